Context: an optimization exercise on an open-source flow, tuned for small area, a short achievable clock period and few clock cycles. The choices shown serve that exercise and are no tape-out recipe.
At most, simulation tests tie the RTL to the original design; equivalence was not proved.
Order is by start time. A run may have started before the one above it ended, and the first run may already hold edits.
Not every run is shown, and edits may drop behaviour that the tests do not exercise.
No functional check of the RTL was part of run 4.
Power and IR drop assume default switching activity.

==> design/flow/design.v <==
`default_nettype none
module riscv32i (
    input  wire         clk,
    input  wire [31:0]  GPIO0_R0_CH1,    
    input  wire [31:0]  GPIO0_R0_CH2,    
    input  wire [31:0]  GPIO0_R1_CH1,    
    input  wire [31:0]  GPIO0_R1_CH2,    
    output wire         STOP_sim,
    output wire         data_mem_enb,
    output wire [3:0]   data_mem_web,
    output wire [31:0]  data_mem_addrb,
    output wire [31:0]  data_mem_dinb,
    input  wire [31:0]  data_mem_doutb,
    output wire         ins_mem_enb,
    output wire [31:0]  ins_mem_addrb,
    input  wire [31:0]  ins_mem_doutb
);
    reg  [1:0] ctl_prev;
    reg        rst_p, start_p, run;
    always @(posedge clk) begin
        ctl_prev <= GPIO0_R0_CH1[1:0];
        rst_p    <= GPIO0_R0_CH1[1] & ~ctl_prev[1];
        start_p  <= GPIO0_R0_CH1[0] & ~ctl_prev[0];
    end
    wire reset = rst_p;
    always @(posedge clk)
        if (reset)        run <= 1'b0;
        else if (start_p) run <= 1'b1;
    wire go = run | start_p;
    reg  [31:0] pc_f;            
    reg  [31:0] pc_d;            
    reg         d_valid;
    reg         x_valid;
    reg  [31:0] x_a, x_b, x_t, x_c2;
    reg  [31:0] noff;            
    reg  [4:0]  x_sh;            
    reg         xa_m1, xa_m2, xb_m1, xb_m2;    
    reg  [4:0]  x_rd;
    reg         x_we;            
    reg  [2:0]  x_f3;
    reg         x_sub, x_arith, x_uset, x_link, x_br, x_pred, x_jalr, x_ld, x_st;
    reg  [31:0] m1_res;
    reg  [4:0]  m1_rd;
    reg         m1_we, m1_ld;
    reg  [2:0]  m1_f3;
    reg  [31:0] m2_res;
    reg  [4:0]  m2_rd;
    reg         m2_we, m2_ld;
    reg  [2:0]  m2_f3;
    reg  [1:0]  m2_al;
    reg         dm_en;
    reg  [3:0]  dm_we;
    reg  [31:0] dm_addr, dm_din;
    reg  [31:0] rf [1:31];
    reg  [31:0] rfv;
    wire [31:0] m2_wdata;
    wire [31:0] ins = ins_mem_doutb;
    wire [6:0]  op  = ins[6:0];
    wire [4:0]  rd  = ins[11:7];
    wire [2:0]  f3  = ins[14:12];
    wire [4:0]  rs1 = ins[19:15];
    wire [4:0]  rs2 = ins[24:20];
    wire op_lui   = (op == 7'b0110111);
    wire op_auipc = (op == 7'b0010111);
    wire op_jal   = (op == 7'b1101111);
    wire op_jalr  = (op == 7'b1100111);
    wire op_br    = (op == 7'b1100011);
    wire op_ld    = (op == 7'b0000011);
    wire op_st    = (op == 7'b0100011);
    wire op_alur  = (op == 7'b0110011);
    wire [31:0] imm_i = {{20{ins[31]}}, ins[31:20]};
    wire [31:0] imm_s = {{20{ins[31]}}, ins[31:25], ins[11:7]};
    wire [31:0] imm_b = {{19{ins[31]}}, ins[31], ins[7], ins[30:25], ins[11:8], 1'b0};
    wire [31:0] imm_u = {ins[31:12], 12'b0};
    wire [31:0] imm_j = {{11{ins[31]}}, ins[31], ins[19:12], ins[20], ins[30:21], 1'b0};
    wire use_rs1 = ~(op_lui | op_auipc | op_jal);
    wire use_rs2 = op_alur | op_br | op_st;
    wire wr_rd   = ~(op_br | op_st) & (rd != 5'd0);
    wire [31:0] x_res;
    wire f21 = m2_we & (m2_rd == rs1);
    wire f22 = m2_we & (m2_rd == rs2);
    wire [31:0] rf1 = (rs1 == 5'd0 || !rfv[rs1]) ? 32'd0 : rf[rs1];
    wire [31:0] rf2 = (rs2 == 5'd0 || !rfv[rs2]) ? 32'd0 : rf[rs2];
    wire [31:0] rv1 = f21 ? m2_wdata : rf1;
    wire [31:0] rv2 = f22 ? m2_wdata : rf2;
    wire ld_x  = x_we & x_ld;
    wire ld_m1 = m1_we & m1_ld;
    wire replay = (use_rs1 & ((ld_x & (x_rd == rs1)) | (ld_m1 & (m1_rd == rs1)))) |
                  (use_rs2 & ((ld_x & (x_rd == rs2)) | (ld_m1 & (m1_rd == rs2))));
    wire [31:0] sum_j = pc_d + imm_j;
    wire [31:0] sum_b = pc_d + imm_b;
    wire [31:0] sum_u = pc_d + imm_u;
    wire [31:0] pc4   = pc_d + 32'd4;
    wire pred = op_br & ins[31];             
    wire        x_redir;
    wire [31:0] x_target;
    wire d_ok    = go & d_valid & ~x_redir;
    wire d_pass  = d_ok & ~replay;
    wire d_redir = d_pass & (op_jal | pred);
    assign ins_mem_enb   = go | ~d_valid;
    assign ins_mem_addrb = pc_f;
    always @(posedge clk) begin
        if (reset) begin
            pc_f    <= GPIO0_R1_CH1;
            d_valid <= 1'b0;
        end else if (!go) begin
            if (!d_valid) begin
                d_valid <= 1'b1;
                pc_d    <= pc_f;
                pc_f    <= pc_f + 32'd4;
            end
        end else begin
            pc_d <= pc_f;
            if (x_redir) begin
                pc_f    <= x_target;
                d_valid <= 1'b0;
            end else if (d_ok & replay) begin
                pc_f    <= pc_d;
                d_valid <= 1'b0;
            end else if (d_redir) begin
                pc_f    <= op_jal ? sum_j : sum_b;
                d_valid <= 1'b0;
            end else begin
                pc_f    <= pc_f + 32'd4;
                d_valid <= 1'b1;
            end
        end
    end
    always @(posedge clk) begin
        if (reset) begin
            x_valid <= 1'b0;
            x_we    <= 1'b0;
        end else begin
            x_valid <= d_pass;
            x_we    <= d_pass & wr_rd;
        end
        x_rd   <= rd;
        x_f3   <= f3;
        x_a    <= rv1;
        xa_m1  <= x_we & (x_rd == rs1);
        xa_m2  <= m1_we & (m1_rd == rs1);
        xb_m1  <= use_rs2 & x_we & (x_rd == rs2);
        xb_m2  <= use_rs2 & m1_we & (m1_rd == rs2);
        x_b    <= (op_alur | op_br | op_st) ? rv2 :
                  op_lui ? imm_u : op_auipc ? sum_u : imm_i;
        x_sh   <= op_alur ? rv2[4:0] : ins[24:20];
        x_t    <= (pred | op_jal | op_jalr) ? pc4 : sum_b;
        x_c2   <= op_st ? imm_s : imm_i;
        x_sub  <= op_alur & ins[30];
        x_arith <= ins[30];
        x_uset <= op_lui | op_auipc;
        x_link <= op_jal | op_jalr;
        x_br   <= op_br;
        x_pred <= pred;
        x_jalr <= op_jalr;
        x_ld   <= op_ld;
        x_st   <= op_st;
    end
    wire [31:0] a  = xa_m1 ? m1_res : xa_m2 ? m2_res : x_a;
    wire [31:0] b  = xb_m1 ? m1_res : xb_m2 ? m2_res : x_b;
    wire [4:0]  sh = xb_m1 ? m1_res[4:0] : xb_m2 ? m2_res[4:0] : x_sh;
    wire [31:0] sum   = x_sub ? a - b : a + b;
    wire        eq    = (a == b);
    wire        ltu   = (a < b);
    wire        lt    = (a[31] != b[31]) ? a[31] : ltu;
    wire [31:0] sll   = a << sh;
    wire signed [32:0] sa = {x_arith & a[31], a};
    wire signed [32:0] sr = sa >>> sh;
    wire [31:0] srx   = sr[31:0];
    reg  [31:0] alu;
    always @(*) begin
        case (x_f3)
            3'd0: alu = sum;
            3'd1: alu = sll;
            3'd2: alu = {31'd0, lt};
            3'd3: alu = {31'd0, ltu};
            3'd4: alu = a ^ b;
            3'd5: alu = srx;
            3'd6: alu = a | b;
            default: alu = a & b;
        endcase
    end
    assign x_res = x_link ? x_t : x_uset ? x_b : alu;
    reg cond;
    always @(*) begin
        case (x_f3)
            3'd0: cond = eq;
            3'd1: cond = ~eq;
            3'd4: cond = lt;
            3'd5: cond = ~lt;
            3'd6: cond = ltu;
            default: cond = ~ltu;
        endcase
    end
    always @(posedge clk) noff <= 32'd0 - GPIO0_R0_CH2;
    wire [31:0] addr = a + x_c2 + noff;
    assign x_redir  = x_valid & (x_jalr | (x_br & (cond ^ x_pred)));
    assign x_target = x_jalr ? {sum[31:1], 1'b0} : x_t;
    reg [3:0]  web;
    reg [31:0] wdat;
    always @(*) begin
        case (x_f3[1:0])
            2'd0: begin web = 4'b0001 << addr[1:0];         wdat = {4{b[7:0]}};  end
            2'd1: begin web = addr[1] ? 4'b1100 : 4'b0011;  wdat = {2{b[15:0]}}; end
            default: begin web = 4'b1111;                   wdat = b;            end
        endcase
    end
    always @(posedge clk) begin
        if (reset) begin
            dm_en <= 1'b0;
            dm_we <= 4'b0000;
        end else begin
            dm_en <= x_valid & (x_ld | x_st);
            dm_we <= (x_valid & x_st) ? web : 4'b0000;
        end
        dm_addr <= addr;
        dm_din  <= wdat;
    end
    assign data_mem_enb   = dm_en;
    assign data_mem_web   = dm_we;
    assign data_mem_addrb = dm_addr;
    assign data_mem_dinb  = dm_din;
    always @(posedge clk) begin
        if (reset) begin
            m1_we <= 1'b0;
            m2_we <= 1'b0;
        end else begin
            m1_we <= x_we;
            m2_we <= m1_we;
        end
        m1_rd  <= x_rd;
        m1_res <= x_res;
        m1_ld  <= x_ld;
        m1_f3  <= x_f3;
        m2_rd  <= m1_rd;
        m2_res <= m1_res;
        m2_ld  <= m1_ld;
        m2_f3  <= m1_f3;
        m2_al  <= dm_addr[1:0];
    end
    wire [31:0] lw  = data_mem_doutb;
    wire [15:0] lh  = m2_al[1] ? lw[31:16] : lw[15:0];
    wire [7:0]  lb  = m2_al[0] ? lh[15:8] : lh[7:0];
    reg  [31:0] ldv;
    always @(*) begin
        case (m2_f3)
            3'd0: ldv = {{24{lb[7]}}, lb};
            3'd1: ldv = {{16{lh[15]}}, lh};
            3'd4: ldv = {24'd0, lb};
            3'd5: ldv = {16'd0, lh};
            default: ldv = lw;
        endcase
    end
    assign m2_wdata = m2_ld ? ldv : m2_res;
    integer k;
    always @(posedge clk) begin
        for (k = 1; k < 32; k = k + 1)
            if (m2_we && m2_rd == k) rf[k] <= m2_wdata;
    end
    always @(posedge clk) begin
        if (reset) rfv <= 32'd0;
        else if (m2_we) rfv[m2_rd] <= 1'b1;
    end
    reg       hit, stop;
    reg [4:0] cnt;
    always @(posedge clk) begin
        if (reset) begin
            hit  <= 1'b0;
            cnt  <= 5'd0;
            stop <= 1'b0;
        end else begin
            if (dm_we == 4'b1111 && dm_addr[31:2] == 30'd0 && dm_din == GPIO0_R1_CH2)
                hit <= 1'b1;
            if (hit && cnt != 5'd31) cnt <= cnt + 5'd1;
            if (cnt >= 5'd30) stop <= 1'b1;
        end
    end
    assign STOP_sim = stop;
endmodule
==> design/flow/run.sh <==
#!/bin/bash
# synth_recipe.tcl (not shown) runs the flow's synth.tcl, then flattens the netlist and writes it again
# the make line also repeats each setting of config.mk as NAME=value (left out here)
make -C /OpenROAD-flow-scripts/flow DESIGN_CONFIG=/design/flow/config.mk WORK_HOME=/design/flow/orfs CLKGATE_MAP_FILE= SYNTH_SCRIPT=/design/flow/synth_recipe.tcl finish
==> design/flow/config.mk <==
export PLATFORM = sky130hd
export DESIGN_NAME = riscv32i
export DESIGN_NICKNAME = riscv32i
export VERILOG_FILES = /design/flow/design.v
export SDC_FILE = /design/flow/constraint.sdc
export NUM_CORES = 4
export LEC_CHECK = 0
export CAP_MARGIN = 20
export CORE_MARGIN = 2
export CORE_UTILIZATION = 30
export PLACE_DENSITY = 0.5
export SLEW_MARGIN = 20
==> design/flow/constraint.sdc <==
create_clock -name core_clock -period 10.0 [get_ports {clk}]
set_input_delay 2.0000 -clock core_clock [delete_from_list [all_inputs] [get_ports {clk}]]
set_output_delay 2.0000 -clock core_clock [all_outputs]
set_load 0.01 [all_outputs]
==> summary.txt, run 1 <==
The run gives 67,100 as the total via count in the routed design. The internal power of the cells totals 11,300 µW. The area fraction in compound gates after synthesis was 0.219. Root buffer cell: clkbuf_16. The final period utilization is 0.707, and the share of the yosys chip area belonging to registers is 0.525. The combinational share of power is 0.198, and the simple logic cell fraction of the synthesized area is 0.101. Largest fanout on the critical path: 22. Total routing usage reported by global routing: 0.306.

The switching fraction of total power is 0.312. The run gives 0.0303 µW as the leakage power. The sequential cells in the finished layout cover a total of 39,100 µm².

Setup violations remaining at the end of the flow were counted as 0. Critical register-to-register path endpoint: pc_f[31]. Sort of element at the start of the critical path: a flop. Prior to clock tree synthesis, the placed netlist has a worst setup slack of 2.95 ns. The number of nets with antenna violations after detailed routing is 0. Buffers inserted to repair hold after CTS numbered 0.

The tools report the remaining global-route overflow as 0. The time the worst path needs with I/O delays and setup is 7.07 ns. The run gives 62,800 as the number of global-route vias before repair. The post-detailed-route via-to-cell ratio came out at 6.48.

Data on the critical path is required at its endpoint by 10.58 ns. The longest clock path from root to sink contains 3 buffers. For the worst flop-to-flop path, the logic depth is 17. The tools report the count of endpoints failing hold in the final timing report as 0.

The startpoint identified for the worst hold timing path is m1_f3[1]. For this design the total switching power over the nets is 5110 µW. The xor-xnor portion of the synthesized cell area works out to 0.0329. Counting every net in the synthesized netlist gives 7,145. Ranked by instance count, the synthesized netlist is headed by edfxtp_1, nor2_1, nand2_1, a221oi_1, clkbuf_1. The cell depth of the worst hold path works out to 0. The class of the most critical hold timing path is flop to flop. Count of buffers from port buffering: 265. Measured along the y axis, the die boundary spans 502 µm. Buffers added to address setup during post-CTS repair amount to 0. The multiplexer share of the synthesized area was 0.0455; the area growth from synthesis to layout was 17.4%. The portion of synthesized cell area occupied by the leading cell type is 0.427, and the sequential group share of total power is 0.439. The fraction of the mapped netlist area in adder cells is 0.0421, and the max-cap violation count is 0. The run gives 7,331 as the total number of nets in the final design. Gates resized during post-CTS repair numbered 0. Clock-pin slew was measured on the worst setup and hold paths at 0.06 ns. In this run the critical register-to-register path is launched from xb_m2.

The run gives 0.158 as the normalized max-slew margin. Sorting the synthesized cells by area gives the leading types as edfxtp_1, dfxtp_1, a221oi_1. For the pin with the worst max-slew slack, the measured transition is 1.26 ns. The largest single stage delay on the critical path is 0.86 ns. Among all stages on the critical path, the largest delay is contributed by a21oi_1. The share of synthesized flip-flops with an asynchronous set or reset is 0.

The critical path capture point type was a flop. Sum of internal, switching and leakage power: 16,400 µW. For this block, the initial DRC count from the detailed router was 12,200.

296 I/O pins were placed. The tools report the total negative slack for setup checks as 0 ns. For hold timing, the worst endpoint is m2_f3[1]. At the end of routability-driven placement, the weighted congestion stood at 1.00. In this run, synthesis inferred 1,056 flip-flops with an integrated enable. The fraction of layout instances using a drive strength above 1 is 0.103. After synthesis, the largest family of logic cells by area is compound AO/OA/AOI/OAI gates. IR analysis of the VDD net gives a maximum drop of 211 µV.

The class of the most critical setup path is flop to flop. For the final database, setup skew stands at 0.0612 ns. The top achievable clock speed is 141 MHz.

The primary flip-flop cell chosen by synthesis mapping was edfxtp_1. The clock power share came out at 0.362. TritonCTS built the clock tree. For the first-pass GRT wire length, the log shows 535,000 µm.

Setup repair after global routing left no endpoint under its margin. The multi-input combinational cells in the finished layout cover a total of 33,600 µm². The H-tree was split into 4 levels. The Yosys step of the flow raised 34 warnings. The max-slew violation count was 0; the arrival time reported for the critical path endpoint was 7.65 ns. The total wire length after detailed routing was 401,000 µm; the count of different cell masters after synthesis was 92. For the worst-skew pair, the clock arrives at the later sink with an insertion delay of 0.86 ns. The number of flip-flops and latches in the synthesized netlist is 1,422. After detailed routing, the number of remaining DRC violations is 0.

Power per standard cell area: 188 nW/µm². Entering global routing, the biggest net connects 62 pins. The synthesized design spends more area on one cell type than any other, namely edfxtp_1.

The cell count after synthesis came out at 6,724. For the area of the die, the log shows 252,000 µm². Number of clock sinks: 1,422. Detailed placement ended at an HPWL of 256,000 µm.

The core region is 246,000 µm². The run finished with no timing, DRC or antenna violations. The initial antenna violation count is 22, and the worst setup slack after layout is 2.93 ns. From left edge to right edge, the die measures 502 µm. The first detailed-routing pass took 10 iterations.

The dominant cell by count in the synthesized netlist was edfxtp_1. The logs give 182 for the number of standard-cell rows in the floorplan and 156 for the number of buffers created by CTS. The average wire per cell in the routed design was 38.7 µm. Walking the worst path, the cells encountered are buf_4, mux2i_1, nor2_1, a21oi_1, ha_1, nor4_1, nand3_1, nor4_1, nor3_1, a21oi_1, o211a_1, a2111oi_4, o21ai_4, buf_4, nand2b_1, a211oi_1, or4b_1.

The count of filler cells inserted in the layout was 24,200. Across all register-to-register paths, the minimum setup slack is 2.93 ns. For the starting density of the core, the log shows 0.302. The synthesized area divided by synthesized cell count works out to 11.1 µm².

In this run the cell area of the synthesized design comes to 74,300 µm².
-- through the flow --
step,std cells,cell area (µm²),util,hold slack (ns)
global placement,10100,82000,0.333,0.321
CTS,10300,87200,0.354,0.335
detailed placement,10100,82000,0.333,0.316
finish,10400,87200,0.354,0.335
global route,10300,87200,0.354,0.348
floorplan,6724,74300,-,0.310
-- power by group through the flow --
| stage | logic [µW] | registers [µW] | clock network, µW |
|---|---|---|---|
| after floorplan | 1720 | 7130 | 0 |
| after global placement | 3130 | 7300 | 0 |
| after detailed placement | 3140 | 7300 | 0 |
| after CTS | 3150 | 7170 | 5950 |
| after global routing | 3410 | 7200 | 6190 |
| final | 3250 | 7190 | 5930 |
-- per-layer routing --
| metal | wire length [µm] | GRT usage | vias up |
|---|---|---|---|
| met3 | 50900 | 0.0970 | 1446 |
| met4 | 32500 | 0.203 | 18 |
| met1 | 149000 | 0.383 | 33100 |
| met5 | 127 | 0 | - |
| li1 | - | - | 26800 |
| met2 | 169000 | 0.451 | 5684 |
-- worst max-delay path: cells and delay by family, from the launching register on --
family / cells / cell delay [ns]
AOI/OAI and AO/OA: 6 / 2.10
DFF: 1 / 0.80
buffers and inverters: 2 / 0.80
adders and majority gates: 1 / 0.49
muxes: 1 / 0.23
and+or+nand+nor: 7 / 2.38
-- cells by family after synthesis --
group / count (synthesis)
AO/OA/AOI/OAI: 2188
AND/OR/NAND/NOR: 1621
flip-flops: 1422
buffers and inverters: 681
multiplexers: 305
XOR/XNOR: 279
adder cells (fa/ha/maj): 228
-- final cells by class --
| cell class | count | share of cell area |
|---|---|---|
| diodes | 9 | 0.000258 |
| inverters | 203 | 0.00873 |
| clock inverters | 84 | 0.0110 |
| well taps | 3312 | 0.0475 |
| flip-flops and latches | 1422 | 0.448 |
| clock buffers | 200 | 0.0481 |
| repair buffers | 506 | 0.0515 |
| multi-input cells | 4621 | 0.385 |
-- layout by cell type (no fill, tap or decap), drive strengths merged, types with 33 or more instances in the layout --
cell and count:
fa 37, nand4 155, o21ai 234, buf 243, nand2 504, ha 191
a21o 48, a31oi 48, a221oi 426, edfxtp 1056, nand2b 44, nor2 509
clkinv 65, nor2b 45, o21a 50, clkbuf 200, clkdlybuf4s50 263, o211ai 41
xor2 108, a22o 334, nor3 86, inv 203, dfxtp 366, xnor2 171
o22ai 86, a211oi 75, a22oi 138, mux2 33, mux2i 249, nand3 99
a21oi 386, nor4 35, a222oi 66
-- flip-flops by register name (all words and copies together), names as in the netlist, 12 cells and up --
signal and count:
m2_res 32, x_c2 12, dm_addr 32, rfv 31, pc_d 32, x_a 32
pc_f 32, dm_din 32, m1_res 32, x_t 32, rf 992, x_b 32
noff 32
-- worst max-delay path by stage --
stage / depth (start not counted) / startpoint / slack, ns / to
finish: 17 / xb_m2 / 2.93 / pc_f[31]
global route: 17 / xb_m2 / 2.76 / pc_f[31]
CTS: 17 / xb_m2 / 3.09 / pc_f[31]
detailed placement: 15 / ins_mem_doutb[8] / 2.95 / pc_f[31]
global placement: 15 / ins_mem_doutb[8] / 2.89 / pc_f[31]
floorplan: 19 / xb_m2 / 4.76 / pc_f[14]
Testbench counts, summed over its fixed seeds: cycles 32,556.
==> run 2: changes to the inputs <==
--- a/design/flow/config.mk
+++ b/design/flow/config.mk
@@ -8,5 +8,6 @@
 export CAP_MARGIN = 20
 export CORE_MARGIN = 2
-export CORE_UTILIZATION = 30
-export PLACE_DENSITY = 0.5
+export CORE_UTILIZATION = 50
+export PLACE_DENSITY = 0.65
+export SETUP_SLACK_MARGIN = 5
 export SLEW_MARGIN = 20
==> run 2 against run 1 <==
Compared with the run above: critical path depth decreased by 9; critical endpoint is now x_a[28]; combinational power increased by 6.5%; largest power group unchanged; fmax grew 35%; clock skew about the same; highest routed layer unchanged; register-to-register slack better by 1.8 ns; largest cell class unchanged.
==> summary.txt, run 2 <==
From synthesis to final layout, the design area changed by 18.8%. The final period utilization is 0.522 (-0.185), and the post-detailed-route via-to-cell ratio is 7.64 (+18%). Leaving out fill and tap cells, the most frequent cells in the layout are edfxtp_1, nand2_1, a221oi_1, nor2_1, dfxtp_1. The clock-pin transition on the worst setup and hold timing paths is 0.06 ns (about the same). The switching fraction of total power is 0.310 (-0.00241). The remaining design rule violation count was 0 (unchanged).

Horizontal extent of the die: 390 µm (-22%). The most used flip-flop cell after synthesis is edfxtp_1. The run gives 1.07 (+6.6%) as the routability congestion estimate from global placement. The total number of nets in the final design is 7,434 (+1.4%), and the normalized max-slew margin is 0.203 (+0.0455). For the number of buffers created by CTS, the log shows 151 (-3.2%). The estimated wirelength of the detail-placed design was 237,000 µm (-7.5%).

Setup repair after global routing could not meet its margin everywhere. The run gives 0.359 (-0.003) as the clock power share. The class of the most critical hold timing path was flop to flop. The run gives 0.477 (+0.171) as the total routing usage reported by global routing. Yosys attributes the largest share of cell area to edfxtp_1, dfxtp_1, a221oi_1. The tools report the maximum clock insertion buffer count as 3 (unchanged).

Arrival time reported for the critical path endpoint: 5.88 ns (-1.77 ns). TritonCTS built the clock tree. The total number of yosys warnings is 34 (unchanged). The flip-flop count of the largest register, all copies and words added is 992 (unchanged), and the top achievable clock speed is 191 MHz (+35%). The run gives 179 µV (-15%) as the worst ir drop on vdd. Clock latency at the later pin of the worst-skew pair: 0.81 ns (-0.05 ns). The clock skew is 0.0616 ns (+0.000456 ns), and the total wire length after detailed routing is 376,000 µm (-6.3%).

The tools report the cell-internal power as 11,400 µW (+1.6%). The total negative slack for setup checks is 0 ns (unchanged), and the area of the placeable core is 148,000 µm² (-40%). The logs give 35,000 µm² (+4.2%) for the area of combinational cells with multiple inputs and 5130 µW (+0.48%) for the net switching power. The starting density of the core is 0.503 (+0.201). Root buffer cell: clkbuf_16. For the remaining global-route overflow, the log shows 0 (unchanged). The number of cells produced by synthesis was 6,724 (unchanged); the share of synthesized flip-flops with an asynchronous set or reset was 0 (unchanged). The dominant cell by count in the synthesized netlist is edfxtp_1. The largest net degree at the start of global routing was 61 (-1.6%); the maximum level of the CTS H-tree was 4 (unchanged). The final-report setup violation count is 0 (unchanged).

The class of the most critical setup path was input pin to flop. The run gives 0.433 (-0.006) as the sequential group share of total power. The number of clock sinks came out at 1,422 (unchanged).

The power per standard cell area was 188 nW/µm² (about the same). The flow ran to the end and the layout has no timing, DRC or antenna violations. The violation count after the first detailed-routing iteration came out at 13,900 (+14%). The number of search-and-repair iterations in the first detailed-routing pass is 11 (+1).

The height of the die works out to 390 µm (-22%). rf holds more flip-flops than any other register. The sort of element at the start of the critical path is an input pin. The max-cap violation count is 0 (unchanged), and the fraction of layout instances using a drive strength above 1 is 0.148 (+0.0449).

The library cell used most frequently in the layout, excluding fill and tap cells, is edfxtp_1. The average wire per cell in the routed design works out to 41.3 µm (+6.8%). The number of global-route vias before repair is 64,200 (+2.2%). The logs give 92 (unchanged) for the count of different cell masters after synthesis and 12,100 (-50%) for the count of filler cells inserted in the layout. The portion of synthesized cell area occupied by the leading cell type was 0.427 (unchanged); the initial antenna violation count was 20 (-9.1%).

The number of nets with antenna violations after detailed routing is 0 (unchanged), and the net count after synthesis is 7,145 (unchanged). Counting instances in the post-synthesis netlist gives the leading cell types as edfxtp_1, nor2_1, nand2_1, a221oi_1, clkbuf_1. The slew at the pin closest to its max-slew limit was 1.19 ns (-0.0710 ns); the number of standard-cell rows in the floorplan was 141 (-23%).

The synthesized area divided by synthesized cell count is 11.1 µm² (unchanged). The logs give 0 (unchanged) for the number of hold buffers added after cts and 16,600 µW (+1.3%) for the sum of internal, switching and leakage power. The count of buffers from port buffering came out at 265 (unchanged). The number of flops mapped to enable cells by yosys was 1,056 (unchanged); the max-slew violation count was 0 (unchanged).

The area of the die was 152,000 µm² (-40%). The first-pass GRT wire length was 507,000 µm (-5.2%); the data required time at the worst endpoint was 10.65 ns (+0.07 ns). The number of flip-flops and latches in the synthesized netlist was 1,422 (unchanged).

The time the worst path needs with I/O delays and setup came out at 5.22 ns (-1.85 ns). The logs give 74,300 µm² (unchanged) for the cell area after synthesis and 69,400 (+3.4%) for the total via count in the routed design. The leakage power came out at 0.0312 µW (+3.1%).

The run gives 0.208 (+0.010) as the combinational share of power. Top-level I/O count: 296 (unchanged). The run gives 0.322 ns (-0.0132 ns) as the tightest hold margin. The tools report the share of the yosys chip area belonging to registers as 0.525 (unchanged). The count of endpoints failing hold in the final timing report was 0 (unchanged). The largest fanout on the critical path is 18 (-18%).

The combined flip-flop and latch cell area came out at 39,100 µm² (about the same). The critical path capture point type was a flop. Summed over all instances, the cell type with the most area after synthesis is edfxtp_1.
-- run 2: final cells by class --
cell class	instances	area share
Antenna cell	17	0.000482
Clock buffer	182	0.0455
Clock inverter	97	0.0139
Inverter	203	0.00907
Multi-Input combinational cell	4625	0.397
Sequential cell	1422	0.442
Tap cell	1930	0.0274
Timing Repair Buffer	607	0.0643
Timing Repair inverter	3	0.000227
-- run 2: final timing paths --
kind / start / depth (start not counted) / end / slack [ns]
setup / recovery: ins_mem_doutb[19] / 8 / x_a[28] / 4.78
hold / removal: m1_f3[1] / 0 / m2_f3[1] / 0.32
setup reg to reg: xb_m1 / 17 / pc_f[14] / 4.78
hold reg to reg: m1_f3[1] / 0 / m2_f3[1] / 0.32
-- run 2: power groups by stage --
stage | combinational [µW] | clock, µW | sequential (µW)
finish | 3460 | 5950 | 7170
global route | 3570 | 6170 | 7170
CTS | 3190 | 5930 | 7140
detailed placement | 3070 | 0 | 7250
global placement | 3060 | 0 | 7260
floorplan | 1720 | 0 | 7130
-- run 2: what timing repair did --
item,in CTS,in global routing
setup endpoints to repair,260,126
gates cloned,9,5
pin swaps,35,40
gates resized for setup,226,139
setup buffers,69,47
-- run 2: critical path, stage by stage --
cell and delay, ns:
dlygate4sd2_1 0.79, nand3b_1 0.48, nor2_4 0.92, buf_4 0.58, a222oi_1 0.20, nand4_1 0.15, o22ai_1 0.21, o22ai_1 0.48
-- run 2: kinds of logic after synthesis --
| group | count (synthesis) | share of synthesized area |
|---|---|---|
| simple gates | 1621 | 0.101 |
| mux | 305 | 0.0455 |
| flops | 1422 | 0.525 |
| compound gates | 2188 | 0.219 |
| xor+xnor | 279 | 0.0329 |
| fa+ha+maj | 228 | 0.0421 |
| buf+inv | 681 | 0.0349 |
-- run 2: per-layer routing --
| layer | routed length (µm) | up-vias | GRT usage |
|---|---|---|---|
| li1 | - | 27000 | - |
| met1 | 127000 | 33200 | 0.587 |
| met2 | 151000 | 7007 | 0.669 |
| met3 | 58700 | 2129 | 0.180 |
| met4 | 38800 | 16 | 0.380 |
| met5 | 139 | - | 0.00893 |
-- run 2: metrics by stage --
stage	utilization	setup slack, ns	area [µm²]	instances
floorplan	-	5.00	74400	6724
global placement	0.543	3.04	80100	8657
detailed placement	0.543	2.94	80200	8658
CTS	0.590	4.93	87100	9015
global route	0.598	4.75	88300	9073
finish	0.598	4.78	88300	9086
==> run 3: changes to the inputs <==
==> design/flow/flow/run.sh (new file) <==
#!/bin/bash
# Standard ORFS layout (standard.sh), with these changes:
#  - port buffers are sky130_fd_sc_hd__buf_4 instead of the default delay-cell buffers
#  - the resizer may swap cells across footprints (MATCH_CELL_FOOTPRINT=0)
#  - setup repair aims for a margin of SETUP_SLACK_MARGIN below the design's period
set -euo pipefail
bash standard.sh \
  "BUFFER_PORTS_ARGS=-buffer_cell sky130_fd_sc_hd__buf_4" \
  MATCH_CELL_FOOTPRINT=0 \
  SETUP_SLACK_MARGIN=5.5 \
  finish > make_finish.log 2>&1
==> design/flow/standard.sh (new file) <==
#!/bin/bash
# synth_recipe.tcl (not shown) runs the flow's synth.tcl, then flattens the netlist and writes it again
# the make line also repeats each setting of config.mk as NAME=value (left out here)
make -C /OpenROAD-flow-scripts/flow DESIGN_CONFIG=/design/flow/config.mk WORK_HOME=/design/flow/orfs CLKGATE_MAP_FILE= SYNTH_SCRIPT=/design/flow/synth_recipe.tcl "${@:-finish}"
--- a/design/flow/config.mk
+++ b/design/flow/config.mk
@@ -10,4 +10,3 @@
 export CORE_UTILIZATION = 50
 export PLACE_DENSITY = 0.65
-export SETUP_SLACK_MARGIN = 5
 export SLEW_MARGIN = 20
removed: design/flow/run.sh
==> run 3 against run 2 <==
Compared with the run above: largest power group unchanged; clock-buffer cell count is 9 higher; non-clock buffer count fell by 11; global-route usage is 0.51 points higher; critical endpoint is now pc_f[31]; first-iteration DRC count increased by 3.5%; register-to-register slack better by 0.13 ns; critical path depth grew 9; combinational power is 2% higher; hold slack better by 0.0049 ns; critical path type is now flop to flop; setup slack improved by 0.13 ns.
==> summary.txt, run 3 <==
The flow ran to the end and the layout has no timing, DRC or antenna violations. The total via count in the routed design came out at 68,900 (-0.65%). The tools report the final-report setup violation count as 0 (unchanged). The logs give 19 (-5.0%) for the initial antenna violation count and 381,000 µm (+1.4%) for the total wire length after detailed routing. The fraction of layout instances using a drive strength above 1 is 0.194 (+0.0458), and the clock skew is 0.0765 ns (+0.0148 ns). The run gives 0.688 (+0.0190) as the global-route met2 utilization. TritonCTS built the clock tree. The data required time at the worst endpoint is 10.56 ns (-0.09 ns).

The run gives 0 (unchanged) as the max-cap violation count. The flip-flop count of the largest register, all copies and words added is 992 (unchanged). The remaining global-route overflow is 0 (unchanged). The power per standard cell area is 188 nW/µm² (+0.15%).

The tools report the design area as 88,300 µm² (about the same). The tools report the number of clock sinks as 1,422 (unchanged). Counting stages on the worst path, the most repeated cell is buf_4. After synthesis, the cell types taking the most area are edfxtp_1, dfxtp_1, a221oi_1.

The slowest stage of the critical path belongs to the cell o21a_1. The total number of nets in the final design was 7,420 (-0.19%); the worst ir drop on vdd was 197 µV (+10%). Switching fraction of total power: 0.315 (+0.00578). The count of endpoints failing hold in the final timing report was 0 (unchanged). The most used flip-flop cell after synthesis is edfxtp_1. The logs give 0 ns (unchanged) for the total negative slack for setup checks and 0 (unchanged) for the number of nets with antenna violations after detailed routing. The maximum clock insertion buffer count is 3 (unchanged). Leaving out fill and tap cells, the most frequent cells in the layout are edfxtp_1, buf_4, nand2_1, nor2_1, a221oi_1. The logs give 5230 µW (+2.0%) for the net switching power and 0.433 (about the same) for the sequential group share of total power.

The startpoint identified for the worst register-to-register timing path is xa_m2. For the number of global-route vias before repair, the log shows 63,300 (-1.4%). The height of the die is 390 µm (unchanged), and the count of different cell masters after synthesis is 92 (unchanged). The run gives 0.146 (-0.0571) as the normalized max-slew margin.

Setup repair after global routing could not meet its margin everywhere. Walking the worst path, the cells encountered are buf_4, clkbuf_16, mux2i_1, o21a_1, ha_1, nor3_1, nand4b_1, buf_4, o22ai_2, a21o_4, a311oi_4, a2111oi_4, o21ai_4, buf_12, nor2b_4, o211ai_1, or4b_1. The total routing usage reported by global routing was 0.482 (+0.00507); the area of combinational cells with multiple inputs was 35,700 µm² (+2.1%).

The number of hold buffers added after cts came out at 0 (unchanged). Summed over all instances, the cell type with the most area after synthesis is edfxtp_1. The tools report the number of search-and-repair iterations in the first detailed-routing pass as 13 (+2).

Root buffer cell: clkbuf_16. The run gives 11,400 µW (-0.71%) as the cell-internal power. The class of the most critical hold timing path is flop to flop.

The run gives 0.525 (unchanged) as the share of the yosys chip area belonging to registers. The number of standard-cell rows in the floorplan is 141 (unchanged), and the routability congestion estimate from global placement is 1.02 (-4.4%). The area of the die was 152,000 µm² (unchanged). For the remaining design rule violation count, the log shows 0 (unchanged).

The horizontal extent of the die is 390 µm (unchanged), and the number of cells produced by synthesis is 6,724 (unchanged). The count of buffers from port buffering was 265 (unchanged); the global-route met3 utilization was 0.172 (-0.00853). The first element of the critical path is xa_m2.

The tools report the max-slew violation count as 0 (unchanged). The run gives 232,000 µm (-1.7%) as the estimated wirelength of the detail-placed design. The peak per-stage delay on the critical path came out at 0.64 ns (-0.28 ns).

The logs give 74,300 µm² (unchanged) for the cell area after synthesis and 0.0315 µW (+0.80%) for the leakage power. The dominant cell by count in the synthesized netlist is edfxtp_1. By count the netlist is led by edfxtp_1, nor2_1, nand2_1, a221oi_1, clkbuf_1. The run gives 148,000 µm² (unchanged) as the area of the placeable core. Tightest hold margin: 0.327 ns (+0.00494 ns). Combined flip-flop and latch cell area: 39,100 µm² (about the same). The portion of synthesized cell area occupied by the leading cell type came out at 0.427 (unchanged). Largest net degree at the start of global routing: 61 (unchanged). The count of filler cells inserted in the layout came out at 12,100 (-0.091%).

Total number of yosys warnings: 34 (unchanged). The tools report the starting density of the core as 0.503 (unchanged). The tools report the sort of element at the start of the critical path as a flop. The violation count after the first detailed-routing iteration was 14,400 (+3.5%); the clock-pin transition on the worst setup and hold timing paths was 0.07 ns (about the same).

The first-pass GRT wire length was 508,000 µm (+0.21%); the share of synthesized flip-flops with an asynchronous set or reset was 0 (unchanged). For the top achievable clock speed, the log shows 196 MHz (+2.5%). The number of flops mapped to enable cells by yosys was 1,056 (unchanged).

The register containing the most flip-flops in the final layout is rf. Number of buffers created by CTS: 151 (unchanged). The cell area reported after detailed placement is 79,500 µm² (-0.80%), and the largest fanout on the critical path is 10 (-8). The slew at the pin closest to its max-slew limit is 1.27 ns (+0.0794 ns). The sum of internal, switching and leakage power is 16,600 µW (+0.12%), and the clock latency at the later pin of the worst-skew pair is 0.84 ns (+0.03 ns). The tools report the combinational share of power as 0.212 (+0.004). Most common cell after layout, fill and taps aside: edfxtp_1. The number of flip-flops and latches in the synthesized netlist came out at 1,422 (unchanged).

The tools report the met1 track demand over resource as 0.598 (+0.0104). Area growth from synthesis to layout: 18.8% (about the same). Critical path capture point type: a flop. The final period utilization is 0.510 (-0.0126). The average wire per cell in the routed design works out to 42.0 µm (+1.6%). The worst setup path is of the flop to flop kind. The post-detailed-route via-to-cell ratio came out at 7.60 (-0.47%). The arrival time reported for the critical path endpoint is 5.66 ns (-0.22 ns).

The startpoint identified for the worst hold timing path is m1_f3[0]. After global routing, the most crowded layer is met2. The synthesized area divided by synthesized cell count is 11.1 µm² (unchanged).

For the maximum level of the CTS H-tree, the log shows 4 (unchanged). The run gives 0.355 (-0.004) as the clock power share. The top-level I/O count is 296 (unchanged), and the net count after synthesis is 7,145 (unchanged).

The time the worst path needs with I/O delays and setup was 5.10 ns (-0.126 ns).
[run 3: cell counts after synthesis]
No cell type changed its count.
[run 3: final cells by class]
| type | count | share of cell area |
|---|---|---|
| Timing Repair inverter | 2 | 0.000113 |
| Timing Repair Buffer | 596 | 0.0566 |
| Inverter | 203 | 0.00914 |
| Antenna cell | 18 | 0.000510 |
| Tap cell | 1930 | 0.0274 |
| Clock inverter | 85 | 0.0119 |
| Multi-Input combinational cell | 4623 | 0.405 |
| Clock buffer | 191 | 0.0467 |
| Sequential cell | 1422 | 0.443 |
[run 3: cells by family after synthesis]
kind of cell             after synthesis  synth area share
AO/OA/AOI/OAI                       2188             0.219
XOR/XNOR                             279            0.0329
adder cells (fa/ha/maj)              228            0.0421
buffers and inverters                681            0.0349
flip-flops                          1422             0.525
multiplexers                         305            0.0455
AND/OR/NAND/NOR                     1621             0.101
[run 3: worst paths after layout]
| check | endpoint | slack [ns] | cells past startpoint |
|---|---|---|---|
| worst max register to register | pc_f[31] | 4.90 | 17 |
| worst max-delay path | pc_f[31] | 4.90 | 17 |
| worst min-delay path | m2_f3[0] | 0.33 | 0 |
| worst min register to register | m2_f3[0] | 0.33 | 0 |
[run 3: power groups by stage]
| stage | clock, µW | combinational (µW) | sequential (µW) |
|---|---|---|---|
| after floorplan | 0 | 1750 | 7130 |
| after global placement | 0 | 3090 | 7270 |
| after detailed placement | 0 | 3100 | 7260 |
| after CTS | 5890 | 3250 | 7150 |
| after global routing | 6110 | 3640 | 7180 |
| final | 5890 | 3520 | 7180 |
[run 3: timing repair]
action | CTS | global route
gates resized for setup | 266 | 170
pin swaps | 67 | 70
cloned | 11 | 2
setup endpoints to repair | 215 | 141
setup buffers | 84 | 54
[run 3: layer usage]
layer / wire, µm / up-vias / part of all wire
met4: 37900 / 20 / 0.099
met1: 130000 / 32900 / 0.34
met3: 58100 / 2044 / 0.15
met5: 344 / - / 0.00090
li1: - / 27000 / -
met2: 155000 / 6962 / 0.41
[run 3: through the flow]
stage | utilization | std cells | setup WS (ns)
detailed placement | 0.539 | 8625 | 3.17
finish | 0.598 | 9070 | 4.90
global placement | 0.539 | 8624 | 3.19
CTS | 0.589 | 8996 | 4.92
floorplan | - | 6724 | 5.20
global route | 0.598 | 9061 | 4.84
[run 3: critical path, delay by kind of cell (launching register included)]
family          cells  cell delay, ns
flops               1            0.42
buf+inv             4            0.74
simple gates        4            0.97
fa+ha+maj           1            0.49
compound gates      7            1.98
mux                 1            0.20
==> run 4: changes to the inputs <==
--- a/design/flow/design.v
+++ b/design/flow/design.v
@@ -35,9 +35,10 @@
     reg  [31:0] noff;            
     reg  [4:0]  x_sh;            
-    reg         xa_m1, xa_m2, xb_m1, xb_m2;    
+    reg         xa_m1, xb_m1;    
+    reg         r_eq, r_ne, r_lt, r_ge, r_ltu, r_geu, r_jr;   
     reg  [4:0]  x_rd;
     reg         x_we;            
     reg  [2:0]  x_f3;
-    reg         x_sub, x_arith, x_uset, x_link, x_br, x_pred, x_jalr, x_ld, x_st;
+    reg         x_sub, x_arith, x_uset, x_link, x_jalr, x_ld, x_st;
     reg  [31:0] m1_res;
     reg  [4:0]  m1_rd;
@@ -78,17 +79,21 @@
     wire wr_rd   = ~(op_br | op_st) & (rd != 5'd0);
     wire [31:0] x_res;
+    wire f11 = m1_we & (m1_rd == rs1);
+    wire f12 = m1_we & (m1_rd == rs2);
     wire f21 = m2_we & (m2_rd == rs1);
     wire f22 = m2_we & (m2_rd == rs2);
     wire [31:0] rf1 = (rs1 == 5'd0 || !rfv[rs1]) ? 32'd0 : rf[rs1];
     wire [31:0] rf2 = (rs2 == 5'd0 || !rfv[rs2]) ? 32'd0 : rf[rs2];
-    wire [31:0] rv1 = f21 ? m2_wdata : rf1;
-    wire [31:0] rv2 = f22 ? m2_wdata : rf2;
+    wire [31:0] rv1 = f11 ? m1_res : f21 ? m2_wdata : rf1;
+    wire [31:0] rv2 = f12 ? m1_res : f22 ? m2_wdata : rf2;
     wire ld_x  = x_we & x_ld;
     wire ld_m1 = m1_we & m1_ld;
     wire replay = (use_rs1 & ((ld_x & (x_rd == rs1)) | (ld_m1 & (m1_rd == rs1)))) |
                   (use_rs2 & ((ld_x & (x_rd == rs2)) | (ld_m1 & (m1_rd == rs2))));
-    wire [31:0] sum_j = pc_d + imm_j;
-    wire [31:0] sum_b = pc_d + imm_b;
-    wire [31:0] sum_u = pc_d + imm_u;
+    wire [31:0] sum_j, sum_b, sum_u;
+    wire        co_j, co_b, co_u;
+    ks_add add_j (.a(pc_d), .b(imm_j), .ci(1'b0), .s(sum_j), .co(co_j));
+    ks_add add_b (.a(pc_d), .b(imm_b), .ci(1'b0), .s(sum_b), .co(co_b));
+    ks_add add_u (.a(pc_d), .b(imm_u), .ci(1'b0), .s(sum_u), .co(co_u));
     wire [31:0] pc4   = pc_d + 32'd4;
     wire pred = op_br & ins[31];             
@@ -127,11 +132,22 @@
         end
     end
+    wire bq = d_pass & op_br;
+    wire [2:0] bf = {f3[2:1], f3[0] ^ pred};
     always @(posedge clk) begin
         if (reset) begin
             x_valid <= 1'b0;
             x_we    <= 1'b0;
+            r_eq <= 1'b0; r_ne <= 1'b0; r_lt <= 1'b0; r_ge <= 1'b0;
+            r_ltu <= 1'b0; r_geu <= 1'b0; r_jr <= 1'b0;
         end else begin
             x_valid <= d_pass;
             x_we    <= d_pass & wr_rd;
+            r_eq  <= bq & (bf == 3'd0);
+            r_ne  <= bq & (bf == 3'd1);
+            r_lt  <= bq & (bf == 3'd4);
+            r_ge  <= bq & (bf == 3'd5);
+            r_ltu <= bq & (bf == 3'd6);
+            r_geu <= bq & (bf == 3'd7);
+            r_jr  <= d_pass & op_jalr;
         end
         x_rd   <= rd;
@@ -139,7 +155,5 @@
         x_a    <= rv1;
         xa_m1  <= x_we & (x_rd == rs1);
-        xa_m2  <= m1_we & (m1_rd == rs1);
         xb_m1  <= use_rs2 & x_we & (x_rd == rs2);
-        xb_m2  <= use_rs2 & m1_we & (m1_rd == rs2);
         x_b    <= (op_alur | op_br | op_st) ? rv2 :
                   op_lui ? imm_u : op_auipc ? sum_u : imm_i;
@@ -151,16 +165,17 @@
         x_uset <= op_lui | op_auipc;
         x_link <= op_jal | op_jalr;
-        x_br   <= op_br;
-        x_pred <= pred;
         x_jalr <= op_jalr;
         x_ld   <= op_ld;
         x_st   <= op_st;
     end
-    wire [31:0] a  = xa_m1 ? m1_res : xa_m2 ? m2_res : x_a;
-    wire [31:0] b  = xb_m1 ? m1_res : xb_m2 ? m2_res : x_b;
-    wire [4:0]  sh = xb_m1 ? m1_res[4:0] : xb_m2 ? m2_res[4:0] : x_sh;
-    wire [31:0] sum   = x_sub ? a - b : a + b;
+    wire [31:0] a  = xa_m1 ? m1_res : x_a;
+    wire [31:0] b  = xb_m1 ? m1_res : x_b;
+    wire [4:0]  sh = xb_m1 ? m1_res[4:0] : x_sh;
+    wire [31:0] sum, dif;
+    wire        co_s, co_d;
+    ks_add add_s (.a(a), .b(x_sub ? ~b : b), .ci(x_sub), .s(sum), .co(co_s));
+    ks_add add_d (.a(a), .b(~b), .ci(1'b1), .s(dif), .co(co_d));    
     wire        eq    = (a == b);
-    wire        ltu   = (a < b);
+    wire        ltu   = ~co_d;
     wire        lt    = (a[31] != b[31]) ? a[31] : ltu;
     wire [31:0] sll   = a << sh;
@@ -182,18 +197,12 @@
     end
     assign x_res = x_link ? x_t : x_uset ? x_b : alu;
-    reg cond;
-    always @(*) begin
-        case (x_f3)
-            3'd0: cond = eq;
-            3'd1: cond = ~eq;
-            3'd4: cond = lt;
-            3'd5: cond = ~lt;
-            3'd6: cond = ltu;
-            default: cond = ~ltu;
-        endcase
-    end
     always @(posedge clk) noff <= 32'd0 - GPIO0_R0_CH2;
-    wire [31:0] addr = a + x_c2 + noff;
-    assign x_redir  = x_valid & (x_jalr | (x_br & (cond ^ x_pred)));
+    wire [31:0] cs_s = a ^ x_c2 ^ noff;
+    wire [31:0] cs_c = (a & x_c2) | (a & noff) | (x_c2 & noff);
+    wire [31:0] addr;
+    wire        co_a;
+    ks_add add_a (.a(cs_s), .b({cs_c[30:0], 1'b0}), .ci(1'b0), .s(addr), .co(co_a));
+    assign x_redir  = (r_eq & eq) | (r_ne & ~eq) | (r_lt & lt) | (r_ge & ~lt) |
+                      (r_ltu & ltu) | (r_geu & ~ltu) | r_jr;
     assign x_target = x_jalr ? {sum[31:1], 1'b0} : x_t;
     reg [3:0]  web;
@@ -278,2 +287,32 @@
     assign STOP_sim = stop;
 endmodule
+module ks_add (
+    input  wire [31:0] a,
+    input  wire [31:0] b,
+    input  wire        ci,
+    output wire [31:0] s,
+    output wire        co
+);
+    wire [31:0] p0 = a ^ b;
+    wire [31:0] g0 = a & b;
+    wire [32:0] g [0:6];
+    wire [32:0] p [0:6];
+    assign g[0] = {g0, ci};
+    assign p[0] = {p0, 1'b0};
+    genvar k, i;
+    generate
+        for (k = 0; k < 6; k = k + 1) begin : lv
+            for (i = 0; i < 33; i = i + 1) begin : bt
+                if (i >= (1 << k)) begin : c
+                    assign g[k+1][i] = g[k][i] | (p[k][i] & g[k][i - (1 << k)]);
+                    assign p[k+1][i] = p[k][i] & p[k][i - (1 << k)];
+                end else begin : n
+                    assign g[k+1][i] = g[k][i];
+                    assign p[k+1][i] = p[k][i];
+                end
+            end
+        end
+    endgenerate
+    assign s  = p0 ^ g[6][31:0];
+    assign co = g[6][32];
+endmodule
==> run 4 against run 3 <==
Compared with the run above: routed wire length is 3.3% lower; final cell count is 0.86% higher; sequential cell count is 3 higher; die area is 0.82% lower; clock power is 4.4% lower; still clean on timing, DRC and antenna; non-clock buffer count is 101 higher; clock-buffer cell count is 1 lower; clock skew is 0.018 ns lower; largest cell class unchanged; final area hardly changed; first-iteration DRC count is 3.0% higher; hold slack better by 0.0029 ns; fmax is 5.8% higher.
==> summary.txt, run 4 <==
The tools report the max-cap violation count as 0 (unchanged). The net count after synthesis was 7,134 (-0.15%). The total negative slack for setup checks is 0 ns (unchanged), and the share of the yosys chip area belonging to registers is 0.530 (+0.00522). The number of flip-flops and latches in the synthesized netlist is 1,425 (+0.21%), and the count of buffers from port buffering is 265 (unchanged).

The peak per-stage delay on the critical path came out at 0.89 ns (+0.25 ns). Leaving out fill and tap cells, the most frequent cell in the layout is edfxtp_1. The clock latency at the later pin of the worst-skew pair was 0.83 ns (about the same); the total number of nets in the final design was 7,540 (+1.6%). The largest individual stage delay along the critical path comes from the cell clkinvlp_2. The largest fanout on the critical path was 16 (+6); the top-level I/O count was 296 (unchanged).

Category of cells accounting for the largest share of critical-path delay: buffers and inverters. The run gives 222,000 µm (-4.5%) as the estimated wirelength of the detail-placed design. The run gives 0.604 (+0.00585) as the end-of-flow core utilization. The run finished with no timing, DRC or antenna violations. Top achievable clock speed: 208 MHz (+5.8%).

The time the worst path needs with I/O delays and setup was 4.82 ns (-0.279 ns). Summed over all instances, the cell type with the most area after synthesis is edfxtp_1. The tools report the cell area after synthesis as 73,700 µm² (-0.83%).

The number of flops mapped to enable cells by yosys works out to 1,056 (unchanged). Post-detailed-route via-to-cell ratio: 7.65 (+0.70%). Number of global-route vias before repair: 64,800 (+2.4%). The slew at the pin closest to its max-slew limit came out at 1.17 ns (-0.102 ns). The tools report the critical path capture point type as a flop.

The starting density of the core is 0.505 (+0.00119), and the count of different cell masters after synthesis is 94 (+2.2%). The number of cells produced by synthesis is 6,684 (-0.59%). By area the synthesized netlist is led by edfxtp_1, dfxtp_1, a22oi_1. Sum of internal, switching and leakage power: 15,500 µW (-6.7%). The critical path goes through buf_4, mux4_2, nor3b_1, a21oi_1, a21oi_1, nor2_1, a21oi_1, mux2i_2, clkinvlp_2. Count of non-filler cells in the finished layout: 9,148 (+0.86%).

The setup path with the least slack is of type input pin to flop. Leaving out fill and tap cells, the most frequent cells in the layout are edfxtp_1, buf_4, nand2_1, nor2_1, a21oi_1. The final period utilization is 0.482 (-0.0279). Cell count after placement: 8,624 (-0.012%).

The run gives 17 (+4) as the number of search-and-repair iterations in the first detailed-routing pass. The number of buffers and inverters on the critical path came out at 2 (-2). TritonCTS built the clock tree.

The area of the die came out at 151,000 µm² (-0.82%). Combined flip-flop and latch cell area: 39,100 µm² (+0.13%). The largest net degree at the start of global routing is 63 (+3.3%). The number of standard-cell rows in the floorplan was 140 (-0.71%). The register containing the most flip-flops in the final layout is rf. Number of nets with antenna violations after detailed routing: 0 (unchanged). The tools report the data required time at the worst endpoint as 10.31 ns (-0.25 ns).

Total via count in the routed design: 70,000 (+1.6%). For the total number of yosys warnings, the log shows 35 (+2.9%). The root buffer cell was clkbuf_16. The synthesized area divided by synthesized cell count is 11.0 µm² (-0.24%). For the total routing usage reported by global routing, the log shows 0.469 (-0.0130).

The first-pass GRT wire length came out at 497,000 µm (-2.1%). The remaining design rule violation count is 0 (unchanged). The remaining global-route overflow came out at 0 (unchanged). Clock skew: 0.0585 ns (-0.0180 ns). The height of the die was 388 µm (-0.41%). The leakage power is 0.0315 µW (about the same).

The final-report setup violation count came out at 0 (unchanged). The sort of element at the start of the critical path was an input pin. Net switching power: 4660 µW (-11%). The tools report the arrival time reported for the critical path endpoint as 5.13 ns (-0.53 ns). The number of clock sinks came out at 1,425 (+0.21%). The power per standard cell area is 175 nW/µm² (-6.7%), and the total wire length after detailed routing is 368,000 µm (-3.3%). The switching fraction of total power is 0.301 (-0.0143), and the clock-pin transition on the worst setup and hold timing paths is 0.06 ns (about the same).

The tools report the normalized max-slew margin as 0.216 (+0.0696). The tools report the initial antenna violation count as 17 (-2). The clock power share is 0.364 (+0.009). Horizontal extent of the die: 388 µm (-0.41%).

The number of hold buffers added after cts came out at 0 (unchanged). The portion of synthesized cell area occupied by the leading cell type was 0.430 (+0.00358). Yosys instantiated no cell more often than edfxtp_1. The tools report the number of buffers created by CTS as 150 (-0.66%). Compared with the post-synthesis result, the final layout area differs by 19.6%.

The most used flip-flop cell after synthesis is edfxtp_1. In the synthesized netlist, the cells that appear most often are edfxtp_1, nor2_1, nand2_1, a21oi_1, a22oi_1. The tightest hold margin was 0.329 ns (+0.00294 ns); the routability congestion estimate from global placement was 1.10 (+7.5%). The area of the placeable core came out at 146,000 µm² (-1.1%).

Setup repair after global routing could not meet its margin everywhere. The max-slew violation count came out at 0 (unchanged). In this run the worst hold path is classified as flop to flop. The logs give 3 (unchanged) for the maximum clock insertion buffer count and 0.179 (-0.033) for the combinational share of power. Most repeated library cell on the critical path: a21oi_1. The share of synthesized flip-flops with an asynchronous set or reset was 0 (unchanged); the average wire per cell in the routed design was 40.3 µm (-4.1%).

The sequential group share of total power is 0.457 (+0.024), and the worst ir drop on vdd is 161 µV (-18%). The tools report the maximum level of the CTS H-tree as 4 (unchanged). The tools report the cell-internal power as 10,800 µW (-4.8%). The run gives 35,100 µm² (-1.7%) as the area of combinational cells with multiple inputs.

The flip-flop count of the largest register, all copies and words added was 992 (unchanged). The violation count after the first detailed-routing iteration is 14,800 (+3.0%), and the count of endpoints failing hold in the final timing report is 0 (unchanged). The fraction of layout instances using a drive strength above 1 is 0.200 (+0.00612). The count of filler cells inserted in the layout is 11,800 (-2.3%).
[run 4: cell types whose count changed in the layout (fill, tap and decap cells not counted), sizes merged, moves of 41 or more]
cell | previous run | this run
a21oi | 386 | 444
nand2 | 504 | 463
inv | 192 | 149
o21ai | 234 | 294
a221oi | 426 | 269
a22o | 334 | 243
nand3 | 99 | 143
buf | 588 | 689
a22oi | 138 | 385
o22ai | 86 | 20
mux2i | 249 | 194
[run 4: path summary, 6_finish.rpt]
check	slack [ns]	to	from	depth (start not counted)
max	5.18	rf[1][14]	data_mem_doutb[31]	9
min	0.33	m2_f3[0]	m1_f3[0]	0
max reg2reg	5.34	pc_f[7]	xa_m1	17
min reg2reg	0.33	m2_f3[0]	m1_f3[0]	0
[run 4: logic make-up (layout without fill, tap and decap cells)]
| family | count (synthesis) | count (layout) | share of synthesized area |
|---|---|---|---|
| compound gates | 2152 | 2153 | 0.208 |
| simple gates | 1652 | 1658 | 0.105 |
| flops | 1425 | 1425 | 0.530 |
| buf+inv | 623 | 1141 | 0.0324 |
| xor+xnor | 317 | 317 | 0.0377 |
| mux | 258 | 258 | 0.0392 |
| fa+ha+maj | 257 | 257 | 0.0472 |
| other cells | 0 | 22 | 0 |
[run 4: timing repair]
item,in CTS,in global routing
gates cloned,15,6
setup buffers,113,97
pin swaps,66,72
resized for setup,250,175
endpoints found under the setup margin,156,117
[run 4: per-stage QoR]
| stage | instance area, µm² | setup slack (ns) |
|---|---|---|
| 2_1_floorplan | 74000 | 5.32 |
| 5_1_grt | 88100 | 5.28 |
| 6_report | 88200 | 5.18 |
| 3_3_place_gp | 79000 | 3.40 |
| 3_5_place_dp | 79100 | 3.35 |
| 4_1_cts | 86400 | 5.40 |
[run 4: metal layers]
| layer | routed length, µm | global-route usage | vias up |
|---|---|---|---|
| li1 | - | - | 27000 |
| met1 | 118000 | 0.545 | 32900 |
| met2 | 146000 | 0.658 | 7537 |
| met3 | 62600 | 0.218 | 2556 |
| met4 | 41800 | 0.387 | 22 |
| met5 | 249 | 0.00734 | - |
[run 4: final cells by class]
| type | count | share of cell area |
|---|---|---|
| inverter | 167 | 0.00799 |
| timing repair buffer | 697 | 0.0668 |
| tap | 1917 | 0.0272 |
| antenna | 22 | 0.000624 |
| multi-input combinational | 4643 | 0.398 |
| clock buffer | 190 | 0.0456 |
| clock inverter | 81 | 0.00959 |
| timing repair inverter | 6 | 0.000369 |
| sequential | 1425 | 0.444 |
[run 4: power by group through the flow]
stage          Sequential (µW)  Combinational, µW  Clock [µW]
2_1_floorplan             7060               1430           0
3_3_place_gp              7170               2430           0
3_5_place_dp              7170               2450           0
4_1_cts                   7060               2550        5600
5_1_grt                   7090               2870        5820
6_report                  7080               2770        5630
==> run 5: changes to the inputs <==
--- a/design/flow/design.v
+++ b/design/flow/design.v
@@ -28,8 +28,10 @@
         else if (start_p) run <= 1'b1;
     wire go = run | start_p;
-    reg  [31:0] pc_f;            
+    reg  [31:0] pc_seq, pc_tgt;  
+    reg         use_tgt;
     reg  [31:0] pc_d;            
     reg         d_valid;
-    reg         x_valid;
+    reg         x_valid;         
+    reg         x_sq;            
     reg  [31:0] x_a, x_b, x_t, x_c2;
     reg  [31:0] noff;            
@@ -38,5 +40,7 @@
     reg         r_eq, r_ne, r_lt, r_ge, r_ltu, r_geu, r_jr;   
     reg  [4:0]  x_rd;
-    reg         x_we;            
+    reg         x_we_r;          
+    wire        x_we = x_we_r & ~x_sq;
+    wire        xv   = x_valid & ~x_sq;
     reg  [2:0]  x_f3;
     reg         x_sub, x_arith, x_uset, x_link, x_jalr, x_ld, x_st;
@@ -100,47 +104,46 @@
     wire        x_redir;
     wire [31:0] x_target;
-    wire d_ok    = go & d_valid & ~x_redir;
-    wire d_pass  = d_ok & ~replay;
-    wire d_redir = d_pass & (op_jal | pred);
+    wire [31:0] pc_f = use_tgt ? pc_tgt : pc_seq;
+    wire d_seq = go & d_valid & ~replay;           
     assign ins_mem_enb   = go | ~d_valid;
     assign ins_mem_addrb = pc_f;
+    always @(posedge clk) pc_tgt <= x_target;
     always @(posedge clk) begin
         if (reset) begin
-            pc_f    <= GPIO0_R1_CH1;
+            pc_seq  <= GPIO0_R1_CH1;
+            use_tgt <= 1'b0;
             d_valid <= 1'b0;
         end else if (!go) begin
+            use_tgt <= 1'b0;
             if (!d_valid) begin
                 d_valid <= 1'b1;
                 pc_d    <= pc_f;
-                pc_f    <= pc_f + 32'd4;
+                pc_seq  <= pc_f + 32'd4;
             end
         end else begin
-            pc_d <= pc_f;
-            if (x_redir) begin
-                pc_f    <= x_target;
-                d_valid <= 1'b0;
-            end else if (d_ok & replay) begin
-                pc_f    <= pc_d;
-                d_valid <= 1'b0;
-            end else if (d_redir) begin
-                pc_f    <= op_jal ? sum_j : sum_b;
-                d_valid <= 1'b0;
-            end else begin
-                pc_f    <= pc_f + 32'd4;
-                d_valid <= 1'b1;
-            end
+            pc_d    <= pc_f;
+            use_tgt <= x_redir;
+            d_valid <= ~x_redir & ~(d_valid & (replay | op_jal | pred));
+            if (d_valid & replay)
+                pc_seq <= pc_d;
+            else if (d_seq & (op_jal | pred))
+                pc_seq <= op_jal ? sum_j : sum_b;
+            else
+                pc_seq <= pc_f + 32'd4;
         end
     end
-    wire bq = d_pass & op_br;
+    wire bq = d_seq & op_br;
     wire [2:0] bf = {f3[2:1], f3[0] ^ pred};
     always @(posedge clk) begin
         if (reset) begin
             x_valid <= 1'b0;
-            x_we    <= 1'b0;
+            x_we_r  <= 1'b0;
+            x_sq    <= 1'b0;
             r_eq <= 1'b0; r_ne <= 1'b0; r_lt <= 1'b0; r_ge <= 1'b0;
             r_ltu <= 1'b0; r_geu <= 1'b0; r_jr <= 1'b0;
         end else begin
-            x_valid <= d_pass;
-            x_we    <= d_pass & wr_rd;
+            x_valid <= d_seq;
+            x_we_r  <= d_seq & wr_rd;
+            x_sq    <= x_redir;
             r_eq  <= bq & (bf == 3'd0);
             r_ne  <= bq & (bf == 3'd1);
@@ -149,5 +152,5 @@
             r_ltu <= bq & (bf == 3'd6);
             r_geu <= bq & (bf == 3'd7);
-            r_jr  <= d_pass & op_jalr;
+            r_jr  <= d_seq & op_jalr;
         end
         x_rd   <= rd;
@@ -203,6 +206,6 @@
     wire        co_a;
     ks_add add_a (.a(cs_s), .b({cs_c[30:0], 1'b0}), .ci(1'b0), .s(addr), .co(co_a));
-    assign x_redir  = (r_eq & eq) | (r_ne & ~eq) | (r_lt & lt) | (r_ge & ~lt) |
-                      (r_ltu & ltu) | (r_geu & ~ltu) | r_jr;
+    assign x_redir  = ~x_sq & ((r_eq & eq) | (r_ne & ~eq) | (r_lt & lt) | (r_ge & ~lt) |
+                               (r_ltu & ltu) | (r_geu & ~ltu) | r_jr);
     assign x_target = x_jalr ? {sum[31:1], 1'b0} : x_t;
     reg [3:0]  web;
@@ -220,6 +223,6 @@
             dm_we <= 4'b0000;
         end else begin
-            dm_en <= x_valid & (x_ld | x_st);
-            dm_we <= (x_valid & x_st) ? web : 4'b0000;
+            dm_en <= xv & (x_ld | x_st);
+            dm_we <= (xv & x_st) ? web : 4'b0000;
         end
         dm_addr <= addr;
--- a/design/flow/config.mk
+++ b/design/flow/config.mk
@@ -8,5 +8,7 @@
 export CAP_MARGIN = 20
 export CORE_MARGIN = 2
-export CORE_UTILIZATION = 50
-export PLACE_DENSITY = 0.65
+export CORE_UTILIZATION = 40
+export CTS_CLUSTER_DIAMETER = 80
+export CTS_CLUSTER_SIZE = 24
+export PLACE_DENSITY = 0.6
 export SLEW_MARGIN = 20
==> run 5 against run 4 <==
Compared with the run above: clock-buffer cell count shrank 83; final cell count grew 6.2%; clock skew grew 0.028 ns; critical path depth increased by 3; final area is 1.9% lower; largest power group unchanged; synthesized cell count increased by 2.8%; utilization fell by 14 points; non-clock buffer count down 69; still clean; hold slack improved by 0.0067 ns; die area grew 27%; highest routed layer unchanged; sequential share of layout area is 1.7 points higher; clock power shrank 23%.
==> summary.txt, run 5 <==
The end-of-flow core utilization was 0.461 (-0.142). The largest net degree at the start of global routing came out at 65 (+3.2%). Total routing usage reported by global routing: 0.380 (-0.0893).

The tools report the data required time at the worst endpoint as 10.74 ns (+0.43 ns). For the cell area after synthesis, the log shows 75,300 µm² (+2.1%). Synthesized area divided by synthesized cell count: 11.0 µm² (-0.65%). The post-detailed-route via-to-cell ratio was 7.04 (-8.0%); the remaining global-route overflow was 0 (unchanged).

The largest fanout on the critical path is 19 (+3), and the net count after synthesis is 7,319 (+2.6%). The count of different cell masters after synthesis is 93 (-1.1%), and the tightest hold margin is 0.336 ns (+0.00670 ns). The register-to-register path setup slack was 5.42 ns (+0.08 ns); the cell depth of the worst hold path was 0 (unchanged). The final-report setup violation count came out at 0 (unchanged). The maximum clock insertion buffer count was 3 (unchanged); the number of nets with antenna violations after detailed routing was 0 (unchanged). The run gives 159 (+14%) as the number of standard-cell rows in the floorplan. The number of buffers created by CTS came out at 92 (-39%). The number of flops mapped to enable cells by yosys is 1,056 (unchanged), and the remaining design rule violation count is 0 (unchanged). Dominant cell by count in the synthesized netlist: edfxtp_1. The clock skew was 0.0869 ns (+0.0284 ns); the slew at the pin closest to its max-slew limit was 1.19 ns (+0.0157 ns). The slowest stage cell on the critical path was nor3_1. The top achievable clock speed was 217 MHz (+4.6%); the peak per-stage delay on the critical path was 0.61 ns (-0.28 ns). The share of the yosys chip area belonging to registers was 0.529 (-0.00188); the starting density of the core was 0.402 (-0.103). The total number of yosys warnings was 35 (unchanged). The number of hold buffers added after cts was 0 (unchanged).

The run gives 0 (unchanged) as the max-slew violation count. The class of the most critical hold timing path is flop to flop. After synthesis, the most frequently instantiated cells are edfxtp_1, a22oi_1, nor2_1, a21oi_1, nand2_1. The number of flip-flops and latches in the synthesized netlist is 1,459 (+2.4%), and the number of search-and-repair iterations in the first detailed-routing pass is 13 (-4). The count of buffers from port buffering was 265 (unchanged).

TritonCTS built the clock tree. The worst setup path is captured at a flop. The count of filler cells inserted in the layout was 17,200 (+46%); the final period utilization was 0.460 (-0.0214).

The total via count in the routed design is 68,400 (-2.3%). The logs give 183 µV (+14%) for the worst ir drop on vdd and 6,869 (+2.8%) for the number of cells produced by synthesis. The tools report the total wire length after detailed routing as 379,000 µm (+2.9%).

For the routability congestion estimate from global placement, the log shows 1.02 (-6.6%). The count of endpoints failing hold in the final timing report is 0 (unchanged). By area the synthesized netlist is led by edfxtp_1, dfxtp_1, a22oi_1.

The time the worst path needs with I/O delays and setup is 4.60 ns (-0.214 ns). The cell sitting at the root of the clock tree is a clkbuf_16. For hold timing, the worst endpoint is m2_f3[1].

The area of the placeable core is 187,000 µm² (+28%). Setup repair after global routing could not meet its margin everywhere. The average wire per cell in the routed design works out to 39.0 µm (-3.0%). The most common cell after layout, fill and taps aside was edfxtp_1. The cell type with the largest total area after synthesis is edfxtp_1. The first-pass GRT wire length was 510,000 µm (+2.5%); the flip-flop count of the largest register, all copies and words added was 992 (unchanged). Clock-pin transition on the worst setup and hold timing paths: 0.10 ns (+0.04 ns). The area of the die was 192,000 µm² (+27%); the maximum level of the CTS H-tree was 3 (-1). The startpoint of the lowest-slack register-to-register path was xa_m1.

The height of the die works out to 438 µm (+13%). The arrival time reported for the critical path endpoint is 5.34 ns (+0.21 ns), and the violation count after the first detailed-routing iteration is 12,900 (-13%). The run gives 0.84 ns (about the same) as the clock latency at the later pin of the worst-skew pair. The startpoint identified for the worst hold timing path is m1_f3[1].

The leakage power is 0.0308 µW (-2.2%). Critical register-to-register path endpoint: d_valid. The number of clock sinks was 1,459 (+2.4%); the normalized max-slew margin was 0.207 (-0.00865).

Among the stages of the critical path, the cell type that occurs most often is buf_4. The tools report the number of global-route vias before repair as 63,500 (-1.9%). Walking the worst path, the cells encountered are buf_4, nand3b_1, nor2_4, buf_4, buf_4, a22o_1, a221oi_1, nand3_1, nor3_1, nor3_1, a21oi_1, a21oi_1. The run gives 0 (unchanged) as the max-cap violation count.

The estimated wirelength of the detail-placed design is 237,000 µm (+6.8%). The run gives 296 (unchanged) as the top-level I/O count. The total number of nets in the final design was 7,575 (+0.46%); the portion of synthesized cell area occupied by the leading cell type was 0.421 (-0.00886). Sort of element at the start of the critical path: an input pin. Count of non-filler cells in the finished layout: 9,713 (+6.2%). Cell count after placement: 9,428 (+9.3%).

More flip-flops sit in one register than any other, and that register is rf. The total negative slack for setup checks is 0 ns (unchanged). The run finished with no timing, DRC or antenna violations. For the initial antenna violation count, the log shows 22 (+5).

The class of the most critical setup path was input pin to flop. The area growth from synthesis to layout was 14.9%. The power per standard cell area was 174 nW/µm² (-0.72%).

In the synthesized netlist the dominant register cell turns out to be edfxtp_1. The share of synthesized flip-flops with an asynchronous set or reset came out at 0 (unchanged). The library cells used most frequently in the layout, excluding fill and tap cells, are edfxtp_1, a22oi_1, buf_4, nor2_1, a21oi_1. The horizontal extent of the die is 438 µm (+13%). The fraction of layout instances using a drive strength above 1 was 0.164 (-0.0356). The cell depth of the worst flop-to-flop path works out to 14 (-3).
-- run 5: cell types whose count changed after synthesis, sizes merged, moves of 41 or more --
cell	change
a22oi	+322
a221oi	-168
a22o	-147
buf	+90
clkbuf	-80
xnor2	+50
xor2	-47
nor2	+46
nor3	+42
mux2	+41
-- run 5: report_power, final --
| part | switching (µW) | internal (µW) | total, µW |
|---|---|---|---|
| clock network | 2430 | 1910 | 4340 |
| registers | 460 | 6980 | 7440 |
| logic | 2130 | 1160 | 3290 |
-- run 5: worst max-delay path, delay by kind of cell --
family / cells / cell delay (ns)
AND/OR/NAND/NOR: 5 / 1.34
AO/OA/AOI/OAI: 4 / 0.56
buffers and inverters: 3 / 1.35
-- run 5: logic make-up (layout without fill, tap and decap cells) --
kind of cell	Yosys count	count (layout)	share of synthesized area
adders and majority gates	257	257	0.0462
xor gates and xnor gates	320	320	0.0372
muxes	304	304	0.0458
and+or+nand+nor	1721	1721	0.108
DFF	1459	1459	0.529
buffers and inverters	646	972	0.0347
AOI/OAI and AO/OA	2162	2162	0.199
other	0	23	0
-- run 5: stage by stage --
stage,power [µW],worst slack (ns),cell area [µm²]
floorplan,9030,5.44,75300
detailed placement,10600,3.63,81300
CTS,14800,5.45,85400
finish,15100,5.40,86500
global placement,10600,3.61,81300
global route,15400,5.45,86400
-- run 5: what timing repair did --
item,CTS,global route
gates cloned,0,1
resized for setup,106,102
pin swaps,18,22
setup buffers,37,60
setup endpoints to repair,171,95
-- run 5: final cells by class --
type | count | area [µm²] | area share
clock buffer | 107 | 2410 | 0.0279
multi-input combinational | 4764 | 34600 | 0.400
clock inverter | 57 | 803 | 0.00929
tap | 2495 | 3120 | 0.0361
antenna | 23 | 57.6 | 0.000666
timing repair buffer | 628 | 4980 | 0.0576
sequential | 1459 | 39800 | 0.460
inverter | 180 | 708 | 0.00819
-- run 5: worst max path at each step --
stage	startpoint	end	depth (start not counted)
global route	xa_m1	dm_addr[23]	16
floorplan	ins_mem_doutb[22]	pc_seq[21]	14
finish	ins_mem_doutb[18]	x_a[8]	12
detailed placement	ins_mem_doutb[21]	x_b[11]	13
global placement	ins_mem_doutb[21]	x_sh[0]	13
CTS	xa_m1	dm_addr[23]	17
-- run 5: metal layers --
metal	wire, µm	share of wire	global-route usage
met5	403	0.0011	0.00199
met4	36500	0.096	0.277
met3	54700	0.14	0.139
met2	159000	0.42	0.563
met1	128000	0.34	0.454
Testbench counts for the RTL of run 5, summed over its fixed seeds: cycles 32,556.
==> run 6: changes to the inputs <==
--- a/design/flow/config.mk
+++ b/design/flow/config.mk
@@ -9,6 +9,4 @@
 export CORE_MARGIN = 2
 export CORE_UTILIZATION = 40
-export CTS_CLUSTER_DIAMETER = 80
-export CTS_CLUSTER_SIZE = 24
 export PLACE_DENSITY = 0.6
 export SLEW_MARGIN = 20
==> run 6 against run 5 <==
Compared with the run above: still clean; die area unchanged; power up 12%; combinational power about the same; register-to-register slack better by 0.07 ns; final area up 2.4%.
==> summary.txt, run 6 <==
Traced cell by cell, the critical path runs through buf_4, or2_2, nor2_4, buf_4, a22oi_1, nand3_1, nor4_1, nor3_2, a21oi_1, a21oi_1. The number of search-and-repair iterations in the first detailed-routing pass came out at 13 (unchanged). The total routing usage reported by global routing was 0.381 (+0.00153); the remaining global-route overflow was 0 (unchanged). The kind of cell with the highest combined delay along the critical path is simple AND/OR/NAND/NOR gates. The share of synthesized flip-flops with an asynchronous set or reset was 0 (unchanged); the flip-flop count of the largest register, all copies and words added was 992 (unchanged). For the area of the die, the log shows 192,000 µm² (unchanged). For the share of the yosys chip area belonging to registers, the log shows 0.529 (unchanged). The run gives 237,000 µm (unchanged) as the estimated wirelength of the detail-placed design.

The time the worst path needs with I/O delays and setup was 4.67 ns (+0.0659 ns). The final-report setup violation count is 0 (unchanged), and the total via count in the routed design is 68,900 (+0.66%). The average wire per cell in the routed design is 38.7 µm (-0.84%), and the worst setup slack after layout is 5.33 ns (-0.0659 ns). The post-place setup slack was 3.63 ns (unchanged); the post-detailed-route via-to-cell ratio was 7.00 (-0.57%). The cell type with the largest total area after synthesis is edfxtp_1. For the number of standard-cell rows in the floorplan, the log shows 159 (unchanged). The number of flip-flops and latches in the synthesized netlist works out to 1,459 (unchanged).

The number of buffers created by CTS was 160 (+74%); the count of buffers from port buffering was 265 (unchanged). The maximum clock insertion buffer count was 3 (unchanged). The cell area reported after detailed placement is 81,300 µm² (unchanged).

The total wire length after detailed routing is 381,000 µm (+0.39%). The final period utilization is 0.467 (+0.00659). The number of nets with antenna violations after detailed routing came out at 0 (unchanged).

The class of the most critical setup path was input pin to flop. In the post-synthesis netlist, the biggest area contributors are edfxtp_1, dfxtp_1, a22oi_1. Among all flip-flop cells after synthesis, the most frequent one is edfxtp_1. The leakage power is 0.0318 µW (+3.5%), and the synthesized area divided by synthesized cell count is 11.0 µm² (unchanged). The commonest cells after synthesis are edfxtp_1, a22oi_1, nor2_1, a21oi_1, nand2_1. The design area was 88,500 µm² (+2.4%). The clock-pin transition on the worst setup and hold timing paths is 0.06 ns (-0.04 ns), and the violation count after the first detailed-routing iteration is 13,400 (+3.8%). The run gives 9,428 (unchanged) as the cell count after placement.

The tools report the routability congestion estimate from global placement as 1.02 (unchanged). The run gives 64,300 (+1.2%) as the number of global-route vias before repair. The number of cells produced by synthesis was 6,869 (unchanged); the area growth from synthesis to layout was 17.6%. The initial antenna violation count is 28 (+27%). The count of non-filler cells in the finished layout came out at 9,833 (+1.2%). Area of combinational cells with multiple inputs: 34,600 µm² (about the same). The slowest stage cell on the critical path is buf_4. The class of the most critical hold timing path was flop to flop. The logs give 0.330 ns (-0.00654 ns) for the tightest hold margin and 512,000 µm (+0.44%) for the first-pass GRT wire length. The slew at the pin closest to its max-slew limit is 1.24 ns (+0.0536 ns), and the arrival time reported for the critical path endpoint is 5.41 ns (+0.07 ns). STA classifies the critical path endpoint as a flop.

The logs give 35 (unchanged) for the total number of yosys warnings and 4 (+1) for the maximum level of the CTS H-tree. The data required time at the worst endpoint is 10.74 ns (about the same). Setup repair after global routing could not meet its margin everywhere. For the count of different cell masters after synthesis, the log shows 93 (unchanged). The net count after synthesis is 7,319 (unchanged). The number of buffers and inverters on the critical path came out at 2 (-1). The largest fanout on the critical path came out at 25 (+6). Leaving out fill and tap cells, the most frequent cell in the layout is edfxtp_1.

The tree is rooted in a clkbuf_16. The tools report the largest net degree at the start of global routing as 65 (unchanged). Top-level I/O count: 296 (unchanged).

The count of endpoints failing hold in the final timing report was 0 (unchanged); the fraction of layout instances using a drive strength above 1 was 0.174 (+0.00965). For the max-cap violation count, the log shows 0 (unchanged). STA classifies the critical path startpoint as an input pin. The run gives 187,000 µm² (unchanged) as the area of the placeable core. The run gives 0 (unchanged) as the max-slew violation count.

The combined flip-flop and latch cell area came out at 39,800 µm² (about the same). For the starting density of the core, the log shows 0.402 (unchanged). The tools report the remaining design rule violation count as 0 (unchanged). The dominant cell by count in the synthesized netlist was edfxtp_1. The run gives 214 MHz (-1.4%) as the top achievable clock speed. TritonCTS built the clock tree. The power per standard cell area was 190 nW/µm² (+9.0%).

The portion of synthesized cell area occupied by the leading cell type was 0.421 (unchanged). The peak per-stage delay on the critical path was 0.74 ns (+0.13 ns); the total number of nets in the final design was 7,644 (+0.91%). The run gives 146 µV (-20%) as the worst ir drop on vdd.

The run finished with no timing, DRC or antenna violations. The number of clock sinks is 1,459 (unchanged), and the count of filler cells inserted in the layout is 17,000 (-1.1%). The clock skew is 0.0823 ns (-0.00460 ns). The top cell types in the final layout, fill and taps aside, are edfxtp_1, a22oi_1, buf_4, nor2_1, a21oi_1.

The cell area after synthesis is 75,300 µm² (unchanged), and the horizontal extent of the die is 438 µm (unchanged). The number of flops mapped to enable cells by yosys came out at 1,056 (unchanged). The height of the die was 438 µm (unchanged). rf holds more flip-flops than any other register. The logs give 0 ns (unchanged) for the total negative slack for setup checks and 0.165 (-0.0415) for the normalized max-slew margin. The clock latency at the later pin of the worst-skew pair was 0.87 ns (+0.03 ns).
==> run 6: cell counts after synthesis <==
Identical to the previous run, type by type.
==> run 6: logic make-up (layout without fill, tap and decap cells) <==
logic type | count (synthesis) | after routing | share of synthesized area
fa+ha+maj | 257 | 257 | 0.0462
mux | 304 | 304 | 0.0458
xor+xnor | 320 | 320 | 0.0372
compound gates | 2162 | 2162 | 0.199
flops | 1459 | 1459 | 0.529
buf+inv | 646 | 1102 | 0.0347
other cells | 0 | 13 | 0
simple gates | 1721 | 1721 | 0.108
==> run 6: final cells by class <==
type                       count  share of cell area
timing repair buffer         629              0.0563
clock buffer                 201              0.0488
tap                         2495              0.0353
antenna                       13            0.000367
clock inverter                92              0.0114
sequential                  1459               0.450
inverter                     180             0.00789
multi-input combinational   4764               0.390
==> run 6: repair_timing <==
action / CTS / global route
setup endpoints to repair: 173 / 98
setup buffers: 36 / 60
resized for setup: 103 / 99
hold buffers: 0 / 0
gates cloned: 0 / 2
pin swaps: 19 / 19
==> run 6: report_power, final <==
group / switching, µW / total [µW] / internal (µW)
Sequential: 459 / 7450 / 6990
Clock: 2630 / 6090 / 3450
Combinational: 2130 / 3290 / 1150
Total: 5220 / 16800 / 11600
==> run 6: metal layers <==
metal / wire [µm] / up-vias / share of wire / global-route usage
met5: 408 / - / 0.0011 / 0.00199
met3: 55200 / 2014 / 0.14 / 0.140
met1: 129000 / 33100 / 0.34 / 0.456
met2: 159000 / 6494 / 0.42 / 0.563
li1: - / 27300 / - / -
met4: 37300 / 33 / 0.098 / 0.282
==> run 6: final timing paths <==
check | start | to | slack [ns] | cells after the start
max | ins_mem_doutb[15] | x_a[20] | 5.33 | 10
min | m1_f3[1] | m2_f3[1] | 0.33 | 0
max reg2reg | xa_m1 | m1_res[18] | 5.49 | 14
min reg2reg | m1_f3[1] | m2_f3[1] | 0.33 | 0
==> run 6: metrics by stage <==
step	utilization	power, µW
4_1_cts	0.467	16600
3_5_place_dp	0.434	10600
6_report	0.472	16800
3_3_place_gp	0.434	10600
2_1_floorplan	-	9030
5_1_grt	0.472	17200
==> run 7: changes to the inputs <==
--- a/design/flow/flow/run.sh
+++ b/design/flow/flow/run.sh
@@ -8,4 +8,4 @@
   "BUFFER_PORTS_ARGS=-buffer_cell sky130_fd_sc_hd__buf_4" \
   MATCH_CELL_FOOTPRINT=0 \
-  SETUP_SLACK_MARGIN=5.5 \
+  SETUP_SLACK_MARGIN=6.5 \
   finish > make_finish.log 2>&1
--- a/design/flow/config.mk
+++ b/design/flow/config.mk
@@ -9,4 +9,6 @@
 export CORE_MARGIN = 2
 export CORE_UTILIZATION = 40
+export CTS_CLUSTER_DIAMETER = 80
+export CTS_CLUSTER_SIZE = 24
 export PLACE_DENSITY = 0.6
 export SLEW_MARGIN = 20
==> run 7 against run 6 <==
Compared with the run above: clock power fell by 29%; still clean on timing, DRC and antenna; highest routed layer unchanged; first-iteration DRC count rose by 28%; fmax rose by 10%; final area rose by 15%; sequential power barely moved.
==> summary.txt, run 7 <==
The normalized max-slew margin is 0.180 (+0.0150). The tools report the number of standard-cell rows in the floorplan as 159 (unchanged). The number of flip-flops and latches in the synthesized netlist works out to 1,459 (unchanged). The number of hold buffers added after cts was 0 (unchanged). The logs give 0.86 ns (about the same) for the clock latency at the later pin of the worst-skew pair and 102,000 µm² (+15%) for the design area.

The number of buffers created by CTS came out at 88 (-45%). The critical path capture point type is a flop. Setup repair after global routing could not meet its margin everywhere. The estimated wirelength of the detail-placed design came out at 231,000 µm (-2.4%). The starting density of the core was 0.402 (unchanged).

The clock-pin transition on the worst setup and hold timing paths was 0.10 ns (+0.04 ns). The worst hold path belongs to the class flop to flop. The worst setup path is launched from an input pin. For the maximum level of the CTS H-tree, the log shows 3 (-1). For the largest net degree at the start of global routing, the log shows 65 (unchanged). The area growth from synthesis to layout was 35.6%; the number of cells produced by synthesis was 6,869 (unchanged).

The tools report the final-report setup violation count as 0 (unchanged). The run gives 0 ns (unchanged) as the total negative slack for setup checks. The top cell types in the final layout, fill and taps aside, are edfxtp_1, buf_4, a22oi_1, nor2_1, nand2_1. The horizontal extent of the die works out to 438 µm (unchanged). The post-detailed-route via-to-cell ratio came out at 7.33 (+4.7%).

Fraction of layout instances using a drive strength above 1: 0.334 (+0.160). Synthesized area divided by synthesized cell count: 11.0 µm² (unchanged). The run gives 93 (unchanged) as the count of different cell masters after synthesis. The logs give 0.102 ns (+0.0200 ns) for the clock skew and 236 MHz (+10%) for the top achievable clock speed. Initial antenna violation count: 31 (+11%). The final period utilization was 0.424 (-0.0429). The time the worst path needs with I/O delays and setup works out to 4.24 ns (-0.429 ns).

The cell type with the largest total area after synthesis is edfxtp_1. Leaving out fill and tap cells, the most frequent cell in the layout is edfxtp_1. The cell depth of the worst hold path works out to 0 (unchanged). The net count after synthesis was 7,319 (unchanged); the top-level I/O count was 296 (unchanged). The cell area after synthesis is 75,300 µm² (unchanged). The number of clock sinks was 1,459 (unchanged); the portion of synthesized cell area occupied by the leading cell type was 0.421 (unchanged).

The maximum clock insertion buffer count was 3 (unchanged); the worst setup slack after layout was 5.76 ns (+0.429 ns). Count of endpoints failing hold in the final timing report: 0 (unchanged). The flow ran to the end and the layout has no timing, DRC or antenna violations. The count of buffers from port buffering came out at 265 (unchanged). The cell depth of the worst flop-to-flop path is 21 (+7). After synthesis, the cell types taking the most area are edfxtp_1, dfxtp_1, a22oi_1. Share of synthesized flip-flops with an asynchronous set or reset: 0 (unchanged).

The number of search-and-repair iterations in the first detailed-routing pass was 16 (+3); the power per standard cell area was 160 nW/µm² (-16%). The height of the die is 438 µm (unchanged). The logs give 1.06 (+3.4%) for the routability congestion estimate from global placement and 0.0366 µW (+15%) for the leakage power. The first-pass GRT wire length was 562,000 µm (+9.7%). The tools report the number of global-route vias before repair as 69,200 (+7.6%).

The total number of nets in the final design was 8,251 (+7.9%); the number of flops mapped to enable cells by yosys was 1,056 (unchanged). The max-slew violation count came out at 0 (unchanged). The area of the die came out at 192,000 µm² (unchanged).

TritonCTS built the clock tree. The flip-flop count of the largest register, all copies and words added was 992 (unchanged). The remaining design rule violation count is 0 (unchanged), and the violation count after the first detailed-routing iteration is 17,200 (+28%). Largest fanout on the critical path: 8 (-68%). The number of nets with antenna violations after detailed routing was 0 (unchanged). edfxtp_1 is the most common cell in the netlist. By count the netlist is led by edfxtp_1, a22oi_1, nor2_1, a21oi_1, nand2_1. Cell area reported after detailed placement: 82,100 µm² (+0.88%). In the synthesized netlist the dominant register cell turns out to be edfxtp_1. The post-place setup slack was 3.72 ns (+0.0922 ns); the total number of yosys warnings was 35 (unchanged). Slew at the pin closest to its max-slew limit: 1.23 ns (-0.00941 ns).

Share of the yosys chip area belonging to registers: 0.529 (unchanged). The logs give 163 µV (+12%) for the worst ir drop on vdd and 187,000 µm² (unchanged) for the area of the placeable core. The logs give 4.92 ns (-0.49 ns) for the arrival time reported for the critical path endpoint and 0.421 (+0.0395) for the total routing usage reported by global routing. The average wire per cell in the routed design is 41.4 µm (+7.0%).

rf holds more flip-flops than any other register. The remaining global-route overflow is 0 (unchanged). Data required time at the worst endpoint: 10.67 ns (-0.07 ns). The end-of-flow core utilization is 0.545 (+0.0721).

The tools report the max-cap violation count as 0 (unchanged). The total via count in the routed design is 76,200 (+11%). The worst setup path is of the input pin to flop kind. Clock tree synthesis selected as its root buffer the cell clkbuf_16. The total wire length after detailed routing is 430,000 µm (+13%).
==> run 7: final timing paths <==
path                            slack [ns]               from         end
worst min-delay path                  0.34           m1_f3[1]    m2_f3[1]
worst max-delay path                  5.76  ins_mem_doutb[24]     x_b[10]
worst min register to register        0.34           m1_f3[1]    m2_f3[1]
worst max register to register        5.78              xa_m1  pc_tgt[25]
==> run 7: power by group <==
part	switching [µW]	leakage [µW]	internal (µW)	total [µW]
clock	2400	0.00148	1930	4330
combinational	2680	0.0220	1910	4590
sequential	462	0.0130	6980	7440
==> run 7: repair_timing <==
action                                   CTS  global route
cloned                                    64            13
buffers inserted                         558           212
pin swaps                                425           367
resized for setup                       1288           495
endpoints found under the setup margin   430           341
==> run 7: kinds of logic (layout without fill, tap and decap cells) <==
logic type | Yosys count | count (layout) | synth area share
buffers and inverters | 646 | 1619 | 0.0347
multiplexers | 304 | 305 | 0.0458
AND/OR/NAND/NOR | 1721 | 1723 | 0.108
XOR/XNOR | 320 | 320 | 0.0372
adder cells (fa/ha/maj) | 257 | 257 | 0.0462
AO/OA/AOI/OAI | 2162 | 2177 | 0.199
flip-flops | 1459 | 1459 | 0.529
other | 0 | 28 | 0
==> run 7: per-layer routing <==
layer,track usage,routed length [µm],up-vias
met4,0.299,43200,48
li1,-,-,28500
met1,0.516,142000,36700
met2,0.570,165000,8316
met3,0.207,79000,2613
met5,0.0102,851,-
==> run 7: worst max-delay path, cell delays in order <==
cell and delay, ns:
buf_16 0.13, or3b_4 0.29, buf_6 0.12, nor2_4 0.04
buf_12 0.16, buf_12 0.18, a22oi_1 0.17, nand4_1 0.13
or3_4 0.40, o32ai_4 0.65, o211ai_1 0.20, o211ai_1 0.28
o21ai_1 0.11
==> run 7: layout make-up <==
class / count / area, µm²
Antenna cell: 28 / 70.1
Clock buffer: 95 / 2270
Clock inverter: 54 / 827
Fill cell: 15300 / 85400
Inverter: 180 / 826
Multi-Input combinational cell: 4782 / 40800
Sequential cell: 1459 / 39800
Tap cell: 2495 / 3120
Timing Repair Buffer: 1289 / 14300
Timing Repair inverter: 1 / 5.00
==> run 7: per-stage QoR <==
| step | total power [µW] | instances | hold WS (ns) |
|---|---|---|---|
| finish | 16400 | 10400 | 0.337 |
| global route | 16600 | 10400 | 0.347 |
| CTS | 15600 | 10100 | 0.339 |
| detailed placement | 10600 | 9357 | 0.312 |
| global placement | 10500 | 9357 | 0.313 |
| floorplan | 9170 | 6869 | 0.310 |
==> run 8: changes to the inputs <==
--- a/design/flow/flow/run.sh
+++ b/design/flow/flow/run.sh
@@ -8,4 +8,4 @@
   "BUFFER_PORTS_ARGS=-buffer_cell sky130_fd_sc_hd__buf_4" \
   MATCH_CELL_FOOTPRINT=0 \
-  SETUP_SLACK_MARGIN=6.5 \
+  SETUP_SLACK_MARGIN=5.5 \
   finish > make_finish.log 2>&1
--- a/design/flow/config.mk
+++ b/design/flow/config.mk
@@ -8,7 +8,7 @@
 export CAP_MARGIN = 20
 export CORE_MARGIN = 2
-export CORE_UTILIZATION = 40
-export CTS_CLUSTER_DIAMETER = 80
-export CTS_CLUSTER_SIZE = 24
-export PLACE_DENSITY = 0.6
+export CORE_UTILIZATION = 45
+export CTS_CLUSTER_DIAMETER = 85
+export CTS_CLUSTER_SIZE = 26
+export PLACE_DENSITY = 0.65
 export SLEW_MARGIN = 20
==> run 8 against run 7 <==
Compared with the run above: setup slack worse by 0.50 ns; still clean on timing, DRC and antenna; fmax shrank 11%; final area is 16% lower; critical endpoint is now x_a[19]; final cell count is 9.5% lower; first-iteration DRC count is 13% lower; synthesized area unchanged; clock skew decreased by 0.027 ns; die area decreased by 11%; clock-buffer cell count is 2 lower; routed wire length is 12% lower.
==> summary.txt, run 8 <==
The tools report the number of global-route vias before repair as 64,300 (-7.1%). Register containing the most flip-flops in the final layout: rf. The horizontal extent of the die is 413 µm (-5.7%), and the synthesized area divided by synthesized cell count is 11.0 µm² (unchanged). The tools report the count of filler cells inserted in the layout as 14,700 (-4.5%). The tools report the top-level I/O count as 296 (unchanged). In the synthesized netlist, the cells that appear most often are edfxtp_1, a22oi_1, nor2_1, a21oi_1, nand2_1. Routability congestion estimate from global placement: 1.03 (-3.0%). The switching fraction of total power is 0.328 (-0.0114), and the simple logic cell fraction of the synthesized area is 0.108 (unchanged).

The run gives 0 (unchanged) as the final-report setup violation count. By area, the combinational part of the netlist is dominated by compound AO/OA/AOI/OAI gates. The violation count after the first detailed-routing iteration came out at 15,000 (-13%). For the worst ir drop on vdd, the log shows 200 µV (+23%). For the count of endpoints failing hold in the final timing report, the log shows 0 (unchanged). The portion of synthesized cell area occupied by the leading cell type was 0.421 (unchanged); the number of flip-flops and latches in the synthesized netlist was 1,459 (unchanged). Cell-internal power: 9730 µW (-10%). The cell depth of the worst flop-to-flop path works out to 15 (-29%). The class of the most critical setup path is input pin to flop. The share of the yosys chip area belonging to registers came out at 0.529 (unchanged). The total number of nets in the final design was 7,564 (-8.3%). Yosys attributes the largest share of cell area to edfxtp_1, dfxtp_1, a22oi_1. The tools report the number of clock sinks as 1,459 (unchanged). The tools report the estimated wirelength of the detail-placed design as 234,000 µm (+1.1%). The power per standard cell area is 169 nW/µm² (+5.4%), and the first-pass GRT wire length is 510,000 µm (-9.2%).

The slew at the pin closest to its max-slew limit works out to 1.25 ns (+0.0205 ns). The run gives 75,300 µm² (unchanged) as the cell area after synthesis. The final period utilization is 0.474 (+0.0499), and the combinational share of power is 0.224 (-0.056).

Fraction of layout instances using a drive strength above 1: 0.160 (-0.174). The run gives 93 (unchanged) as the count of different cell masters after synthesis. The tools report the sequential group share of total power as 0.512 (+0.057).

The area growth from synthesis to layout works out to 13.8%. The flip-flop count of the largest register, all copies and words added is 992 (unchanged), and the data required time at the worst endpoint is 10.60 ns (-0.07 ns). The peak per-stage delay on the critical path was 0.63 ns (-0.02 ns); the number of buffers and inverters on the critical path was 3 (-1). The run gives 0 (unchanged) as the remaining design rule violation count.

For the global-route met3 utilization, the log shows 0.205 (-0.00254). Dominant cell by count in the synthesized netlist: edfxtp_1. The total via count in the routed design was 69,800 (-8.3%); the maximum clock insertion buffer count was 3 (unchanged). The cell that appears most often on the critical path is buf_4. Setup repair after global routing left no endpoint under its margin. For the maximum level of the CTS H-tree, the log shows 3 (unchanged).

The logs give 0 (unchanged) for the number of hold buffers added after cts and 80,900 µm² (-1.4%) for the cell area reported after detailed placement. The number of flops mapped to enable cells by yosys works out to 1,056 (unchanged). The post-detailed-route via-to-cell ratio is 7.44 (+1.4%), and the area fraction in compound gates after synthesis is 0.199 (unchanged). The total negative slack for setup checks came out at 0 ns (unchanged).

The count of buffers from port buffering was 265 (unchanged); the largest net degree at the start of global routing was 65 (unchanged). The worst setup path is launched from an input pin. The total wire length after detailed routing was 380,000 µm (-12%).

The layer carrying the most global-route usage was met2. The most used flip-flop cell after synthesis is edfxtp_1. TritonCTS built the clock tree. Initial antenna violation count: 20 (-35%). The max-slew violation count was 0 (unchanged). The global-route met2 utilization was 0.600 (+0.0299). The min-delay analysis places its worst path in the category flop to flop. The logs give 7,319 (unchanged) for the net count after synthesis and 5.34 ns (+0.42 ns) for the arrival time reported for the critical path endpoint. The largest individual stage delay along the critical path comes from the cell buf_4. The max-cap violation count came out at 0 (unchanged). The share of synthesized flip-flops with an asynchronous set or reset came out at 0 (unchanged). The run finished with no timing, DRC or antenna violations. The run gives 35 (unchanged) as the total number of yosys warnings. The tightest hold margin is 0.308 ns (-0.0298 ns), and the design area is 85,700 µm² (-16%). The leakage power is 0.0305 µW (-16%). The starting density of the core came out at 0.452 (+0.0500). Of all cell types, the one taking the most synthesized area is edfxtp_1.

The logs give 76 (-14%) for the number of buffers created by CTS and 171,000 µm² (-11%) for the area of the die. Critical path capture point type: a flop. The average wire per cell in the routed design was 40.5 µm (-2.2%); the number of cells produced by synthesis was 6,869 (unchanged). The multiplexer share of the synthesized area came out at 0.0458 (unchanged). Walking the worst path, the cells encountered are buf_4, nand3b_1, nor2_4, buf_4, buf_4, a22oi_1, nand4_1, nor4_1, nor3_2, a21oi_1, a21oi_1. The clock skew is 0.0755 ns (-0.0269 ns), and the largest fanout on the critical path is 22 (+14).

The normalized max-slew margin was 0.167 (-0.0137). For the number of nets with antenna violations after detailed routing, the log shows 0 (unchanged). The most common cell after layout, fill and taps aside was edfxtp_1.

The time the worst path needs with I/O delays and setup came out at 4.74 ns (+0.499 ns). Height of the die: 413 µm (-5.7%). The run gives 0 (unchanged) as the remaining global-route overflow. The clock power share is 0.264 (about the same), and the top achievable clock speed is 211 MHz (-11%).

The number of standard-cell rows in the floorplan is 150 (-5.7%). The fraction of the mapped netlist area in adder cells was 0.0462 (unchanged). The run gives 0.507 (-0.00873) as the met1 track demand over resource. For the total routing usage reported by global routing, the log shows 0.430 (+0.00860). Cell depth of the worst hold path: 0 (unchanged). The logs give 4740 µW (-15%) for the net switching power and 0.81 ns (-0.05 ns) for the clock latency at the later pin of the worst-skew pair. Root buffer cell: clkbuf_16. The number of search-and-repair iterations in the first detailed-routing pass was 11 (-5). In the layout the commonest cells are edfxtp_1, a22oi_1, buf_4, nor2_1, nand2_1. The area of the placeable core is 167,000 µm² (-11%), and the xor-xnor portion of the synthesized cell area is 0.0372 (unchanged). The clock-pin transition on the worst setup and hold timing paths was 0.11 ns (about the same); the critical path depth was 11 (-2). Category of cells accounting for the largest share of critical-path delay: buffers and inverters.
run 8: cell types whose count changed in the layout (fill, tap and decap cells not counted), moves of 82 or more:
| cell | change |
|---|---|
| o21ai_0 | +109 |
| a21oi_2 | -91 |
| buf_12 | -129 |
| buf_4 | -235 |
| buf_6 | -175 |
| a21oi_1 | +111 |
| nor3_1 | +82 |
run 8: per-layer routing:
metal  vias up  part of all wire
met4        37              0.11
met5         -            0.0021
li1      27000                 -
met1     33000              0.33
met3      2402              0.17
met2      7363              0.39
run 8: final timing paths:
check | from | endpoint | slack, ns
max | ins_mem_doutb[17] | x_a[19] | 5.26
min reg2reg | m1_f3[1] | m2_f3[1] | 0.31
min | m1_f3[1] | m2_f3[1] | 0.31
max reg2reg | xa_m1 | m1_res[14] | 5.44
run 8: power groups by stage:
stage	clock, µW	sequential [µW]	combinational (µW)
finish	3830	7410	3240
global route	4000	7410	3380
CTS	3790	7380	3030
detailed placement	0	7520	2960
global placement	0	7510	2930
floorplan	0	7300	1730
run 8: layout make-up:
type	count	area [µm²]	area share
flip-flops and latches	1459	39800	0.465
repair inverters	1	5.00	0.0000584
clock buffers	93	2000	0.0233
clock inverters	38	578	0.00675
repair buffers	632	5280	0.0616
well taps	2204	2760	0.0322
inverters	180	702	0.00819
diodes	22	55.1	0.000643
multi-input cells	4764	34500	0.403
run 8: per-stage QoR:
step                setup WS (ns)  cells   util  total power (µW)
floorplan                    5.44   6869      -              9030
global placement             3.50   9128  0.485             10400
detailed placement           3.46   9128  0.485             10500
CTS                          5.43   9316  0.507             14200
global route                 5.49   9374  0.514             14800
finish                       5.26   9393  0.514             14500
run 8: logic make-up (layout without fill, tap and decap cells):
kind of cell,after synthesis,count (layout)
compound gates,2162,2162
simple gates,1721,1721
buf+inv,646,944
fa+ha+maj,257,257
mux,304,304
flops,1459,1459
xor+xnor,320,320
other cells,0,22
run 8: repair_timing:
action / CTS / global route
hold endpoints to repair: 0 / 0
setup buffers: 56 / 52
endpoints found under the setup margin: 162 / 104
resized for setup: 145 / 135
gates cloned: 1 / 3
pin swaps: 29 / 25
run 8: worst reg2reg max path, delay by kind of cell, from the launching register on:
family,cells,cell delay [ns]
adder cells (fa/ha/maj),1,0.41
flip-flops,1,0.37
AO/OA/AOI/OAI,7,1.81
multiplexers,1,0.18
buffers and inverters,4,0.77
XOR/XNOR,1,0.74
AND/OR/NAND/NOR,1,0.19

==> static timing again, ports no longer ideal <==
The flow's constraints put no driver on any port. The routed layouts listed below were extracted and timed again, unchanged, in two steps.
Step 1, drivers: a clkbuf_16 drives clk and a buf_2 each remaining input, both assumed.
Step 2 moves the port delays by t, midway between the first and last clock arrival at a register: inputs arrive t later, outputs are due t later. That takes back most of the time a late clock gives input paths.
a / b / c = ideal / step 1 / step 2; a / b = the first two.
| run | shift t [ns] | setup WS [ns] | worst data-port slew with drivers (ns) |
|---|---|---|---|
| run 1 | 0.916 | 2.929 / 2.929 / 2.929 | 0.07 |
| run 2 | 0.867 | 4.776 / 4.778 / 3.969 | 0.06 |
| run 3 | 0.883 | 4.902 / 4.902 / 4.305 | 0.07 |
| run 4 | 0.887 | 5.182 / 5.239 / 4.353 | 0.15 |
| run 5 | 0.887 | 5.395 / 5.418 / 4.563 | 0.09 |
| run 6 | 0.910 | 5.330 / 5.377 / 4.467 | 0.09 |
| run 7 | 0.915 | 5.759 / 5.541 / 4.625 | 0.40 |
| run 8 | 0.856 | 5.260 / 5.331 / 4.476 | 0.14 |
After both steps every run listed still meets setup and hold. The setup slack of run 7, which loses most, moves by -0.218 ns with the drivers and by -1.134 ns with both steps.
